What follows belongs to an exercise in optimizing a design on an open flow for small area, a short achievable clock period and few clock cycles; a production flow would make more cautious choices.
RTL that was checked went through simulation tests only; none was proved equivalent to the original.
Order is by start time. A run may have started before the one above it ended, and the first run may already hold edits.
Some runs may be left out. An edit can pass the tests and still lose a function that they never use.
Function not checked in runs 5 and 6: the RTL went through the layout flow alone.

**flow/config.mk**
```make
export PLATFORM = sky130hd
export DESIGN_NAME = fft_radix2_top
export DESIGN_NICKNAME = fft_radix2_top
export VERILOG_FILES = /design/flow/design.v
export SDC_FILE = /design/flow/constraint.sdc
export NUM_CORES = 8
export LEC_CHECK = 0
export CAP_MARGIN = 20
export CORE_MARGIN = 2
export CORE_UTILIZATION = 40
export SLEW_MARGIN = 20
```
**flow/constraint.sdc**
```tcl
create_clock -name core_clock -period 20.0 [get_ports {clk}]
set_input_delay 4.0000 -clock core_clock [delete_from_list [all_inputs] [get_ports {clk}]]
set_output_delay 4.0000 -clock core_clock [all_outputs]
set_load 0.01 [all_outputs]
```
**flow/design.v**
```verilog
module complex_adder #(
    parameter WIDTH = 16
)(
    input  signed [WIDTH-1:0] a_real,
    input  signed [WIDTH-1:0] a_imag,
    input  signed [WIDTH-1:0] b_real,
    input  signed [WIDTH-1:0] b_imag,
    output signed [WIDTH-1:0] sum_real,
    output signed [WIDTH-1:0] sum_imag,
    output                    overflow
);
    wire signed [WIDTH:0] temp_real;
    wire signed [WIDTH:0] temp_imag;
    assign temp_real = {a_real[WIDTH-1], a_real} + {b_real[WIDTH-1], b_real};
    assign temp_imag = {a_imag[WIDTH-1], a_imag} + {b_imag[WIDTH-1], b_imag};
    wire overflow_real = (temp_real > 17'sd32767) | (temp_real < -17'sd32768);
    wire overflow_imag = (temp_imag > 17'sd32767) | (temp_imag < -17'sd32768);
    assign overflow = overflow_real | overflow_imag;
    assign sum_real = overflow_real ? 
                      (temp_real[WIDTH] ? 16'sh8000 : 16'sh7FFF) :
                      temp_real[WIDTH-1:0];
    assign sum_imag = overflow_imag ? 
                      (temp_imag[WIDTH] ? 16'sh8000 : 16'sh7FFF) :
                      temp_imag[WIDTH-1:0];
endmodule
module complex_subtractor #(
    parameter WIDTH = 16
)(
    input  signed [WIDTH-1:0] a_real,
    input  signed [WIDTH-1:0] a_imag,
    input  signed [WIDTH-1:0] b_real,
    input  signed [WIDTH-1:0] b_imag,
    output signed [WIDTH-1:0] diff_real,
    output signed [WIDTH-1:0] diff_imag,
    output                    overflow
);
    wire signed [WIDTH:0] temp_real;
    wire signed [WIDTH:0] temp_imag;
    assign temp_real = {a_real[WIDTH-1], a_real} - {b_real[WIDTH-1], b_real};
    assign temp_imag = {a_imag[WIDTH-1], a_imag} - {b_imag[WIDTH-1], b_imag};
    wire overflow_real = (temp_real > 17'sd32767) | (temp_real < -17'sd32768);
    wire overflow_imag = (temp_imag > 17'sd32767) | (temp_imag < -17'sd32768);
    assign overflow = overflow_real | overflow_imag;
    assign diff_real = overflow_real ? 
                       (temp_real[WIDTH] ? 16'sh8000 : 16'sh7FFF) :
                       temp_real[WIDTH-1:0];
    assign diff_imag = overflow_imag ? 
                       (temp_imag[WIDTH] ? 16'sh8000 : 16'sh7FFF) :
                       temp_imag[WIDTH-1:0];
endmodule
module complex_multiplier #(
    parameter WIDTH = 16
)(
    input                     clk,
    input                     rst_n,
    input                     enable,
    input  signed [WIDTH-1:0] a_real,
    input  signed [WIDTH-1:0] a_imag,
    input  signed [WIDTH-1:0] b_real,
    input  signed [WIDTH-1:0] b_imag,
    output signed [WIDTH-1:0] result_real,
    output signed [WIDTH-1:0] result_imag,
    output reg                valid
);
    wire signed [31:0] ac, bd, ad, bc;
    assign ac = a_real * b_real;
    assign bd = a_imag * b_imag;
    assign ad = a_real * b_imag;
    assign bc = a_imag * b_real;
    wire signed [32:0] real_temp, imag_temp;
    assign real_temp = ac - bd;
    assign imag_temp = ad + bc;
    wire signed [WIDTH-1:0] real_scaled, imag_scaled;
    assign real_scaled = real_temp[30:15];   
    assign imag_scaled = imag_temp[30:15];
    reg signed [WIDTH-1:0] result_real_reg;
    reg signed [WIDTH-1:0] result_imag_reg;
    always @(posedge clk or negedge rst_n) begin
        if (!rst_n) begin
            result_real_reg <= 16'sd0;
            result_imag_reg <= 16'sd0;
            valid <= 1'b0;
        end else if (enable) begin
            result_real_reg <= real_scaled;
            result_imag_reg <= imag_scaled;
            valid <= 1'b1;
        end else begin
            valid <= 1'b0;
        end
    end
    assign result_real = result_real_reg;
    assign result_imag = result_imag_reg;
endmodule
module register_bank #(
    parameter WIDTH = 16,
    parameter DEPTH = 16
)(
    input wire clk,
    input wire rst_n,
    input wire we,           
    input wire signed [WIDTH*DEPTH-1:0] data_in_real,    
    input wire signed [WIDTH*DEPTH-1:0] data_in_imag,
    output wire signed [WIDTH*DEPTH-1:0] data_out_real,
    output wire signed [WIDTH*DEPTH-1:0] data_out_imag
);
    reg signed [WIDTH-1:0] regs_real [0:DEPTH-1];
    reg signed [WIDTH-1:0] regs_imag [0:DEPTH-1];
    integer i;
    always @(posedge clk or negedge rst_n) begin
        if (!rst_n) begin
            for (i = 0; i < DEPTH; i = i + 1) begin
                regs_real[i] <= {WIDTH{1'b0}};
                regs_imag[i] <= {WIDTH{1'b0}};
            end
        end else if (we) begin
            for (i = 0; i < DEPTH; i = i + 1) begin
                regs_real[i] <= data_in_real[(i+1)*WIDTH-1 -: WIDTH];
                regs_imag[i] <= data_in_imag[(i+1)*WIDTH-1 -: WIDTH];
            end
        end
    end
    genvar j;
    generate
        for (j = 0; j < DEPTH; j = j + 1) begin : flatten_output
            assign data_out_real[(j+1)*WIDTH-1 -: WIDTH] = regs_real[j];
            assign data_out_imag[(j+1)*WIDTH-1 -: WIDTH] = regs_imag[j];
        end
    endgenerate
endmodule
module twiddle_rom_radix2 #(
    parameter WIDTH = 16
)(
    input      [2:0] addr,      
    output reg signed [WIDTH-1:0] tw_real,
    output reg signed [WIDTH-1:0] tw_imag
);
    always @(*) begin
        case(addr)
            3'd0: begin   
                tw_real = 16'sd32767;    
                tw_imag = 16'sd0;        
            end
            3'd1: begin   
                tw_real = 16'sd30273;    
                tw_imag = -16'sd12540;   
            end
            3'd2: begin   
                tw_real = 16'sd23170;    
                tw_imag = -16'sd23170;   
            end
            3'd3: begin   
                tw_real = 16'sd12540;    
                tw_imag = -16'sd30273;   
            end
            3'd4: begin   
                tw_real = 16'sd0;        
                tw_imag = -16'sd32767;   
            end
            3'd5: begin   
                tw_real = -16'sd12540;   
                tw_imag = -16'sd30273;   
            end
            3'd6: begin   
                tw_real = -16'sd23170;   
                tw_imag = -16'sd23170;   
            end
            3'd7: begin   
                tw_real = -16'sd30273;   
                tw_imag = -16'sd12540;   
            end
        endcase
    end
endmodule
module butterfly_radix2 #(
    parameter WIDTH = 16
)(
    input                     clk,
    input                     rst_n,
    input                     enable,
    input  signed [WIDTH-1:0] x0_real,
    input  signed [WIDTH-1:0] x0_imag,
    input  signed [WIDTH-1:0] x1_real,
    input  signed [WIDTH-1:0] x1_imag,
    input  signed [WIDTH-1:0] tw_real,
    input  signed [WIDTH-1:0] tw_imag,
    output signed [WIDTH-1:0] y0_real,
    output signed [WIDTH-1:0] y0_imag,
    output signed [WIDTH-1:0] y1_real,
    output signed [WIDTH-1:0] y1_imag,
    output                    valid
);
    wire signed [WIDTH-1:0] sum_real, sum_imag;
    wire ov_add;
    complex_adder #(.WIDTH(WIDTH)) adder (
        .a_real(x0_real),
        .a_imag(x0_imag),
        .b_real(x1_real),
        .b_imag(x1_imag),
        .sum_real(sum_real),
        .sum_imag(sum_imag),
        .overflow(ov_add)
    );
    wire signed [WIDTH-1:0] diff_real, diff_imag;
    wire ov_sub;
    complex_subtractor #(.WIDTH(WIDTH)) subtractor (
        .a_real(x0_real),
        .a_imag(x0_imag),
        .b_real(x1_real),
        .b_imag(x1_imag),
        .diff_real(diff_real),
        .diff_imag(diff_imag),
        .overflow(ov_sub)
    );
    reg signed [WIDTH-1:0] sum_real_reg, sum_imag_reg;
    always @(posedge clk or negedge rst_n) begin
        if (!rst_n) begin
            sum_real_reg <= 16'sd0;
            sum_imag_reg <= 16'sd0;
        end else begin
            sum_real_reg <= sum_real;
            sum_imag_reg <= sum_imag;
        end
    end
    wire signed [WIDTH-1:0] mult_real, mult_imag;
    wire mult_valid;
    complex_multiplier #(.WIDTH(WIDTH)) multiplier (
        .clk(clk),
        .rst_n(rst_n),
        .enable(enable),
        .a_real(diff_real),
        .a_imag(diff_imag),
        .b_real(tw_real),
        .b_imag(tw_imag),
        .result_real(mult_real),
        .result_imag(mult_imag),
        .valid(mult_valid)
    );
    assign y0_real = sum_real_reg;
    assign y0_imag = sum_imag_reg;
    assign y1_real = mult_real;
    assign y1_imag = mult_imag;
    assign valid = mult_valid;
endmodule
module control_radix2 (
    input  wire clk,
    input  wire rst_n,
    input  wire start,       
    output reg  [1:0] cycle,       
    output reg  bf_enable,   
    output reg  reg_we,      
    output reg  mux_sel,     
    output reg  done,        
    output reg  data_valid   
);
    localparam IDLE      = 4'd0;
    localparam CYCLE_0   = 4'd1;
    localparam WAIT_0    = 4'd2;
    localparam CYCLE_1   = 4'd3;
    localparam WAIT_1    = 4'd4;
    localparam CYCLE_2   = 4'd5;
    localparam WAIT_2    = 4'd6;
    localparam CYCLE_3   = 4'd7;
    localparam WAIT_3    = 4'd8;
    localparam DONE      = 4'd9;
    reg [3:0] state, next_state;
    always @(posedge clk or negedge rst_n) begin
        if (!rst_n)
            state <= IDLE;
        else
            state <= next_state;
    end
    always @(*) begin
        case (state)
            IDLE: begin
                if (start)
                    next_state = CYCLE_0;
                else
                    next_state = IDLE;
            end
            CYCLE_0: next_state = WAIT_0;
            WAIT_0:  next_state = CYCLE_1;
            CYCLE_1: next_state = WAIT_1;
            WAIT_1:  next_state = CYCLE_2;
            CYCLE_2: next_state = WAIT_2;
            WAIT_2:  next_state = CYCLE_3;
            CYCLE_3: next_state = WAIT_3;
            WAIT_3:  next_state = DONE;
            DONE: begin
                if (start)
                    next_state = CYCLE_0;
                else
                    next_state = IDLE;
            end
            default: next_state = IDLE;
        endcase
    end
    always @(*) begin
        cycle = 2'd0;
        bf_enable = 1'b0;
        reg_we = 1'b0;
        mux_sel = 1'b0;
        done = 1'b0;
        data_valid = 1'b0;
        case (state)
            IDLE: begin
                mux_sel = 1'b0;   
            end
            CYCLE_0: begin
                cycle = 2'd0;
                bf_enable = 1'b1;
                mux_sel = 1'b0;   
            end
            WAIT_0: begin
                cycle = 2'd0;
                reg_we = 1'b1;    
                mux_sel = 1'b0;
            end
            CYCLE_1: begin
                cycle = 2'd1;
                bf_enable = 1'b1;
                mux_sel = 1'b1;   
            end
            WAIT_1: begin
                cycle = 2'd1;
                reg_we = 1'b1;
                mux_sel = 1'b1;
            end
            CYCLE_2: begin
                cycle = 2'd2;
                bf_enable = 1'b1;
                mux_sel = 1'b1;   
            end
            WAIT_2: begin
                cycle = 2'd2;
                reg_we = 1'b1;
                mux_sel = 1'b1;
            end
            CYCLE_3: begin
                cycle = 2'd3;
                bf_enable = 1'b1;
                mux_sel = 1'b1;   
            end
            WAIT_3: begin
                cycle = 2'd3;
                reg_we = 1'b1;
                mux_sel = 1'b1;
            end
            DONE: begin
                done = 1'b1;
                data_valid = 1'b1;
                mux_sel = 1'b1;   
            end
            default: begin
            end
        endcase
    end
endmodule
module fft_radix2_top #(
    parameter WIDTH = 16
)(
    input wire clk,
    input wire rst_n,
    input wire start,
    input wire signed [WIDTH*16-1:0] data_in_real,
    input wire signed [WIDTH*16-1:0] data_in_imag,
    output wire signed [WIDTH*16-1:0] data_out_real,
    output wire signed [WIDTH*16-1:0] data_out_imag,
    output wire done,
    output wire valid
);
    wire [1:0] cycle;
    wire bf_enable, reg_we, mux_sel;
    control_radix2 ctrl (
        .clk(clk),
        .rst_n(rst_n),
        .start(start),
        .cycle(cycle),
        .bf_enable(bf_enable),
        .reg_we(reg_we),
        .mux_sel(mux_sel),
        .done(done),
        .data_valid(valid)
    );
    wire signed [WIDTH*16-1:0] reg_out_real, reg_out_imag;
    wire signed [WIDTH*16-1:0] mux_out_real, mux_out_imag;
    assign mux_out_real = mux_sel ? reg_out_real : data_in_real;
    assign mux_out_imag = mux_sel ? reg_out_imag : data_in_imag;
    wire signed [WIDTH-1:0] bf_out_real [0:15];
    wire signed [WIDTH-1:0] bf_out_imag [0:15];
    genvar i;
    generate
        for (i = 0; i < 8; i = i + 1) begin : butterfly_array
            localparam integer I = i;    
            reg [3:0] idx0, idx1;
            reg [2:0] tw_addr;
            always @(*) begin
                case (cycle)
                    2'd0: begin
                        idx0    = I;               
                        idx1    = I + 8;           
                        tw_addr = I[2:0];          
                    end
                    2'd1: begin
                        idx0    = (I < 4) ? I : (I + 4);    
                        idx1    = idx0 + 4;                
                        tw_addr = ((I & 3) << 1);          
                    end
                    2'd2: begin
                        idx0    = (I & 1) + ((I >> 1) << 2);  
                        idx1    = idx0 + 2;                  
                        tw_addr = (I & 1) ? 3'd4 : 3'd0;      
                    end
                    2'd3: begin
                        idx0    = I << 1;                    
                        idx1    = (I << 1) + 1;              
                        tw_addr = 3'd0;
                    end
                    default: begin
                        idx0    = 4'd0;
                        idx1    = 4'd0;
                        tw_addr = 3'd0;
                    end
                endcase
            end
            wire signed [WIDTH-1:0] x0_real = mux_out_real[(idx0+1)*WIDTH-1 -: WIDTH];
            wire signed [WIDTH-1:0] x0_imag = mux_out_imag[(idx0+1)*WIDTH-1 -: WIDTH];
            wire signed [WIDTH-1:0] x1_real = mux_out_real[(idx1+1)*WIDTH-1 -: WIDTH];
            wire signed [WIDTH-1:0] x1_imag = mux_out_imag[(idx1+1)*WIDTH-1 -: WIDTH];
            wire signed [WIDTH-1:0] tw_real, tw_imag;
            twiddle_rom_radix2 #(.WIDTH(WIDTH)) twiddle (
                .addr(tw_addr),
                .tw_real(tw_real),
                .tw_imag(tw_imag)
            );
            wire signed [WIDTH-1:0] y0_real, y0_imag, y1_real, y1_imag;
            butterfly_radix2 #(.WIDTH(WIDTH)) butterfly (
                .clk(clk),
                .rst_n(rst_n),
                .enable(bf_enable),
                .x0_real(x0_real),
                .x0_imag(x0_imag),
                .x1_real(x1_real),
                .x1_imag(x1_imag),
                .tw_real(tw_real),
                .tw_imag(tw_imag),
                .y0_real(y0_real),
                .y0_imag(y0_imag),
                .y1_real(y1_real),
                .y1_imag(y1_imag),
                .valid()
            );
            assign bf_out_real[i]   = y0_real;
            assign bf_out_imag[i]   = y0_imag;
            assign bf_out_real[i+8] = y1_real;
            assign bf_out_imag[i+8] = y1_imag;
        end
    endgenerate
    wire signed [WIDTH*16-1:0] bf_out_real_flat, bf_out_imag_flat;
    genvar k;
    generate
        for (k = 0; k < 16; k = k + 1) begin : flatten_bf_out
            assign bf_out_real_flat[(k+1)*WIDTH-1 -: WIDTH] = bf_out_real[k];
            assign bf_out_imag_flat[(k+1)*WIDTH-1 -: WIDTH] = bf_out_imag[k];
        end
    endgenerate
    register_bank #(
        .WIDTH(WIDTH),
        .DEPTH(16)
    ) reg_bank (
        .clk(clk),
        .rst_n(rst_n),
        .we(reg_we),
        .data_in_real(bf_out_real_flat),
        .data_in_imag(bf_out_imag_flat),
        .data_out_real(reg_out_real),
        .data_out_imag(reg_out_imag)
    );
    assign data_out_real = reg_out_real;
    assign data_out_imag = reg_out_imag;
endmodule
```
**flow/run.sh**
```bash
#!/bin/bash
# synth_recipe.tcl (not shown) runs the flow's synth.tcl, then flattens the netlist and writes it again
# the make line also repeats each setting of config.mk as NAME=value (left out here)
make -C /OpenROAD-flow-scripts/flow DESIGN_CONFIG=/design/flow/config.mk WORK_HOME=/design/flow/orfs CLKGATE_MAP_FILE= SYNTH_SCRIPT=/design/flow/synth_recipe.tcl finish
```
==> notes.md, run 1 <==
status=timing/DRC/antenna clean; Synth Flop Type=dfrtp_1; die width=894 um; HP Class=flop to flop; commonest non-fill, non-tap cell in the layout=inv_1; CP endpoint kind=flop; largest net degree at the start of global routing=140; Worst Path Max Fanout=22; Final Hold Viols=0; CP bufs+invs=7; Mapped Cells=33,145; number of remaining DRC errors=0; TritonCTS buffer count=146; RSZ-0062 raised after global routing=no; Routed WL per cell=roughly 33 um; initial core utilization=40.2%; GPL Wtd Cong=1.09; postcts setup bufs=0; worst slew pin tran=1.35 ns; drt total wl=between 1,000,000 and 1,500,000 um; period utilisation layout=93.0%; HPWL reported at the end of detailed placement=1,260,000 um; die area=between 700,000 and 800,000 sq um; chip height=around 890 um; critical path class=input pin to flop; Worst R2R Path Depth=52; Tot GR Track Use=a little under two fifths; Core Region=around 790,000 sq um; Regs by FF count=reg_bank.regs_imag: 256 flops, reg_bank.regs_real: 256 flops; clk_skew=0.129 ns; Required @ worst endpoint=20.80 ns; number of vias per cell=5.46; Arrival @ worst endpoint=19.41 ns; routed vias=246,187; antenna violations before repair=218; H-tree depth=4; Longest Clk Path Bufs=4; Avg Cell Area, Syn=about 9.6 sq um; nets=44,699; Fill cells=around 77,000; Max Slew Vio Count=0; minimum clock period=18.61 ns; max-cap violations=0; vias in the first global route=256,117; # IOs=just over 1,000; Yosys reg bits=1,028; Final Cell Area=roughly 350,000 sq um; Worst Hold Depth=1; Setup TNS=0 ns; Synth cell types=around 110; Port Buffers=between 1,000 and 1,500; Area growth syn-to-layout=11.2%; Yosys top cell by area=fa_1; CTS tree=yes; clk slew on worst S/H paths=0.06 ns; most frequent cells in the layout=inv_1 (9,154), fa_1 (6,758), ha_1 (3,191); Ys Warns=8; Crit path depth=51; # hold bufs at CTS=0; critical path's slowest cell=clkdlybuf4s50_1; clock sinks=1,028; antenna viol nets, final=0; Initial DRC Count=25,460; Slew Limit Headroom=7.62%; First-pass DRT Iterations=9; Resized Gates After CTS=0; total grt overflow=0; Crit path max-delay family=compound AO/OA/AOI/OAI gates; clk root buf=clkbuf_16; top cells by area, synth=fa_1 (43%), ha_1 (13%), inv_1 (11%); Netlist Area Pre-Place=~320,000 sq um; R2R Setup Slk=1.58 ns; DP Area=346,000 sq um; post-synth top area share=a little over two fifths; FMAX=53.7 MHz; FP Rows=326; share of layout cells above drive strength 1=8.19%; Post-synth ARST share=100%; sequential share of the synthesized area=8.12%; largest stage delay on the critical path=0.87 ns; worst-skew pair later-pin latency=1.06 ns; final setup vio count=0; nature of the critical path startpoint=input pin; global-route wire length before repair=just over 2,000,000 um; syn nets=43,623; Worst path most repeated cell=fa_1; number of synthesized flops with an enable pin=0
[layout make-up]
| class | instances | area (sq um) | area share [%] |
|---|---|---|---|
| repair buffers | 2081 | 18700 | 5.30 |
| diodes | 235 | 588 | 0.167 |
| clock inverters | 85 | 1180 | 0.335 |
| multi-input cells | 21785 | 255000 | 72.3 |
| well taps | 10496 | 13100 | 3.73 |
| clock buffers | 179 | 3970 | 1.13 |
| flip-flops and latches | 1028 | 25700 | 7.30 |
| inverters | 9179 | 34500 | 9.79 |
[final timing paths]
check,startpoint,to
worst max-delay path,data_in_real[96],flop
worst max register to register,ctrl.state[0],flop
min in group asynchronous,rst_n,asynchronous set/reset pin
worst min register to register,butterfly_array[1].butterfly.sum_real_reg[8],reg_bank.regs_real[1][8]
worst min-delay path,butterfly_array[1].butterfly.sum_real_reg[8],reg_bank.regs_real[1][8]
max in group asynchronous,rst_n,asynchronous set/reset pin
[cells in the mapped netlist, drive strengths merged, types with 223 or more instances]
cell / count
a211oi: 223
a21oi: 1097
and2: 381
clkbuf: 977
dfrtp: 1028
fa: 6758
ha: 3205
inv: 9168
mux2: 636
mux2i: 931
mux4: 285
nand2: 2466
nor2: 1761
o21ai: 948
xnor2: 817
[cells by family (layout without fill, tap and decap cells)]
group / after synthesis / after routing / synth area share (%)
buffers and inverters: 10332 / 11524 / 12.3
adder cells (fa/ha/maj): 9983 / 9983 / 55.4
AND/OR/NAND/NOR: 5522 / 5522 / 7.52
AO/OA/AOI/OAI: 3411 / 3411 / 6.67
multiplexers: 1852 / 1852 / 7.23
flip-flops: 1028 / 1028 / 8.12
XOR/XNOR: 1016 / 1016 / 2.81
other: 1 / 236 / 0.00118
[per-stage QoR]
step	setup WS (ns)	util, %	hold WS [ns]	instances
after floorplan	3.26	-	0.433	33145
after detailed placement	0.845	43.9	0.462	44562
after global placement	0.840	43.9	0.455	44556
after global routing	0.554	44.6	0.411	44930
after CTS	1.80	44.6	0.411	44826
final	1.39	44.7	0.426	45068
[layer usage]
metal  vias to the layer above  track usage [%]  share of wire (%)
met3                      2771             12.1                 11
met1                    128116             45.8                 38
met4                        74             28.0                9.7
met5                         -           0.0477              0.049
met2                     12410             52.7                 42
li1                     102816                -                  -
Testbench counts, summed over its fixed seeds: cycles 3,456.
Power of run 1 is left out: the tool's default activity adds up to more than one toggle a clock period on the data nets, which glitch-free logic cannot reach.
==> run 2: changes to the inputs <==
==> flow/design.v (replaced) <==
module prefix_net #(
    parameter N = 16
)(
    input  [N-1:0] g,
    input  [N-1:0] p,
    output [N-1:0] G,
    output [N-1:0] P
);
    reg [N-1:0] gg, pp, ng, np;
    integer i, l, j;
    always @(*) begin
        gg = g;
        pp = p;
        for (l = 0; (1 << l) < N; l = l + 1) begin
            ng = gg;
            np = pp;
            for (i = 0; i < N; i = i + 1)
                if ((i >> l) & 1) begin
                    j = ((i >> l) << l) - 1;
                    ng[i] = gg[i] | (pp[i] & gg[j]);
                    np[i] = pp[i] & pp[j];
                end
            gg = ng;
            pp = np;
        end
    end
    assign G = gg;
    assign P = pp;
endmodule
module complex_adder #(
    parameter SUB = 0
)(
    input  [15:0] a,
    input  [15:0] b,
    output [15:0] y
);
    wire [15:0] bb = SUB ? ~b : b;
    wire [15:0] g = a & bb;
    wire [15:0] p = a ^ bb;
    wire [15:0] G, P;
    prefix_net #(.N(16)) pn (.g(g), .p(p), .G(G), .P(P));
    wire [15:0] c = SUB ? ({G[14:0], 1'b0} | {P[14:0], 1'b1}) : {G[14:0], 1'b0};
    wire [15:0] s = p ^ c;
    wire ovf = (a[15] == bb[15]) & (s[15] != a[15]);
    assign y = ovf ? {a[15], {15{~a[15]}}} : s;
endmodule
module complex_subtractor #(
    parameter HI = 32766
)(
    input  [15:0] a,
    input  [15:0] b,
    output [15:0] y
);
    wire [15:0] bb = ~b;
    wire [15:0] g = a & bb;
    wire [15:0] p = a ^ bb;
    wire [15:0] G, P;
    prefix_net #(.N(16)) pn (.g(g), .p(p), .G(G), .P(P));
    wire [16:0] c0 = {G, 1'b0};           
    wire [16:0] c1 = {G | P, 1'b1};       
    wire u16 = p[15] ^ c0[16];            
    wire u15 = p[15] ^ c0[15];
    wire t16 = p[15] ^ c1[16];
    wire t15 = p[15] ^ c1[15];
    wire [15:0] c = u16 ? c1[15:0] : c0[15:0];
    wire [15:0] r = p ^ c;
    wire cpos = ~t16 & t15;               
    wire cneg = u16 & ~u15;               
    assign y = cpos ? HI[15:0] : cneg ? 16'h8001 : r;
endmodule
module complex_multiplier #(
    parameter K = 1
)(
    input  signed [16:0] xr,
    input  signed [16:0] xi,
    output signed [15:0] yr,
    output signed [15:0] yi
);
    wire signed [31:0] r = xr;
    wire signed [31:0] i = xi;
    reg signed [31:0] pr, pi;
    always @(*) begin
        case (K)
            1: begin
                pr = (r <<< 15) - (r <<< 11) - (r <<< 9) + (r <<< 6) + r
                   + (i <<< 14) - (i <<< 12) + (i <<< 8) - (i <<< 2);
                pi = (i <<< 15) - (i <<< 11) - (i <<< 9) + (i <<< 6) + i
                   - (r <<< 14) + (r <<< 12) - (r <<< 8) + (r <<< 2);
            end
            3: begin
                pr = (r <<< 14) - (r <<< 12) + (r <<< 8) - (r <<< 2)
                   + (i <<< 15) - (i <<< 11) - (i <<< 9) + (i <<< 6) + i;
                pi = (i <<< 14) - (i <<< 12) + (i <<< 8) - (i <<< 2)
                   - (r <<< 15) + (r <<< 11) + (r <<< 9) - (r <<< 6) - r;
            end
            5: begin
                pr = (i <<< 15) - (i <<< 11) - (i <<< 9) + (i <<< 6) + i
                   - (r <<< 14) + (r <<< 12) - (r <<< 8) + (r <<< 2);
                pi = - (r <<< 15) + (r <<< 11) + (r <<< 9) - (r <<< 6) - r
                     - (i <<< 14) + (i <<< 12) - (i <<< 8) + (i <<< 2);
            end
            7: begin
                pr = (i <<< 14) - (i <<< 12) + (i <<< 8) - (i <<< 2)
                   - (r <<< 15) + (r <<< 11) + (r <<< 9) - (r <<< 6) - r;
                pi = - (r <<< 14) + (r <<< 12) - (r <<< 8) + (r <<< 2)
                     - (i <<< 15) + (i <<< 11) + (i <<< 9) - (i <<< 6) - i;
            end
            2: begin  
                pr = (r <<< 15) - (r <<< 13) - (r <<< 10) - (r <<< 9) + (r <<< 7) + (r <<< 1);
                pi = (i <<< 15) - (i <<< 13) - (i <<< 10) - (i <<< 9) + (i <<< 7) + (i <<< 1);
            end
            default: begin  
                pr = (i <<< 15) - (i <<< 13) - (i <<< 10) - (i <<< 9) + (i <<< 7) + (i <<< 1);
                pi = - (r <<< 15) + (r <<< 13) + (r <<< 10) + (r <<< 9) - (r <<< 7) - (r <<< 1);
            end
        endcase
    end
    assign yr = pr[30:15];
    assign yi = pi[30:15];
endmodule
module register_bank #(
    parameter W = 512
)(
    input              clk,
    input  [W-1:0]     d,
    output reg [W-1:0] q
);
    always @(posedge clk)
        q <= d;
endmodule
module twiddle_rom_radix2 #(
    parameter P = 0,
    parameter FRONT = 2
)(
    input  [255:0] vin_real,
    input  [255:0] vin_imag,
    output [255:0] vout_real,
    output [255:0] vout_imag
);
    genvar g;
    generate
        for (g = 0; g < 8; g = g + 1) begin : bf
            localparam integer A = (P == 0) ? g :
                                   (P == 1) ? ((g < 4) ? g : g + 4) :
                                   (P == 2) ? ((g % 2) + 4 * (g / 2)) : 2 * g;
            localparam integer B = A + ((P == 0) ? 8 : (P == 1) ? 4 : (P == 2) ? 2 : 1);
            localparam integer K = (P == 0) ? g :
                                   (P == 1) ? 2 * (g % 4) :
                                   (P == 2) ? ((g % 2) ? 4 : 0) : 0;
            if (FRONT == 0) begin : back
                assign vout_real[16*g +: 16] = vin_real[16*g +: 16];
                assign vout_imag[16*g +: 16] = vin_imag[16*g +: 16];
                butterfly_back #(.K(K)) u (
                    .d_real(vin_real[16*(g+8) +: 16]), .d_imag(vin_imag[16*(g+8) +: 16]),
                    .y1_real(vout_real[16*(g+8) +: 16]), .y1_imag(vout_imag[16*(g+8) +: 16]));
            end else begin : front
                wire [15:0] dr, di;
                butterfly_radix2 #(.K(K)) u (
                    .x0_real(vin_real[16*A +: 16]), .x0_imag(vin_imag[16*A +: 16]),
                    .x1_real(vin_real[16*B +: 16]), .x1_imag(vin_imag[16*B +: 16]),
                    .y0_real(vout_real[16*g +: 16]), .y0_imag(vout_imag[16*g +: 16]),
                    .d_real(dr), .d_imag(di));
                if (FRONT == 1) begin : only
                    assign vout_real[16*(g+8) +: 16] = dr;
                    assign vout_imag[16*(g+8) +: 16] = di;
                end else begin : both
                    butterfly_back #(.K(K)) ub (
                        .d_real(dr), .d_imag(di),
                        .y1_real(vout_real[16*(g+8) +: 16]), .y1_imag(vout_imag[16*(g+8) +: 16]));
                end
            end
        end
    endgenerate
endmodule
module butterfly_radix2 #(
    parameter K = 0
)(
    input  [15:0] x0_real,
    input  [15:0] x0_imag,
    input  [15:0] x1_real,
    input  [15:0] x1_imag,
    output [15:0] y0_real,
    output [15:0] y0_imag,
    output [15:0] d_real,       
    output [15:0] d_imag
);
    complex_adder #(.SUB(0)) add_r (.a(x0_real), .b(x1_real), .y(y0_real));
    complex_adder #(.SUB(0)) add_i (.a(x0_imag), .b(x1_imag), .y(y0_imag));
    generate
        if (K == 0) begin : k0
            complex_subtractor #(.HI(32766)) sr (.a(x0_real), .b(x1_real), .y(d_real));
            complex_subtractor #(.HI(32766)) si (.a(x0_imag), .b(x1_imag), .y(d_imag));
        end else if (K == 4) begin : k4
            complex_subtractor #(.HI(32766)) sr (.a(x0_imag), .b(x1_imag), .y(d_real));
            complex_subtractor #(.HI(32767)) si (.a(x1_real), .b(x0_real), .y(d_imag));
        end else begin : kx
            complex_adder #(.SUB(1)) sr (.a(x0_real), .b(x1_real), .y(d_real));
            complex_adder #(.SUB(1)) si (.a(x0_imag), .b(x1_imag), .y(d_imag));
        end
    endgenerate
endmodule
module butterfly_back #(
    parameter K = 0
)(
    input  [15:0] d_real,
    input  [15:0] d_imag,
    output [15:0] y1_real,
    output [15:0] y1_imag
);
    generate
        if (K == 0 || K == 4) begin : pass_through
            assign y1_real = d_real;
            assign y1_imag = d_imag;
        end else if (K == 2 || K == 6) begin : k26
            wire signed [16:0] dr = {d_real[15], d_real};
            wire signed [16:0] di = {d_imag[15], d_imag};
            wire signed [16:0] s = dr + di;
            wire signed [16:0] t = di - dr;
            complex_multiplier #(.K(K)) m (.xr(s), .xi(t), .yr(y1_real), .yi(y1_imag));
        end else begin : kodd
            complex_multiplier #(.K(K)) m (.xr({d_real[15], d_real}), .xi({d_imag[15], d_imag}),
                                           .yr(y1_real), .yi(y1_imag));
        end
    endgenerate
endmodule
module control_radix2 (
    input      clk,
    input      rst_n,
    input      start,
    output reg done
);
    always @(posedge clk or negedge rst_n) begin
        if (!rst_n)
            done <= 1'b0;
        else
            done <= start;
    end
endmodule
module fft_radix2_top #(
    parameter WIDTH = 16
)(
    input wire clk,
    input wire rst_n,
    input wire start,
    input wire signed [WIDTH*16-1:0] data_in_real,
    input wire signed [WIDTH*16-1:0] data_in_imag,
    output wire signed [WIDTH*16-1:0] data_out_real,
    output wire signed [WIDTH*16-1:0] data_out_imag,
    output wire done,
    output wire valid
);
    control_radix2 ctrl (.clk(clk), .rst_n(rst_n), .start(start), .done(done));
    assign valid = done;
    wire [255:0] p0r, p0i, f1r, f1i, qr, qi, b1r, b1i, p2r, p2i;
    twiddle_rom_radix2 #(.P(0), .FRONT(2)) pass0 (.vin_real(data_in_real), .vin_imag(data_in_imag), .vout_real(p0r), .vout_imag(p0i));
    twiddle_rom_radix2 #(.P(1), .FRONT(1)) pass1f (.vin_real(p0r), .vin_imag(p0i), .vout_real(f1r), .vout_imag(f1i));
    register_bank #(.W(512)) mid (.clk(clk), .d({f1i, f1r}), .q({qi, qr}));
    twiddle_rom_radix2 #(.P(1), .FRONT(0)) pass1b (.vin_real(qr), .vin_imag(qi), .vout_real(b1r), .vout_imag(b1i));
    twiddle_rom_radix2 #(.P(2), .FRONT(2)) pass2 (.vin_real(b1r), .vin_imag(b1i), .vout_real(p2r), .vout_imag(p2i));
    twiddle_rom_radix2 #(.P(3), .FRONT(2)) pass3 (.vin_real(p2r), .vin_imag(p2i), .vout_real(data_out_real), .vout_imag(data_out_imag));
endmodule
==> run 2 against run 1 <==
Effect of this change: sequential share of layout area is 2.3 points lower; critical path type is now flop to output port; still clean; wire length is 52% lower; first-iteration DRC count is 46% lower; critical path depth is 1 higher; via count is 35% lower; setup slack worse by 0.32 ns; largest cell class unchanged.
==> notes.md, run 2 <==
Top reg by flops=mid.q; syn nets=28,660 (-34%); post-synth top area share=23.1% (-20 points); Worst path most repeated cell=a21oi_1; top cells by area, synth=ha_1 (23%), fa_1 (21%), inv_1 (8.2%); Required @ worst endpoint=16.00 ns (-4.80 ns); Yosys reg bits=513 (-50%); Tot GR Track Use=29.4% (-7.3 points); Setup TNS=0 ns (unchanged); Longest Clk Path Bufs=3 (-1); initial core utilization=40.2% (+0.041 points); Avg Cell Area, Syn=8.04 sq um (-16%); share of layout cells above drive strength 1=3.06% (-5.1 points); Yosys top cell by area=ha_1; Final Hold Viols=0 (unchanged); die area=465,000 sq um (-42%); First-pass DRT Iterations=6 (-3); number of synthesized flops with an enable pin=0 (unchanged); Worst Path Max Fanout=12 (-45%); FMAX=52.8 MHz (-1.7%); clk root buf=clkbuf_16; largest net degree at the start of global routing=32 (-77%); most frequent cell after synthesis=inv_1; Port Buffers=1,028 (unchanged); Post-synth top cells=inv_1 (4,006), ha_1 (3,398), fa_1 (1,886); HP Class=input pin to asynchronous set/reset pin; clk slew on worst S/H paths=0.07 ns (about the same); Netlist Area Pre-Place=184,000 sq um (-42%); Initial DRC Count=13,737 (-46%); most frequent cells in the layout=inv_1 (4,001), ha_1 (3,398), fa_1 (1,883); antenna violations before repair=77 (-65%); Synth Flop Type=dfxtp_1; clock sinks=513 (-50%); sequential share of the synthesized area=5.59% (-2.5 points); chip height=682 um (-24%); Synth cell types=111 (unchanged); antenna viol nets, final=0 (unchanged); H-tree depth=3 (-1); status=timing/DRC/antenna clean; FP Rows=248 (-24%); GPL Wtd Cong=1.04 (-4.4%); critical path class=flop to output port; Ys Warns=9 (+1); drt total wl=701,000 um (-52%); HPWL reported at the end of detailed placement=627,000 um (-50%); Routed WL per cell=23.5 um (-28%); CTS tree=yes; Mapped Cells=22,861 (-31%); Area growth syn-to-layout=11.2% (about the same); largest stage delay on the critical path=0.73 ns (-0.14 ns); # IOs=1,029 (unchanged); minimum clock period=18.92 ns (+0.316 ns); period utilisation layout=94.6% (+1.6 points); TritonCTS buffer count=71 (-51%); commonest non-fill, non-tap cell in the layout=inv_1; die width=682 um (-24%); Largest register FFs=a little over 500; max-cap violations=0 (unchanged); Core Region=457,000 sq um (-42%); critical path's slowest cell=fa_1; nets=29,436 (-34%); final setup vio count=0 (unchanged); Max Slew Vio Count=0 (unchanged); # hold bufs at CTS=0 (unchanged); Post-synth ARST share=0.195% (-100 points); Slew Limit Headroom=7.52% (-0.10 points); routed vias=161,239 (-35%); nature of the critical path startpoint=flop; number of vias per cell=5.40 (-1.1%); Arrival @ worst endpoint=14.92 ns (-4.49 ns); global-route wire length before repair=1,020,000 um (-50%); vias in the first global route=155,926 (-39%); Regs by FF count=mid.q: 512 flops, ctrl.done: 1 flops; total grt overflow=0 (unchanged); final hold slack=3.43 ns (+3.00 ns); CP endpoint kind=output port; number of remaining DRC errors=0 (unchanged); worst slew pin tran=1.37 ns (+0.0256 ns)
## run 2: worst paths after layout
kind	startpoint	end	slack (ns)	cells past startpoint
max	mid.q[400]	data_out_imag[170]	1.08	52
min	rst_n	ctrl.done	3.43	1
max in group asynchronous	rst_n	ctrl.done	16.46	1
min in group core_clock	start	ctrl.done	3.73	1
## run 2: kinds of logic (layout without fill, tap and decap cells)
logic type | after synthesis | in the layout | synth area share [%]
AO/OA/AOI/OAI | 6005 | 6005 | 20.3
XOR/XNOR | 1882 | 1882 | 8.99
adder cells (fa/ha/maj) | 5296 | 5296 | 43.8
buffers and inverters | 4581 | 5413 | 9.39
flip-flops | 513 | 513 | 5.59
multiplexers | 48 | 48 | 0.271
other | 0 | 35 | 0
AND/OR/NAND/NOR | 4536 | 4536 | 11.7
## run 2: area by class of cell
cell class                      instances  area, sq um
Multi-Input combinational cell      17767       157000
Fill cell                           45891       252000
Inverter                             4008        15100
Clock buffer                           81         1880
Timing Repair Buffer                 1276        12200
Clock inverter                         48          614
Sequential cell                       513        10300
Antenna cell                           35         87.6
Tap cell                             6125         7660
## run 2: per-stage QoR
| step | instances | instance area, sq um | utilization (%) | setup slack, ns |
|---|---|---|---|---|
| CTS | 29793 | 204000 | 44.6 | 0.383 |
| detailed placement | 29664 | 201000 | 44.1 | 1.22 |
| floorplan | 22861 | 184000 | - | 3.70 |
| global route | 29830 | 204000 | 44.7 | -0.0423 |
| finish | 29853 | 204000 | 44.7 | 1.08 |
| global placement | 29663 | 201000 | 44.1 | 1.41 |
## run 2: timing repair
action / CTS / global route
endpoints found under the setup margin: 0 / 102
gates resized for setup: 0 / 37
buffers inserted: 0 / 17
## run 2: metal layers
| metal | GRT usage (%) | vias up | routed length [um] |
|---|---|---|---|
| met2 | 45.7 | 5176 | 303000 |
| met1 | 40.6 | 78146 | 313000 |
| met4 | 11.8 | 18 | 32900 |
| li1 | - | 77074 | - |
| met3 | 4.65 | 825 | 52700 |
| met5 | 0 | - | 107 |
## run 2: critical path, delay by kind of cell, from the launching register on
| family | cells | cell delay [ns] |
|---|---|---|
| XOR/XNOR | 2 | 0.37 |
| buffers and inverters | 6 | 0.97 |
| adder cells (fa/ha/maj) | 9 | 3.85 |
| AO/OA/AOI/OAI | 26 | 6.61 |
| flip-flops | 1 | 0.33 |
| AND/OR/NAND/NOR | 9 | 2.04 |
Testbench counts for the RTL of run 2, summed over its fixed seeds: cycles 384.
Power of run 2 is left out for the same reason.
==> run 3: too many edits to list; what changed since run 2 <==
flow/design.v: 261 -> 5150 lines; modules unchanged: 5
  exact_addsub: new, 16 lines
  complex_multiplier: edited, 50 -> 4886 lines, shown in part
  twiddle_rom_radix2: edited, 44 -> 55 lines
  butterfly_radix2: edited, 27 -> 36 lines
  butterfly_back: edited, 24 -> 25 lines
  fft_radix2_top: edited, 23 -> 39 lines
==> module exact_addsub as of run 3 <==
module exact_addsub #(
    parameter SUB = 0
)(
    input  [15:0] a,
    input  [15:0] b,
    output [16:0] y
);
    wire [16:0] aa = {a[15], a};
    wire [16:0] bb = SUB ? ~{b[15], b} : {b[15], b};
    wire [16:0] g = aa & bb;
    wire [16:0] p = aa ^ bb;
    wire [16:0] G, P;
    prefix_net #(.N(17)) pn (.g(g), .p(p), .G(G), .P(P));
    wire [16:0] c = SUB ? ({G[15:0], 1'b0} | {P[15:0], 1'b1}) : {G[15:0], 1'b0};
    assign y = p ^ c;
endmodule
==> module complex_multiplier, changes in run 3, first 42 of 4931 lines <==
@@ -2,49 +2,4885 @@
     parameter K = 1
 )(
-    input  signed [16:0] xr,
-    input  signed [16:0] xi,
-    output signed [15:0] yr,
-    output signed [15:0] yi
+    input  [16:0] xr,
+    input  [16:0] xi,
+    output [15:0] yr,
+    output [15:0] yi
 );
-    wire signed [31:0] r = xr;
-    wire signed [31:0] i = xi;
-    reg signed [31:0] pr, pi;
-    always @(*) begin
-        case (K)
-            1: begin
-                pr = (r <<< 15) - (r <<< 11) - (r <<< 9) + (r <<< 6) + r
-                   + (i <<< 14) - (i <<< 12) + (i <<< 8) - (i <<< 2);
-                pi = (i <<< 15) - (i <<< 11) - (i <<< 9) + (i <<< 6) + i
-                   - (r <<< 14) + (r <<< 12) - (r <<< 8) + (r <<< 2);
-            end
-            3: begin
-                pr = (r <<< 14) - (r <<< 12) + (r <<< 8) - (r <<< 2)
-                   + (i <<< 15) - (i <<< 11) - (i <<< 9) + (i <<< 6) + i;
-                pi = (i <<< 14) - (i <<< 12) + (i <<< 8) - (i <<< 2)
-                   - (r <<< 15) + (r <<< 11) + (r <<< 9) - (r <<< 6) - r;
-            end
-            5: begin
-                pr = (i <<< 15) - (i <<< 11) - (i <<< 9) + (i <<< 6) + i
-                   - (r <<< 14) + (r <<< 12) - (r <<< 8) + (r <<< 2);
-                pi = - (r <<< 15) + (r <<< 11) + (r <<< 9) - (r <<< 6) - r
-                     - (i <<< 14) + (i <<< 12) - (i <<< 8) + (i <<< 2);
-            end
-            7: begin
-                pr = (i <<< 14) - (i <<< 12) + (i <<< 8) - (i <<< 2)
-                   - (r <<< 15) + (r <<< 11) + (r <<< 9) - (r <<< 6) - r;
-                pi = - (r <<< 14) + (r <<< 12) - (r <<< 8) + (r <<< 2)
-                     - (i <<< 15) + (i <<< 11) + (i <<< 9) - (i <<< 6) - i;
-            end
-            2: begin  
==> module twiddle_rom_radix2 as of run 3 <==
module twiddle_rom_radix2 #(
    parameter P = 0,
    parameter FRONT = 2,
    parameter PRE = 0
)(
    input  [255:0] vin_real,
    input  [255:0] vin_imag,
    input  [135:0] din_real,
    input  [135:0] din_imag,
    output [255:0] vout_real,
    output [255:0] vout_imag,
    output [135:0] dout_real,
    output [135:0] dout_imag
);
    genvar g;
    generate
        for (g = 0; g < 8; g = g + 1) begin : bf
            localparam integer A = (P == 0) ? g :
                                   (P == 1) ? ((g < 4) ? g : g + 4) :
                                   (P == 2) ? ((g % 2) + 4 * (g / 2)) : 2 * g;
            localparam integer B = A + ((P == 0) ? 8 : (P == 1) ? 4 : (P == 2) ? 2 : 1);
            localparam integer K = (P == 0) ? g :
                                   (P == 1) ? 2 * (g % 4) :
                                   (P == 2) ? ((g % 2) ? 4 : 0) : 0;
            if (FRONT == 0) begin : back
                assign vout_real[16*g +: 16] = vin_real[16*g +: 16];
                assign vout_imag[16*g +: 16] = vin_imag[16*g +: 16];
                butterfly_back #(.K(K), .PRE(PRE)) u (
                    .d_real(din_real[17*g +: 17]), .d_imag(din_imag[17*g +: 17]),
                    .y1_real(vout_real[16*(g+8) +: 16]), .y1_imag(vout_imag[16*(g+8) +: 16]));
                assign dout_real[17*g +: 17] = 17'd0;
                assign dout_imag[17*g +: 17] = 17'd0;
            end else begin : front
                wire [16:0] dr, di;
                butterfly_radix2 #(.K(K), .PRE(PRE)) u (
                    .x0_real(vin_real[16*A +: 16]), .x0_imag(vin_imag[16*A +: 16]),
                    .x1_real(vin_real[16*B +: 16]), .x1_imag(vin_imag[16*B +: 16]),
                    .y0_real(vout_real[16*g +: 16]), .y0_imag(vout_imag[16*g +: 16]),
                    .d_real(dr), .d_imag(di));
                if (FRONT == 1) begin : only
                    assign vout_real[16*(g+8) +: 16] = 16'd0;
                    assign vout_imag[16*(g+8) +: 16] = 16'd0;
                    assign dout_real[17*g +: 17] = dr;
                    assign dout_imag[17*g +: 17] = di;
                end else begin : both
                    butterfly_back #(.K(K), .PRE(PRE)) ub (
                        .d_real(dr), .d_imag(di),
                        .y1_real(vout_real[16*(g+8) +: 16]), .y1_imag(vout_imag[16*(g+8) +: 16]));
                    assign dout_real[17*g +: 17] = 17'd0;
                    assign dout_imag[17*g +: 17] = 17'd0;
                end
            end
        end
    endgenerate
endmodule
==> module butterfly_radix2 as of run 3 <==
module butterfly_radix2 #(
    parameter K = 0,
    parameter PRE = 0
)(
    input  [15:0] x0_real,
    input  [15:0] x0_imag,
    input  [15:0] x1_real,
    input  [15:0] x1_imag,
    output [15:0] y0_real,
    output [15:0] y0_imag,
    output [16:0] d_real,
    output [16:0] d_imag
);
    complex_adder #(.SUB(0)) add_r (.a(x0_real), .b(x1_real), .y(y0_real));
    complex_adder #(.SUB(0)) add_i (.a(x0_imag), .b(x1_imag), .y(y0_imag));
    wire [15:0] dr, di;
    generate
        if (K == 0) begin : k0
            complex_subtractor #(.HI(32766)) sr (.a(x0_real), .b(x1_real), .y(dr));
            complex_subtractor #(.HI(32766)) si (.a(x0_imag), .b(x1_imag), .y(di));
        end else if (K == 4) begin : k4
            complex_subtractor #(.HI(32766)) sr (.a(x0_imag), .b(x1_imag), .y(dr));
            complex_subtractor #(.HI(32767)) si (.a(x1_real), .b(x0_real), .y(di));
        end else begin : kx
            complex_adder #(.SUB(1)) sr (.a(x0_real), .b(x1_real), .y(dr));
            complex_adder #(.SUB(1)) si (.a(x0_imag), .b(x1_imag), .y(di));
        end
        if ((K == 2 || K == 6) && PRE) begin : pre
            exact_addsub #(.SUB(0)) ps (.a(dr), .b(di), .y(d_real));
            exact_addsub #(.SUB(1)) pt (.a(di), .b(dr), .y(d_imag));
        end else begin : nopre
            assign d_real = {dr[15], dr};
            assign d_imag = {di[15], di};
        end
    endgenerate
endmodule
==> module butterfly_back as of run 3 <==
module butterfly_back #(
    parameter K = 0,
    parameter PRE = 0
)(
    input  [16:0] d_real,
    input  [16:0] d_imag,
    output [15:0] y1_real,
    output [15:0] y1_imag
);
    generate
        if (K == 0 || K == 4) begin : pass_through
            assign y1_real = d_real[15:0];
            assign y1_imag = d_imag[15:0];
        end else if ((K == 2 || K == 6) && PRE) begin : k26pre
            complex_multiplier #(.K(K)) m (.xr(d_real), .xi(d_imag), .yr(y1_real), .yi(y1_imag));
        end else if (K == 2 || K == 6) begin : k26
            wire [16:0] s, t;
            exact_addsub #(.SUB(0)) ps (.a(d_real[15:0]), .b(d_imag[15:0]), .y(s));
            exact_addsub #(.SUB(1)) pt (.a(d_imag[15:0]), .b(d_real[15:0]), .y(t));
            complex_multiplier #(.K(K)) m (.xr(s), .xi(t), .yr(y1_real), .yi(y1_imag));
        end else begin : kodd
            complex_multiplier #(.K(K)) m (.xr(d_real), .xi(d_imag), .yr(y1_real), .yi(y1_imag));
        end
    endgenerate
endmodule
==> module fft_radix2_top as of run 3 <==
module fft_radix2_top #(
    parameter WIDTH = 16
)(
    input wire clk,
    input wire rst_n,
    input wire start,
    input wire signed [WIDTH*16-1:0] data_in_real,
    input wire signed [WIDTH*16-1:0] data_in_imag,
    output wire signed [WIDTH*16-1:0] data_out_real,
    output wire signed [WIDTH*16-1:0] data_out_imag,
    output wire done,
    output wire valid
);
    localparam PRE = 1;    
    control_radix2 ctrl (.clk(clk), .rst_n(rst_n), .start(start), .done(done));
    assign valid = done;
    wire [255:0] p0r, p0i, f1r, f1i, b1r, b1i, p2r, p2i;
    wire [135:0] d1r, d1i, nr, ni;
    wire [127:0] qr, qi;
    wire [135:0] er, ei;
    twiddle_rom_radix2 #(.P(0), .FRONT(2)) pass0 (
        .vin_real(data_in_real), .vin_imag(data_in_imag), .din_real(136'd0), .din_imag(136'd0),
        .vout_real(p0r), .vout_imag(p0i), .dout_real(nr), .dout_imag(ni));
    twiddle_rom_radix2 #(.P(1), .FRONT(1), .PRE(PRE)) pass1f (
        .vin_real(p0r), .vin_imag(p0i), .din_real(136'd0), .din_imag(136'd0),
        .vout_real(f1r), .vout_imag(f1i), .dout_real(d1r), .dout_imag(d1i));
    register_bank #(.W(528)) mid (.clk(clk),
        .d({d1i, d1r, f1i[127:0], f1r[127:0]}),
        .q({ei, er, qi, qr}));
    twiddle_rom_radix2 #(.P(1), .FRONT(0), .PRE(PRE)) pass1b (
        .vin_real({128'd0, qr}), .vin_imag({128'd0, qi}), .din_real(er), .din_imag(ei),
        .vout_real(b1r), .vout_imag(b1i), .dout_real(), .dout_imag());
    twiddle_rom_radix2 #(.P(2), .FRONT(2)) pass2 (
        .vin_real(b1r), .vin_imag(b1i), .din_real(136'd0), .din_imag(136'd0),
        .vout_real(p2r), .vout_imag(p2i), .dout_real(), .dout_imag());
    twiddle_rom_radix2 #(.P(3), .FRONT(2)) pass3 (
        .vin_real(p2r), .vin_imag(p2i), .din_real(136'd0), .din_imag(136'd0),
        .vout_real(data_out_real), .vout_imag(data_out_imag), .dout_real(), .dout_imag());
endmodule
==> run 3 against run 2 <==
Effect of this change: die area is 5.1% lower; via count is 1.1% lower; setup slack worse by 0.027 ns; cell area is 4.8% lower; hold slack worse by 0.056 ns; wire length is 3.4% higher; synthesized cell count is 2.4% lower; synthesized area is 5.2% lower; sequential cell count is 4 higher; critical path type is now input pin to flop; highest routed layer unchanged.
==> notes.md, run 3 <==
status=timing/DRC/antenna clean; largest stage delay on the critical path=0.60 ns (-0.13 ns); Synth Flop Type=dfxtp_1; Longest Clk Path Bufs=4 (+1); CP bufs+invs=3 (-3); top cells by area, synth=ha_1 (23%), fa_1 (17%), inv_1 (8.0%); syn nets=27,527 (-4.0%); period utilisation layout=94.8% (+0.13 points); routed vias=159,426 (-1.1%); CP endpoint kind=flop; Required @ worst endpoint=20.67 ns (+4.67 ns); worst slew pin tran=1.36 ns (-0.0130 ns); number of remaining DRC errors=0 (unchanged); initial core utilization=40.1% (-0.074 points); Post-synth ARST share=0.193% (-0.0015 points); TritonCTS buffer count=76 (+7.0%); antenna violations before repair=144 (+87%); global-route wire length before repair=1,030,000 um (+1.2%); most frequent cells in the layout=inv_1 (3,699), ha_1 (3,236), a21oi_1 (1,834); minimum clock period=18.95 ns (+0.0269 ns); number of vias per cell=5.49 (+1.7%); dpl ws=0.572 ns (-0.646 ns); Crit path max-delay family=compound AO/OA/AOI/OAI gates; Final Hold Viols=0 (unchanged); Slew Limit Headroom=8.74% (+1.2 points); Non-Filler Instances=29,013 (-2.8%); Arrival @ worst endpoint=19.62 ns (+4.70 ns); met3 wire length=52,200 um (-0.85%); Largest register FFs=516 (+0.78%); HP Class=input pin to asynchronous set/reset pin; nets=28,335 (-3.7%); Yosys top cell by area=ha_1; critical path's slowest cell=fa_1; Port Buffers=1,028 (unchanged); commonest non-fill, non-tap cell in the layout=inv_1; HPWL reported at the end of detailed placement=649,000 um (+3.5%); CTS tree=yes; number of synthesized flops with an enable pin=0 (unchanged); Core Region=434,000 sq um (-5.0%); clk root buf=clkbuf_16; post-layout util=44.8% (+0.076 points); Worst Path Max Fanout=8 (-4); chip height=664 um (-2.6%); Worst path most repeated cell=o21bai_1; Regs by FF count=mid.q: 516 flops, ctrl.done: 1 flops; clk slew on worst S/H paths=0.07 ns (about the same); DR WL met2=320,000 um (+5.6%); Max Slew Vio Count=0 (unchanged); Mapped Cells=22,317 (-2.4%); most frequent cell after synthesis=inv_1; drt total wl=725,000 um (+3.4%); Ys Warns=5 (-4); Setup TNS=0 ns (unchanged); Yosys reg bits=517 (+0.78%); # hold bufs at CTS=0 (unchanged); FMAX=52.8 MHz (-0.14%); Top reg by flops=mid.q; share of layout cells above drive strength 1=3.30% (+0.25 points); die width=664 um (-2.6%); Avg Cell Area, Syn=7.80 sq um (-2.9%); final setup vio count=0 (unchanged); H-tree depth=3 (unchanged); DP Cell Count=28,779 (-3.0%); Netlist Area Pre-Place=174,000 sq um (-5.2%); post-synth top area share=23.2% (+0.10 points); Routed WL per cell=25.0 um (+6.4%); RSZ-0062 raised after global routing=no; Post-synth top cells=inv_1 (3,699), ha_1 (3,236), a21oi_1 (1,840); sequential share of the synthesized area=5.94% (+0.35 points); Initial DRC Count=14,328 (+4.3%); critical path class=input pin to flop; max-cap violations=0 (unchanged); Area growth syn-to-layout=11.6%; clock sinks=517 (+0.78%); largest net degree at the start of global routing=31 (-3.1%); origin of the worst setup path=data_in_real[48]; Synth cell types=123 (+11%); total grt overflow=0 (unchanged); # IOs=1,029 (unchanged); setup ws final=1.05 ns (-0.0269 ns); die area=441,000 sq um (-5.1%); FP Rows=242 (-2.4%); antenna viol nets, final=0 (unchanged); GPL Wtd Cong=1.06 (+2.1%); postcts setup bufs=0 (unchanged); vias in the first global route=151,062 (-3.1%); top sig layer=met5; First-pass DRT Iterations=8 (+2); DRT met1 WL=314,000 um (+0.52%); nature of the critical path startpoint=input pin; Tot GR Track Use=31.7% (+2.3 points); Resized Gates After CTS=0 (unchanged)
==> run 3: cell type report <==
type                    instances  area, sq um
fillers                     43829       239000
inverters                    3725        14000
multi-input cells           17502       148000
diodes                         98          245
clock inverters                51          619
well taps                    5734         7170
repair buffers               1303        12300
flip-flops and latches        517        10400
clock buffers                  83         1980
==> run 3: routing by layer <==
metal	up-vias	global-route usage [%]
met5	-	0
met4	48	15.1
met3	915	4.84
met2	5340	50.1
met1	77194	42.3
li1	75929	-
==> run 3: per-stage QoR <==
step	hold slack [ns]	cell area [sq um]
after floorplan	3.70	174000
after global placement	4.15	191000
after detailed placement	4.15	192000
after CTS	3.31	194000
after global routing	3.35	194000
final	3.37	194000
==> run 3: worst max-delay path by stage <==
stage | slack, ns | to | cells past startpoint
finish | 1.05 | mid.q[527] | 56
global route | 0.26 | mid.q[356] | 59
CTS | 1.38 | mid.q[527] | 56
detailed placement | 0.57 | mid.q[527] | 56
global placement | 1.0 | mid.q[527] | 56
floorplan | 2.80 | mid.q[356] | 58
==> run 3: cell families (layout without fill, tap and decap cells) <==
group	after synthesis	after routing	synth area share, %
adder cells (fa/ha/maj)	4729	4729	40.2
multiplexers	50	50	0.292
AO/OA/AOI/OAI	5944	5944	21.1
buffers and inverters	4298	5162	9.33
other	0	98	0
flip-flops	517	517	5.94
AND/OR/NAND/NOR	4835	4835	13.2
XOR/XNOR	1944	1944	9.85
Testbench counts for the RTL of run 3, summed over its fixed seeds: cycles 384.
Power of run 3 is left out for the same reason.
==> run 4: changes to the inputs <==
--- a/flow/config.mk
+++ b/flow/config.mk
@@ -9,3 +9,4 @@
 export CORE_MARGIN = 2
 export CORE_UTILIZATION = 40
+export SETUP_SLACK_MARGIN = 3
 export SLEW_MARGIN = 20
==> run 4 against run 3 <==
Effect of this change: final cell count rose by 0.75%; first-iteration DRC count rose by 0.64%; global-route usage fell by 0.22 points; die area did not move; synthesized cell count did not move.
==> notes.md, run 4 <==
Regs by FF count=mid.q: 516 flops, ctrl.done: 1 flops; commonest non-fill, non-tap cell in the layout=inv_1; Port Buffers=1,028 (unchanged); period utilisation layout=82.9% (-12 points); Routed WL per cell=24.8 um (-0.94%); RSZ-0062 raised after global routing=yes; CP endpoint kind=flop; post-synth top area share=23.2% (unchanged); Ys Warns=5 (unchanged); FP Rows=242 (unchanged); Synth Flop Type=dfxtp_1; total grt overflow=0 (unchanged); GPL Wtd Cong=1.07 (+0.34%); adder-cell area share of the yosys netlist=40.2% (unchanged); antenna violations before repair=120 (-17%); Area growth syn-to-layout=14.0%; initial core utilization=40.1% (unchanged); syn nets=27,527 (unchanged); status=timing/DRC/antenna clean; drt total wl=724,000 um (-0.19%); Worst Path Max Fanout=6 (-2); Core Region=434,000 sq um (unchanged); number of synthesized flops with an enable pin=0 (unchanged); Top Usage Layer GRT=met2; mux share of post-synthesis cell area=0.292% (unchanged); critical path's slowest cell=fa_2; Synth cell types=123 (unchanged); Top reg by flops=mid.q; number of remaining DRC errors=0 (unchanged); Arrival @ worst endpoint=17.21 ns (-2.41 ns); HPWL reported at the end of detailed placement=642,000 um (-1.1%); clock sinks=517 (unchanged); clk root buf=clkbuf_16; Fill cells=43,695 (-0.31%); grt met3 use=4.76% (-0.078 points); Final Cell Area=199,000 sq um (+2.2%); largest stage delay on the critical path=0.65 ns (+0.05 ns); met1 Use GR=42.1% (-0.21 points); number of vias per cell=5.51 (+0.25%); Longest Clk Path Bufs=3 (-1); Synth Area in XOR/XNOR=9.85% (unchanged); max-cap violations=0 (unchanged); area occupied by multi-input gates=150,000 sq um (+1.8%); routed vias=161,029 (+1.0%); most frequent cells in the layout=inv_1 (3,665), ha_1 (3,204), a21oi_1 (1,765); worst slew pin tran=1.34 ns (-0.0196 ns); antenna viol nets, final=0 (unchanged); Non-Filler Instances=29,232 (+0.75%); chip height=664 um (unchanged); post-synthesis compound-gate area fraction=21.1% (unchanged); Largest register FFs=516 (unchanged); global-route wire length before repair=1,030,000 um (-0.41%); share of layout cells above drive strength 1=6.04% (+2.7 points); # IOs=1,029 (unchanged); H-tree depth=3 (unchanged); most frequent cell after synthesis=inv_1; First-pass DRT Iterations=8 (unchanged); largest net degree at the start of global routing=31 (unchanged); clk slew on worst S/H paths=0.06 ns (about the same); Yosys top cell by area=ha_1; die width=664 um (unchanged); final setup vio count=0 (unchanged); Slew Limit Headroom=10.1% (+1.3 points); Post-synth ARST share=0.193% (unchanged); Required @ worst endpoint=20.64 ns (-0.03 ns); sequential share of the synthesized area=5.94% (unchanged); TritonCTS buffer count=71 (-6.6%); DP Cell Count=28,754 (-0.087%); Final Hold Viols=0 (unchanged); register area=10,400 sq um (about the same); nets=28,505 (+0.60%); die area=441,000 sq um (unchanged); post-layout util=45.8% (+0.97 points); simple logic cell fraction of the synthesized area=13.2% (unchanged); GRT met2 Usage=49.2% (-0.86 points); Worst path most repeated cell=a21oi_2; Yosys reg bits=517 (unchanged); # hold bufs at CTS=0 (unchanged); DP Area=191,000 sq um (-0.10%); minimum clock period=16.57 ns (-2.38 ns); HP Class=input pin to asynchronous set/reset pin; CTS tree=yes; Post-synth top cells=inv_1 (3,699), ha_1 (3,236), a21oi_1 (1,840); Avg Cell Area, Syn=7.80 sq um (unchanged); Netlist Area Pre-Place=174,000 sq um (unchanged); top cells by area, synth=ha_1 (23%), fa_1 (17%), inv_1 (8.0%); Initial DRC Count=14,419 (+0.64%); FMAX=60.3 MHz (+14%); largest family of logic cells by synthesized area=adder cells; Mapped Cells=22,317 (unchanged); critical path class=input pin to flop; vias in the first global route=151,598 (+0.35%); Max Slew Vio Count=0 (unchanged); nature of the critical path startpoint=input pin; Setup TNS=0 ns (unchanged); Tot GR Track Use=31.5% (-0.22 points)
run 4: worst max-delay path: cells and delay by family:
kind,cells,cell delay (ns)
fa+ha+maj,12,4.79
compound gates,33,6.36
simple gates,5,0.98
xor+xnor,1,0.16
buf+inv,6,0.92
run 4: what timing repair did:
item,CTS,global route
cloned,0,2
endpoints found under the setup margin,144,284
endpoints found under the hold margin,0,0
setup buffers,33,167
gates resized for setup,242,421
pin swaps,30,129
run 4: cells by family after synthesis:
family,after synthesis
AO/OA/AOI/OAI,5944
AND/OR/NAND/NOR,4835
adder cells (fa/ha/maj),4729
buffers and inverters,4298
XOR/XNOR,1944
flip-flops,517
multiplexers,50
run 4: worst max path at each step:
| stage | cells after the start | startpoint | slack, ns | to |
|---|---|---|---|---|
| finish | 57 | data_in_imag[146] | 3.43 | mid.q[356] |
| global route | 57 | data_in_imag[96] | 2.80 | mid.q[501] |
| CTS | 56 | data_in_real[96] | 2.86 | mid.q[501] |
| detailed placement | 56 | data_in_imag[96] | 0.71 | mid.q[501] |
| global placement | 62 | data_in_real[112] | 1.02 | mid.q[390] |
| floorplan | 57 | data_in_imag[80] | 3.02 | mid.q[356] |
run 4: per-stage QoR:
| stage | worst slack [ns] | hold WS, ns |
|---|---|---|
| 6_report | 3.43 | 3.45 |
| 5_1_grt | 2.80 | 3.43 |
| 4_1_cts | 2.86 | 3.38 |
| 3_5_place_dp | 0.706 | 4.15 |
| 3_3_place_gp | 1.02 | 4.15 |
| 2_1_floorplan | 3.02 | 3.70 |
run 4: area by class of cell:
| cell class | instances | share of cell area (%) |
|---|---|---|
| clock inverter | 43 | 0.239 |
| clock buffer | 85 | 0.983 |
| timing repair buffer | 1478 | 6.94 |
| multi-input combinational | 17502 | 75.7 |
| sequential | 517 | 5.22 |
| antenna | 148 | 0.186 |
| inverter | 3725 | 7.09 |
| tap | 5734 | 3.61 |
run 4: per-layer routing:
| layer | up-vias | routed length (um) |
|---|---|---|
| met1 | 78135 | 313000 |
| met3 | 965 | 52500 |
| met5 | - | 236 |
| met2 | 5651 | 316000 |
| met4 | 36 | 41800 |
| li1 | 76242 | - |
Power of run 4 is left out for the same reason.
==> run 5: changes to the inputs <==
--- a/flow/design.v
+++ b/flow/design.v
@@ -29,5 +29,6 @@
 endmodule
 module complex_adder #(
-    parameter SUB = 0
+    parameter SUB = 0,
+    parameter FAST = 1
 )(
     input  [15:0] a,
@@ -36,10 +37,23 @@
 );
     wire [15:0] bb = SUB ? ~b : b;
-    wire [15:0] g = a & bb;
-    wire [15:0] p = a ^ bb;
-    wire [15:0] G, P;
-    prefix_net #(.N(16)) pn (.g(g), .p(p), .G(G), .P(P));
-    wire [15:0] c = SUB ? ({G[14:0], 1'b0} | {P[14:0], 1'b1}) : {G[14:0], 1'b0};
-    wire [15:0] s = p ^ c;
+    wire [15:0] s;
+    genvar i;
+    generate
+        if (FAST) begin : pf
+            wire [15:0] g = a & bb;
+            wire [15:0] p = a ^ bb;
+            wire [15:0] G, P;
+            prefix_net #(.N(16)) pn (.g(g), .p(p), .G(G), .P(P));
+            wire [15:0] c = SUB ? ({G[14:0], 1'b0} | {P[14:0], 1'b1}) : {G[14:0], 1'b0};
+            assign s = p ^ c;
+        end else begin : rc
+            wire [16:0] c;
+            assign c[0] = SUB ? 1'b1 : 1'b0;
+            for (i = 0; i < 16; i = i + 1) begin : fa
+                assign s[i] = a[i] ^ bb[i] ^ c[i];
+                assign c[i+1] = (a[i] & bb[i]) | (a[i] & c[i]) | (bb[i] & c[i]);
+            end
+        end
+    endgenerate
     wire ovf = (a[15] == bb[15]) & (s[15] != a[15]);
     assign y = ovf ? {a[15], {15{~a[15]}}} : s;
@@ -62,5 +76,6 @@
 endmodule
 module complex_subtractor #(
-    parameter HI = 32766
+    parameter HI = 32766,
+    parameter FAST = 1
 )(
     input  [15:0] a,
@@ -69,18 +84,42 @@
 );
     wire [15:0] bb = ~b;
-    wire [15:0] g = a & bb;
-    wire [15:0] p = a ^ bb;
-    wire [15:0] G, P;
-    prefix_net #(.N(16)) pn (.g(g), .p(p), .G(G), .P(P));
-    wire [16:0] c0 = {G, 1'b0};           
-    wire [16:0] c1 = {G | P, 1'b1};       
-    wire u16 = p[15] ^ c0[16];            
-    wire u15 = p[15] ^ c0[15];
-    wire t16 = p[15] ^ c1[16];
-    wire t15 = p[15] ^ c1[15];
-    wire [15:0] c = u16 ? c1[15:0] : c0[15:0];
-    wire [15:0] r = p ^ c;
-    wire cpos = ~t16 & t15;               
-    wire cneg = u16 & ~u15;               
+    wire [15:0] r;
+    wire cpos, cneg;
+    genvar i;
+    generate
+        if (FAST) begin : pf
+            wire [15:0] g = a & bb;
+            wire [15:0] p = a ^ bb;
+            wire [15:0] G, P;
+            prefix_net #(.N(16)) pn (.g(g), .p(p), .G(G), .P(P));
+            wire [16:0] c0 = {G, 1'b0};           
+            wire [16:0] c1 = {G | P, 1'b1};       
+            wire u16 = p[15] ^ c0[16];            
+            wire u15 = p[15] ^ c0[15];
+            wire t16 = p[15] ^ c1[16];
+            wire t15 = p[15] ^ c1[15];
+            wire [15:0] c = u16 ? c1[15:0] : c0[15:0];
+            assign r = p ^ c;
+            assign cpos = ~t16 & t15;             
+            assign cneg = u16 & ~u15;             
+        end else begin : rc
+            wire [16:0] c;
+            wire [15:0] u;
+            assign c[0] = 1'b0;
+            for (i = 0; i < 16; i = i + 1) begin : fa
+                assign u[i] = a[i] ^ bb[i] ^ c[i];
+                assign c[i+1] = (a[i] & bb[i]) | (a[i] & c[i]) | (bb[i] & c[i]);
+            end
+            wire u16 = a[15] ^ bb[15] ^ c[16];    
+            wire [15:0] ones;                     
+            assign ones[0] = 1'b1;
+            for (i = 1; i < 16; i = i + 1) begin : an
+                assign ones[i] = ones[i-1] & u[i-1];
+            end
+            assign r = u ^ (ones & {16{u16}});
+            assign cpos = ~u16 & (u[15] | (&u[14:0]));    
+            assign cneg = u16 & ~u[15];                   
+        end
+    endgenerate
     assign y = cpos ? HI[15:0] : cneg ? 16'h8001 : r;
 endmodule
@@ -5005,4 +5044,7 @@
                                    (P == 1) ? 2 * (g % 4) :
                                    (P == 2) ? ((g % 2) ? 4 : 0) : 0;
+            localparam integer FY = !((P == 0 && g % 2 == 0) || (P == 1 && g == 4) ||
+                                      (P == 2 && g != 5 && g != 7));
+            localparam integer FD = !((P == 1 && g == 4) || (P == 2 && g != 5 && g != 7));
             if (FRONT == 0) begin : back
                 assign vout_real[16*g +: 16] = vin_real[16*g +: 16];
@@ -5015,5 +5057,5 @@
             end else begin : front
                 wire [16:0] dr, di;
-                butterfly_radix2 #(.K(K), .PRE(PRE)) u (
+                butterfly_radix2 #(.K(K), .PRE(PRE), .FAST_Y0(FY), .FAST_D(FD)) u (
                     .x0_real(vin_real[16*A +: 16]), .x0_imag(vin_imag[16*A +: 16]),
                     .x1_real(vin_real[16*B +: 16]), .x1_imag(vin_imag[16*B +: 16]),
@@ -5038,5 +5080,7 @@
 module butterfly_radix2 #(
     parameter K = 0,
-    parameter PRE = 0
+    parameter PRE = 0,
+    parameter FAST_Y0 = 1,      
+    parameter FAST_D = 1        
 )(
     input  [15:0] x0_real,
@@ -5049,17 +5093,17 @@
     output [16:0] d_imag
 );
-    complex_adder #(.SUB(0)) add_r (.a(x0_real), .b(x1_real), .y(y0_real));
-    complex_adder #(.SUB(0)) add_i (.a(x0_imag), .b(x1_imag), .y(y0_imag));
+    complex_adder #(.SUB(0), .FAST(FAST_Y0)) add_r (.a(x0_real), .b(x1_real), .y(y0_real));
+    complex_adder #(.SUB(0), .FAST(FAST_Y0)) add_i (.a(x0_imag), .b(x1_imag), .y(y0_imag));
     wire [15:0] dr, di;
     generate
         if (K == 0) begin : k0
-            complex_subtractor #(.HI(32766)) sr (.a(x0_real), .b(x1_real), .y(dr));
-            complex_subtractor #(.HI(32766)) si (.a(x0_imag), .b(x1_imag), .y(di));
+            complex_subtractor #(.HI(32766), .FAST(FAST_D)) sr (.a(x0_real), .b(x1_real), .y(dr));
+            complex_subtractor #(.HI(32766), .FAST(FAST_D)) si (.a(x0_imag), .b(x1_imag), .y(di));
         end else if (K == 4) begin : k4
-            complex_subtractor #(.HI(32766)) sr (.a(x0_imag), .b(x1_imag), .y(dr));
-            complex_subtractor #(.HI(32767)) si (.a(x1_real), .b(x0_real), .y(di));
+            complex_subtractor #(.HI(32766), .FAST(FAST_D)) sr (.a(x0_imag), .b(x1_imag), .y(dr));
+            complex_subtractor #(.HI(32767), .FAST(FAST_D)) si (.a(x1_real), .b(x0_real), .y(di));
         end else begin : kx
-            complex_adder #(.SUB(1)) sr (.a(x0_real), .b(x1_real), .y(dr));
-            complex_adder #(.SUB(1)) si (.a(x0_imag), .b(x1_imag), .y(di));
+            complex_adder #(.SUB(1), .FAST(FAST_D)) sr (.a(x0_real), .b(x1_real), .y(dr));
+            complex_adder #(.SUB(1), .FAST(FAST_D)) si (.a(x0_imag), .b(x1_imag), .y(di));
         end
         if ((K == 2 || K == 6) && PRE) begin : pre
--- a/flow/config.mk
+++ b/flow/config.mk
@@ -9,4 +9,4 @@
 export CORE_MARGIN = 2
 export CORE_UTILIZATION = 40
-export SETUP_SLACK_MARGIN = 3
+export SETUP_SLACK_MARGIN = 5
 export SLEW_MARGIN = 20
==> run 5 against run 4 <==
Effect of this change: final cell count fell by 5.7%; hold slack got worse by 0.059 ns; via count fell by 8.7%; core utilization up 5.1 points; now fails the layout checks on capacitance limit, slew limit; cell area rose by 4.2%; setup slack improved by 0.73 ns; first-iteration DRC count fell by 23%.
==> notes.md, run 5 <==
Netlist Area Pre-Place=164,000 sq um (-6.1%); CP endpoint kind=flop; RSZ-0062 raised after global routing=yes; clk slew on worst S/H paths=0.08 ns (+0.02 ns); global-route wire length before repair=938,000 um (-9.0%); Fail Reasons=capacitance limit, slew limit; GPL Wtd Cong=1.04 (-2.3%); Max Slew Vio Count=11 (+11); nature of the critical path startpoint=input pin; syn nets=25,180 (-8.5%); post-synth top area share=25.4% (+2.2 points); Required @ worst endpoint=20.58 ns (-0.06 ns); Crit path max-delay family=compound AO/OA/AOI/OAI gates; Final Hold Viols=0 (unchanged); First-pass DRT Iterations=11 (+3); Post-synth top cells=inv_1 (4,117), ha_1 (2,654), fa_1 (2,078); H-tree depth=3 (unchanged); clock sinks=517 (unchanged); simple logic cell fraction of the synthesized area=10.5% (-2.8 points); worst slew pin tran=1.59 ns (+0.251 ns); initial core utilization=40.2% (+0.080 points); largest net degree at the start of global routing=33 (+6.5%); total grt overflow=0 (unchanged); Yosys reg bits=517 (unchanged); number of vias per cell=5.33 (-3.2%); Synth cell types=96 (-22%); Arrival @ worst endpoint=16.42 ns (-0.79 ns); HP Class=input pin to asynchronous set/reset pin; clk root buf=clkbuf_16; Synth Flop Type=dfxtp_1; Synth Area in XOR/XNOR=8.51% (-1.3 points); TritonCTS buffer count=66 (-7.0%); # IOs=1,029 (unchanged); Non-Filler Instances=27,560 (-5.7%); Worst Path Max Fanout=5 (-1); Mapped Cells=19,933 (-11%); sequential share of the synthesized area=6.33% (+0.39 points); critical path class=input pin to flop; CP bufs+invs=20 (+14); Routed WL per cell=23.7 um (-4.3%); post-synthesis compound-gate area fraction=18.2% (-2.9 points); Slew Limit Headroom=-6.76% (-17 points); Port Buffers=1,028 (unchanged); top cells by area, synth=fa_1 (25%), ha_1 (20%), inv_1 (9.4%); nets=27,256 (-4.4%); Initial DRC Count=11,095 (-23%); share of layout cells above drive strength 1=18.5% (+12 points); DP Cell Count=26,082 (-9.3%); Longest Clk Path Bufs=3 (unchanged); final setup vio count=0 (unchanged); FMAX=63.1 MHz (+4.6%); chip height=643 um (-3.1%); Yosys top cell by area=fa_1; antenna violations before repair=62 (-48%); period utilisation layout=79.2% (-3.7 points); max-cap violations=1 (+1); Tot GR Track Use=30.3% (-1.2 points); die area=414,000 sq um (-6.1%); Avg Cell Area, Syn=8.21 sq um (+5.1%); routed vias=146,977 (-8.7%); minimum clock period=15.84 ns (-0.730 ns); # hold bufs at CTS=0 (unchanged); FP Rows=234 (-3.3%); Post-synth ARST share=0.193% (unchanged); Top reg by flops=mid.q; Area growth syn-to-layout=26.5%; CTS tree=yes; critical path's slowest cell=fa_1; drt total wl=653,000 um (-9.7%); most frequent cells in the layout=inv_1 (3,967), ha_1 (2,424), fa_1 (1,883); largest stage delay on the critical path=0.56 ns (-0.09 ns); Largest register FFs=516 (unchanged); most frequent cell after synthesis=inv_1; adder-cell area share of the yosys netlist=45.8% (+5.6 points); status=complete, but fails checks; Ys Warns=5 (unchanged); vias in the first global route=143,503 (-5.3%); Worst path most repeated cell=buf_4; antenna viol nets, final=0 (unchanged); Fill cells=38,330 (-12%); largest family of logic cells by synthesized area=adder cells; number of remaining DRC errors=0 (unchanged); number of synthesized flops with an enable pin=0 (unchanged); commonest non-fill, non-tap cell in the layout=inv_1; die width=643 um (-3.1%); Regs by FF count=mid.q: 516 flops, ctrl.done: 1 flops; Core Region=407,000 sq um (-6.3%); HPWL reported at the end of detailed placement=559,000 um (-13%); mux share of post-synthesis cell area=0.112% (-0.18 points); Setup TNS=0 ns (unchanged)
-- run 5: cell count changes after synthesis, moves of 91 or more --
cell,before,now
a21o_1,563,450
xor2_1,607,463
inv_1,3699,4117
a21oi_1,1840,1538
nand2_1,1118,788
xnor2_1,1326,1125
fa_1,1459,2078
nor2_1,1557,1162
or3_1,227,124
nand3_1,292,201
nor3_1,386,293
ha_1,3236,2654
o21bai_1,392,276
-- run 5: repair_timing --
action                                  in CTS  in global routing
gates resized for setup                   2295               1726
buffers inserted                           789                464
endpoints found under the hold margin        0                  0
cloned                                      22                 11
endpoints found under the setup margin     704                748
pin swaps                                  613                740
-- run 5: metal layers --
layer / GRT usage (%) / part of all wire, %
met5: 0 / 0.027
met3: 4.07 / 6.6
met1: 40.4 / 43
met4: 15.7 / 6.3
met2: 47.9 / 45
-- run 5: logic make-up (layout without fill, tap and decap cells) --
kind of cell / count (synthesis) / count (layout)
compound gates: 4905 / 4910
simple gates: 3578 / 3599
other cells: 0 / 74
fa+ha+maj: 4738 / 4738
xor+xnor: 1589 / 1589
flops: 517 / 517
mux: 18 / 18
buf+inv: 4588 / 6687
-- run 5: final timing paths --
check | cells after the start | start | to
worst max-delay path | 64 | data_in_real[181] | mid.q[527]
worst min-delay path | 1 | rst_n | ctrl.done
max in group asynchronous | 1 | rst_n | ctrl.done
min in group core_clock | 1 | start | ctrl.done
-- run 5: area by class of cell --
cell class              instances  area (sq um)  share of cell area [%]
multi-input cells           14854        150000                    72.4
inverters                    4120         15700                    7.59
well taps                    5428          6790                    3.28
clock inverters                33           409                   0.198
clock buffers                  84          1820                   0.881
diodes                         74           185                  0.0895
flip-flops and latches        517         10400                    5.04
repair buffers               2450         21800                    10.6
-- run 5: through the flow --
stage	area [sq um]	hold slack, ns	setup slack [ns]	util, %
floorplan	165000	3.70	3.72	-
global placement	181000	4.15	1.08	44.6
detailed placement	181000	4.15	0.906	44.6
CTS	198000	3.35	4.07	48.6
global route	207000	3.39	3.68	50.8
finish	207000	3.39	4.16	50.9
Power of run 5 is left out for the same reason.
==> run 6: changes to the inputs <==
--- a/flow/config.mk
+++ b/flow/config.mk
@@ -6,4 +6,5 @@
 export NUM_CORES = 8
 export LEC_CHECK = 0
+export ABC_AREA = 1
 export CAP_MARGIN = 20
 export CORE_MARGIN = 2
==> run 6 against run 5 <==
Effect of this change: the run now finishes clean; wire length increased by 12%; sequential share of layout area decreased by 0.14 points; clock-buffer cell count shrank 1; fmax up 6.2%.
==> notes.md, run 6 <==
commonest non-fill, non-tap cell in the layout=inv_1; clk root buf=clkbuf_16; Initial DRC Count=13,606 (+23%); Synth Area in XOR/XNOR=4.02% (-4.5 points); mux share of post-synthesis cell area=0.00640% (-0.11 points); GPL Wtd Cong=1.09 (+4.5%); Mapped Cells=25,414 (+27%); drt total wl=733,000 um (+12%); Synth Flop Type=dfxtp_1; Avg Cell Area, Syn=6.93 sq um (-16%); Yosys reg bits=517 (unchanged); number of vias per cell=5.13 (-3.8%); total grt overflow=0 (unchanged); nets=32,339 (+19%); share of layout cells above drive strength 1=11.4% (-7.1 points); nature of the critical path startpoint=flop; HP Class=input pin to asynchronous set/reset pin; clock sinks=517 (unchanged); First-pass DRT Iterations=9 (-2); Required @ worst endpoint=16.00 ns (-4.58 ns); largest family of logic cells by synthesized area=adder cells; Area growth syn-to-layout=20.7%; routed vias=170,130 (+16%); sequential share of the synthesized area=5.88% (-0.45 points); CTS tree=yes; vias in the first global route=162,480 (+13%); post-synth top area share=23.6% (-1.8 points); antenna violations before repair=122 (+97%); H-tree depth=3 (unchanged); Top reg by flops=mid.q; chip height=667 um (+3.7%); critical path's slowest cell=clkdlybuf4s50_1; largest net degree at the start of global routing=31 (-6.1%); Tot GR Track Use=31.8% (+1.5 points); Worst Path Max Fanout=8 (+3); Port Buffers=1,028 (unchanged); Longest Clk Path Bufs=3 (unchanged); Ys Warns=5 (unchanged); max-cap violations=0 (-1); Regs by FF count=mid.q: 516 flops, ctrl.done: 1 flops; Core Region=438,000 sq um (+7.7%); Arrival @ worst endpoint=10.91 ns (-5.51 ns); Routed WL per cell=22.1 um (-6.7%); Netlist Area Pre-Place=176,000 sq um (+7.6%); largest stage delay on the critical path=0.64 ns (+0.08 ns); critical path class=flop to output port; Post-synth top cells=inv_1 (6,131), nand2_1 (5,455), ha_1 (2,654); most frequent cell after synthesis=inv_1; TritonCTS buffer count=69 (+4.5%); post-synthesis compound-gate area fraction=11.6% (-6.7 points); number of synthesized flops with an enable pin=0 (unchanged); die width=667 um (+3.7%); Worst path most repeated cell=fa_1; Largest register FFs=516 (unchanged); die area=445,000 sq um (+7.6%); RSZ-0062 raised after global routing=yes; initial core utilization=40.2% (about the same); minimum clock period=14.91 ns (-0.930 ns); period utilisation layout=74.6% (-4.6 points); adder-cell area share of the yosys netlist=42.5% (-3.3 points); Max Slew Vio Count=0 (-11); number of remaining DRC errors=0 (unchanged); clk slew on worst S/H paths=0.08 ns (about the same); FMAX=67.1 MHz (+6.2%); top cells by area, synth=fa_1 (24%), ha_1 (19%), inv_1 (13%); Setup TNS=0 ns (unchanged); antenna viol nets, final=0 (unchanged); FP Rows=243 (+3.8%); final setup vio count=0 (unchanged); most frequent cells in the layout=inv_1 (5,930), nand2_1 (5,235), ha_1 (2,475); Synth cell types=82 (-15%); Final Hold Viols=0 (unchanged); simple logic cell fraction of the synthesized area=21.8% (+11 points); # IOs=1,029 (unchanged); Post-synth ARST share=0.193% (unchanged); CP endpoint kind=output port; syn nets=30,661 (+22%); HPWL reported at the end of detailed placement=644,000 um (+15%); worst slew pin tran=1.28 ns (-0.307 ns); global-route wire length before repair=1,050,000 um (+12%); Slew Limit Headroom=14.4% (+21 points); status=timing/DRC/antenna clean; Yosys top cell by area=fa_1
-- run 6: layout make-up --
| class | count | area [sq um] |
|---|---|---|
| Antenna cell | 127 | 318 |
| Clock buffer | 83 | 1860 |
| Clock inverter | 44 | 593 |
| Fill cell | 44346 | 226000 |
| Inverter | 6228 | 23900 |
| Multi-Input combinational cell | 18310 | 150000 |
| Sequential cell | 517 | 10400 |
| Tap cell | 5880 | 7360 |
| Timing Repair Buffer | 1963 | 18300 |
| Timing Repair inverter | 3 | 21.3 |
-- run 6: final timing paths --
kind | depth (start not counted) | from | slack (ns) | endpoint
min in group core_clock | 1 | start | 3.72 | ctrl.done
max in group asynchronous | 1 | rst_n | 16.49 | ctrl.done
worst max-delay path | 41 | mid.q[48] | 5.09 | data_out_real[142]
worst min-delay path | 1 | rst_n | 3.42 | ctrl.done
-- run 6: logic make-up after synthesis --
| family | count (synthesis) |
|---|---|
| buffers and inverters | 6604 |
| DFF | 517 |
| and+or+nand+nor | 9171 |
| AOI/OAI and AO/OA | 3580 |
| muxes | 1 |
| adders and majority gates | 4733 |
| xor gates and xnor gates | 808 |
-- run 6: what timing repair did --
action,CTS,global route
pin swaps,116,378
endpoints found under the setup margin,626,659
setup buffers,277,553
hold buffers,0,0
resized for setup,975,1739
cloned,5,19
-- run 6: per-stage QoR --
stage	cell area (sq um)	hold WS (ns)	setup WS, ns	instances	util [%]
global placement	193000	4.15	2.24	32046	44.0
global route	212000	3.39	4.70	33073	48.5
finish	213000	3.42	5.09	33155	48.5
detailed placement	193000	4.15	2.08	32046	44.0
floorplan	176000	3.70	5.01	25414	-
CTS	201000	3.35	4.90	32455	45.9
-- run 6: critical path, delay by kind of cell, from the launching register on --
| kind | cells | cell delay (ns) |
|---|---|---|
| buffers and inverters | 8 | 1.37 |
| AOI/OAI and AO/OA | 2 | 0.34 |
| DFF | 1 | 0.41 |
| adders and majority gates | 17 | 6.43 |
| and+or+nand+nor | 14 | 1.60 |
-- run 6: routing by layer --
layer | routed length [um] | share of wire, % | GRT usage (%)
met5 | 329 | 0.045 | 0
met3 | 54600 | 7.4 | 6.00
met4 | 42400 | 5.8 | 15.3
met2 | 325000 | 44 | 50.6
met1 | 310000 | 42 | 41.5
Power of run 6 is left out for the same reason.
==> run 7: changes to the inputs <==
--- a/flow/design.v
+++ b/flow/design.v
@@ -122,5 +122,5 @@
         end
     endgenerate
-    assign y = cpos ? HI[15:0] : cneg ? 16'h8001 : r;
+    assign y = (cpos | cneg) ? (cpos ? HI[15:0] : 16'h8001) : r;
 endmodule
 module complex_multiplier #(
@@ -5180,7 +5180,29 @@
         .vin_real(p0r), .vin_imag(p0i), .din_real(136'd0), .din_imag(136'd0),
         .vout_real(f1r), .vout_imag(f1i), .dout_real(d1r), .dout_imag(d1i));
-    register_bank #(.W(528)) mid (.clk(clk),
-        .d({d1i, d1r, f1i[127:0], f1r[127:0]}),
-        .q({ei, er, qi, qr}));
+    localparam LWR = PRE ? 132 : 128;
+    localparam LWI = PRE ? 128 : 128;
+    wire [LWR-1:0] lr, mr;
+    wire [LWI-1:0] li, mi;
+    genvar g;
+    generate
+        for (g = 0; g < 8; g = g + 1) begin : lane
+            if (PRE && (g % 2)) begin : st
+                localparam integer O = 16 * g + g / 2;
+                assign lr[O +: 17] = d1r[17*g +: 17];
+                assign li[16*g +: 16] = d1i[17*g + 1 +: 16];
+                assign er[17*g +: 17] = mr[O +: 17];
+                assign ei[17*g +: 17] = {mi[16*g +: 16], mr[O]};
+            end else begin : dd
+                localparam integer O = PRE ? 16 * g + g / 2 : 16 * g;
+                assign lr[O +: 16] = d1r[17*g +: 16];
+                assign li[16*g +: 16] = d1i[17*g +: 16];
+                assign er[17*g +: 17] = {mr[O+15], mr[O +: 16]};
+                assign ei[17*g +: 17] = {mi[16*g+15], mi[16*g +: 16]};
+            end
+        end
+    endgenerate
+    register_bank #(.W(256 + LWR + LWI)) mid (.clk(clk),
+        .d({li, lr, f1i[127:0], f1r[127:0]}),
+        .q({mi, mr, qi, qr}));
     twiddle_rom_radix2 #(.P(1), .FRONT(0), .PRE(PRE)) pass1b (
         .vin_real({128'd0, qr}), .vin_imag({128'd0, qi}), .din_real(er), .din_imag(ei),
==> run 7 against run 6 <==
Effect of this change: core utilization is essentially flat; global-route usage shrank 0.28 points; sequential share of layout area is essentially flat; clock-buffer cell count grew 5; still clean; critical path depth grew 1; die area grew 1.0%; cell area grew 0.81%; fmax grew 0.40%; final cell count grew 0.30%; critical endpoint is now data_out_real[167].
==> notes.md, run 7 <==
status=timing/DRC/antenna clean; FP Rows=244 (+0.41%); Tot GR Track Use=31.6% (-0.28 points); critical path's slowest cell=fa_1; Post-synth ARST share=0.193% (unchanged); most frequent cells in the layout=inv_1 (5,889), nand2_1 (5,092), ha_1 (2,510); Setup TNS=0 ns (unchanged); RSZ-0062 raised after global routing=yes; Netlist Area Pre-Place=178,000 sq um (+1.0%); chip height=671 um (+0.51%); Yosys reg bits=517 (unchanged); syn nets=30,685 (+0.078%); Largest register FFs=516 (unchanged); HPWL reported at the end of detailed placement=646,000 um (+0.45%); max-cap violations=0 (unchanged); global-route wire length before repair=1,060,000 um (+0.79%); top cells by area, synth=fa_1 (23%), ha_1 (19%), inv_1 (13%); dpl ws=2.73 ns (+0.656 ns); Crit path max-delay family=adder cells; Core Region=442,000 sq um (+0.90%); antenna violations before repair=122 (unchanged); GPL Wtd Cong=1.06 (-2.3%); antenna viol nets, final=0 (unchanged); Slew Limit Headroom=10.6% (-3.8 points); CTS tree=yes; setup ws final=5.15 ns (+0.0599 ns); Avg Cell Area, Syn=7.00 sq um (+1.0%); FMAX=67.3 MHz (+0.40%); Yosys top cell by area=fa_1; Synth cell types=87 (+6.1%); H-tree depth=3 (unchanged); Required @ worst endpoint=16.00 ns (about the same); Port Buffers=1,028 (unchanged); Ys Warns=5 (unchanged); Post-synth top cells=inv_1 (6,076), nand2_1 (5,317), ha_1 (2,678); DRT met1 WL=317,000 um (+2.0%); Area growth syn-to-layout=20.5%; top sig layer=met5; Routed WL per cell=22.2 um (+0.46%); number of synthesized flops with an enable pin=0 (unchanged); post-synth top area share=23.4% (-0.19 points); clock sinks=517 (unchanged); Regs by FF count=mid.q: 516 flops, ctrl.done: 1 flops; largest net degree at the start of global routing=31 (unchanged); initial core utilization=40.2% (+0.051 points); DR WL met2=324,000 um (-0.40%); critical path class=flop to output port; most frequent cell after synthesis=inv_1; period utilisation layout=74.3% (-0.30 points); die width=671 um (+0.51%); met3 wire length=53,800 um (-1.4%); Longest Clk Path Bufs=3 (unchanged); sequential share of the synthesized area=5.82% (-0.060 points); total grt overflow=0 (unchanged); worst slew pin tran=1.33 ns (+0.0423 ns); HP Class=input pin to asynchronous set/reset pin; clk slew on worst S/H paths=0.08 ns (about the same); origin of the worst setup path=mid.q[289]; # IOs=1,029 (unchanged); share of layout cells above drive strength 1=12.8% (+1.4 points); Final Hold Viols=0 (unchanged); die area=450,000 sq um (+1.0%); final setup vio count=0 (unchanged); Top reg by flops=mid.q; Mapped Cells=25,410 (-0.016%); routed vias=171,906 (+1.0%); minimum clock period=14.85 ns (-0.0599 ns); First-pass DRT Iterations=9 (unchanged); vias in the first global route=163,294 (+0.50%); Initial DRC Count=14,172 (+4.2%); number of vias per cell=5.17 (+0.74%); final hold slack=3.38 ns (-0.0368 ns); Final Cell Area=214,000 sq um (+0.81%); clk root buf=clkbuf_16; drt total wl=739,000 um (+0.76%); nature of the critical path startpoint=flop; CP bufs+invs=11 (+3); Max Slew Vio Count=0 (unchanged); nets=32,463 (+0.38%); Worst path most repeated cell=fa_1; number of remaining DRC errors=0 (unchanged); Arrival @ worst endpoint=10.85 ns (-0.06 ns); commonest non-fill, non-tap cell in the layout=inv_1; largest stage delay on the critical path=0.43 ns (-0.21 ns); Worst Path Max Fanout=5 (-3); TritonCTS buffer count=72 (+4.3%); CP endpoint kind=output port; Synth Flop Type=dfxtp_1; DP Area=194,000 sq um (+0.70%)
-- run 7: stage by stage --
stage / util [%] / cells
floorplan: - / 25410
global placement: 43.9 / 32075
detailed placement: 43.9 / 32075
CTS: 46.0 / 32555
global route: 48.4 / 33211
finish: 48.5 / 33254
-- run 7: timing repair --
action	4_1_cts	5_1_grt
hold buffers	0	0
setup buffers	341	572
setup endpoints to repair	638	683
hold endpoints to repair	0	0
pin swaps	150	393
cloned	9	20
resized for setup	1300	1784
-- run 7: cell type report --
type,instances,area [sq um]
tap,5904,7390
timing repair inverter,6,40.0
inverter,6168,23600
clock buffer,88,1950
timing repair buffer,2030,18400
multi-input combinational,18393,152000
sequential,517,10400
fill,44642,228000
antenna,106,265
clock inverter,42,556
-- run 7: cell families (layout without fill, tap and decap cells) --
kind of cell	Yosys count	after routing	synth area share, %
AOI/OAI and AO/OA	3653	3654	11.7
xor gates and xnor gates	840	840	4.14
adders and majority gates	4760	4760	42.3
buffers and inverters	6521	8334	14.2
DFF	517	517	5.82
other	0	106	0
and+or+nand+nor	9119	9139	21.9
-- run 7: worst max path at each step --
stage,endpoint,slack [ns],depth (start not counted)
after CTS,data_out_real[183],4.74,40
after global routing,mid.q[353],4.76,71
after detailed placement,mid.q[386],2.73,66
after global placement,mid.q[386],3.00,66
final,data_out_real[167],5.15,42
after floorplan,mid.q[353],5.15,64
-- run 7: metal layers --
layer	vias up	global-route usage, %
met5	-	0.213
met4	54	15.3
met3	1118	5.08
met2	5944	49.6
met1	82741	42.1
li1	82049	-
Testbench counts for the RTL of run 7, summed over its fixed seeds: cycles 384.
Power of run 7 is left out for the same reason.

[afterwards: timing with drivers on the ports]
How much do the figures lean on ideal ports? The routed layouts below were timed once more, with nothing changed but the port constraints.
Step 1 (the two cells are an assumption about what drives the block):
set clk [get_ports {clk}]
set_driving_cell -lib_cell sky130_fd_sc_hd__clkbuf_16 $clk
set_driving_cell -lib_cell sky130_fd_sc_hd__buf_2 [delete_from_list [all_inputs] $clk]
Step 2, shift: input delay + t, output delay - t, t = (earliest + latest rising clock arrival at the registers) / 2. This alone moves slack from input paths to output paths.
a / b / c = ideal / step 1 / step 2; a / b = the first two.
run	t, ns	setup slack, ns	clock arrival spread, ns	slew at the worst register clock pin (ns)
run 1	1.142	1.392 / 1.508 / 0.366	0.129 / 0.130	0.09 / 0.09
run 2	0.843	1.076 / 0.957 / 1.189	0.064 / 0.065	0.07 / 0.07
run 3	0.888	1.049 / 1.142 / 0.254	0.056 / 0.056	0.10 / 0.10
run 4	0.822	3.428 / 3.443 / 2.706	0.071 / 0.072	0.08 / 0.08
run 5	0.812	4.159 / 4.232 / 3.420	0.074 / 0.074	0.08 / 0.08
run 6	0.824	5.088 / 4.972 / 4.544	0.042 / 0.042	0.08 / 0.08
run 7	0.831	5.148 / 5.024 / 4.521	0.078 / 0.078	0.08 / 0.08
For run 1, which loses most, drivers alone change the setup slack by +0.116 ns; drivers and shift together by -1.026 ns.
